What follows belongs to an exercise in optimizing a design on an open flow for small area; a production flow would make more cautious choices.
At most, simulation tests tie the RTL to the original design; equivalence was not proved.
Order is by start time. A run may have started before the one above it ended, and the first run may already hold edits.
The series may have gaps, and a smaller design here may also do less where the tests do not look.
For runs 9, 10 and 14, only the layout was checked, not whether the RTL still works.
The flow treats the clock pin as an ideal source, which a real chip does not have.
Power figures rest on the tool's default switching activity, not on a simulated workload.

==> design.v <==
module pwm_module #(
    parameter PWM_RES = 2500
)(
    input wire clk,                       
    input wire reset,                     
    input wire enable,                    
    input wire signed [8:0] pwm_input,    
    output reg ChannelA,                  
    output reg ChannelB,                  
    output reg PWM_out                    
);
    reg [11:0] counter;                   
    reg [11:0] duty_cycle;                
    reg direction;                        
    always @(posedge clk or posedge reset) begin
        if (reset) begin
            duty_cycle <= 0;
            direction <= 0;
        end else if (enable) begin
            if (pwm_input > 0) begin
                duty_cycle <= (pwm_input * PWM_RES) / 255;
                direction <= 0;   
            end else if (pwm_input < 0) begin
                duty_cycle <= ((-pwm_input) * PWM_RES) / 255;
                direction <= 1;   
            end else begin
                duty_cycle <= 0;
                direction <= 0;   
            end
        end else begin
            duty_cycle <= 0;
            direction <= 0;
        end
    end
    always @(posedge clk or posedge reset) begin
        if (reset) begin
            counter <= 0;
        end else if (enable) begin
            if (counter >= PWM_RES - 1)
                counter <= 0;
            else
                counter <= counter + 1;
        end else begin
            counter <= 0;
        end
    end
    always @(posedge clk or posedge reset) begin
        if (reset) begin
            PWM_out <= 0;
        end else if (enable) begin
            PWM_out <= (counter < duty_cycle) ? 1'b1 : 1'b0;
        end else begin
            PWM_out <= 0;
        end
    end
    always @(posedge clk or posedge reset) begin
        if (reset) begin
            ChannelA <= 0;
            ChannelB <= 0;
        end else if (enable) begin
            if (direction == 0) begin
                ChannelA <= 1;   
                ChannelB <= 0;
            end else begin
                ChannelA <= 0;   
                ChannelB <= 1;
            end
        end else begin
            ChannelA <= 0;
            ChannelB <= 0;
        end
    end
endmodule
module pwm_bus_demo #(
		parameter pwm_WIDTH = 16,
        parameter DATA_WIDTH = 16
	) (
		input  wire [7:0]  slave_address,      
		input  wire        slave_read,         
		output reg  [DATA_WIDTH-1:0] slave_readdata,     
		input  wire        slave_write,        
		input  wire [DATA_WIDTH-1:0] slave_writedata,    
		input  wire        clk,           
		input  wire        reset,         
        input  wire [(DATA_WIDTH/8)-1:0] slave_byteenable,
        output wire channel_A,   
        output wire channel_B,   
        output wire pwm_out
	);
    reg [31:0] mem;
    wire enable = 1'b1;
    reg signed [8:0] pwmInput;
    pwm_module my_ip(
    .clk(clk),                       
    .reset(reset),                     
    .enable(enable),                    
    .pwm_input(pwmInput),    
    .ChannelA(channel_A),                  
    .ChannelB(channel_B),                  
    .PWM_out(pwm_out)                  
);
    always @(posedge clk or posedge reset) begin
        if (reset) begin
            mem <= 32'b0;
            pwmInput <= 9'sd0;
        end else begin
            if (slave_write) begin
                mem <= slave_writedata;
                pwmInput <= slave_writedata[8:0]; 
            end
        end
    end
    always @(posedge clk) begin
        if (!reset && slave_read) begin
            slave_readdata <= mem;
        end
    end
endmodule
==> run.sh <==
#!/bin/bash
# synth_recipe.tcl (not shown) runs the flow's synth.tcl, then flattens the netlist and writes it again
# the make line also repeats each setting of config.mk as NAME=value (left out here)
make -C /OpenROAD-flow-scripts/flow DESIGN_CONFIG=/design/flow/config.mk WORK_HOME=/design/flow/orfs CLKGATE_MAP_FILE= SYNTH_SCRIPT=/design/flow/synth_recipe.tcl finish
==> config.mk <==
export PLATFORM = sky130hd
export DESIGN_NAME = pwm_bus_demo
export DESIGN_NICKNAME = pwm_bus_demo
export VERILOG_FILES = /design/flow/design.v
export SDC_FILE = /design/flow/constraint.sdc
export NUM_CORES = 4
export LEC_CHECK = 0
export CAP_MARGIN = 20
export CORE_MARGIN = 2
export CORE_UTILIZATION = 40
export SLEW_MARGIN = 20
==> constraint.sdc <==
create_clock -name core_clock -period 32.0 [get_ports {clk}]
set_input_delay 6.4000 -clock core_clock [delete_from_list [all_inputs] [get_ports {clk}]]
set_output_delay 6.4000 -clock core_clock [all_outputs]
set_load 0.01 [all_outputs]
==> flow_metrics.tcl, run 1 <==
set metrics [dict create \
    grt_max_degree 45 \
    end_kind "flop" \
    avgViaCountPerCell 6.08 \
    min_period_over_period_pct 93.8 \
    synth_cells 3700 \
    antenna_found_initial 2 \
    drt-total-wl_um 87500 \
    h-tree-depth 3 \
    fin_nets 4209 \
    layout_min_cycle_time_ns 30.03 \
    die_h_um 265 \
    syn_avg_cell_area_um2 7.38 \
    die_area_um2 70400 \
    relSlewSlack_pct 31.4 \
    crit_required_ns 32.21 \
    ys_ff_latch 60 \
    status "no timing/DRC/antenna violations" \
    numPortBuffers 38 \
    setup_ws_ns 1.97 \
    gp_congestion 0.958 \
    final_cell_mix "305 x nor2_1, 283 x nand2_1, 282 x buf_4" \
    netlist_area_um2 27300 \
    grt_pass1_vias 27200 \
    final_common_cell "nor2_1" \
    crit_buf_inv 15 \
    crit_slowest_cell "or4_1" \
    maxCapViolations 0 \
    area_growth_pct 13.4 \
    tightest_slew_ns 1.02 \
    max_freq_ghz 0.0333 \
    diodes 0 \
    vias 29100 \
    hold_buffers 0 \
    synth_cell_types 157 \
    die_w_um 265 \
    drive_gt1_share_pct 14.9 \
    drv_slew 0 \
    cp.depth 110 \
    postSynth.topFlopCell "dfrtp_1" \
    clock_sinks 60 \
    insertion_delay_ns 0.35 \
    synth_nets 4006 \
    crit_path_max_fanout 18 \
    first_iter_violations 2312 \
    dpl.hpwl_um 71700 \
    arrival_ns 30.24 \
    synth-seq-area-share_pct 5.79 \
    core_um2 67400 \
    min_from "my_ip.direction" \
    ant_nets 0 \
    whs_path_depth 0 \
    row_count 95 \
    tritoncts "done" \
    worstRegToRegCells 110 \
    crit_start "pwmInput[0]" \
    timing.final.hold_violations 0 \
    drcViolationCount 0 \
    clock_skew_ns 0.00602 \
    groute.usage.overall_pct 24.3 \
    drt-wirelength-per-cell_um 18.3 \
    grt_first_pass_wirelength_um 143000 \
    cp_common_cell "buf_4" \
    pre_cts_slack_ns 0.718 \
    initial_utilization_pct 40.5 \
    start_kind "flop" \
    ios 49 \
    cts_buffers 9 \
    clk_pin_slew_ns 0.05 \
    cts_root_buf "clkbuf_16" \
    hold_path.class "reg2reg" \
    synth_edf_count 16 \
    clockBufferDepth 2 \
    worstReg2RegStart "pwmInput[0]" \
    crit_path_max_incr_delay_ns 0.62 \
    dr.pass1.iters 5 \
    async_reset_ff_share_pct 73.3 \
    finalSetupViolations 0 \
    synth_warnings 2 \
    crit_family "compound AO/OA/AOI/OAI gates" \
    globalRouteOverflowTotal 0 \
    crit_type "reg2reg" \
]
## cells in the mapped netlist (22+ instances only)
cell type | number | area [um^2]
nand2b_1 | 35 | 219
and2_1 | 58 | 363
inv_1 | 260 | 976
xnor2_1 | 266 | 2330
o21ai_0 | 136 | 681
or2_2 | 27 | 169
nor2b_1 | 30 | 188
o31a_1 | 24 | 210
dfrtp_1 | 44 | 1100
a211oi_1 | 52 | 390
nor2_1 | 306 | 1150
nor4_1 | 40 | 250
o21ai_1 | 47 | 235
nand4_1 | 67 | 419
fa_1 | 81 | 1620
buf_4 | 29 | 218
clkbuf_1 | 55 | 206
xor2_1 | 99 | 867
nand3_1 | 159 | 796
mux2i_1 | 46 | 460
nor3_1 | 140 | 701
ha_1 | 195 | 2440
or4_1 | 22 | 165
a21o_1 | 41 | 308
a31oi_1 | 69 | 432
o31ai_1 | 39 | 293
a21oi_1 | 180 | 901
o21a_1 | 40 | 300
nand2_1 | 284 | 1070
o211ai_1 | 55 | 413
a41oi_1 | 22 | 193
or3_1 | 54 | 338
and3_1 | 52 | 325
o2111ai_1 | 29 | 254
buf_2 | 28 | 140
## cells by family (layout without fill, tap and decap cells)
family / count (synthesis) / in the layout / share of synthesized area [%]
AO/OA/AOI/OAI: 1097 / 1097 / 30.3
XOR/XNOR: 373 / 373 / 12.3
adder cells (fa/ha/maj): 281 / 281 / 15.1
buffers and inverters: 395 / 603 / 6.28
flip-flops: 60 / 60 / 5.79
multiplexers: 67 / 67 / 2.55
AND/OR/NAND/NOR: 1427 / 1427 / 27.8
## final timing paths
check | to | slack [ns]
max | my_ip.duty_cycle[10] | 1.97
min | my_ip.ChannelB | 0.38
max reg2reg | my_ip.duty_cycle[10] | 1.97
min reg2reg | my_ip.ChannelB | 0.38
max in group asynchronous | pwmInput[2] | 24.89
min in group asynchronous | mem[13] | 6.52
## metal layers
metal | part of all wire, % | wire length, um | up-vias | track usage, %
met4 | 1.8 | 1540 | 2 | 4.70
met1 | 48 | 41700 | 13900 | 34.4
li1 | - | - | 14300 | -
met3 | 5.6 | 4910 | 90 | 3.08
met5 | 0.014 | 12 | - | 0
met2 | 45 | 39300 | 819 | 39.5
## worst reg2reg max path, delay by kind of cell (launching register included)
kind	cells	cell delay [ns]
DFF	1	0.50
muxes	3	1.22
AOI/OAI and AO/OA	41	10.36
adders and majority gates	10	3.82
xor gates and xnor gates	5	1.16
buffers and inverters	15	2.98
and+or+nand+nor	36	9.83
## through the flow
step           instances  area [um^2]  hold slack, ns  utilization [%]  setup TNS [ns]
4_1_cts             4758        30400           0.375             45.1               0
3_5_place_dp        4742        30100           0.362             44.6               0
2_1_floorplan       3700        27300           0.354                -               0
6_report            4781        31000           0.375             46.0               0
3_3_place_gp        4742        30100           0.358             44.6               0
5_1_grt             4781        31000           0.389             46.0         -0.0328
## layout make-up
class	count	area [um^2]
Clock buffer	15	288
Timing Repair Buffer	323	2540
Clock inverter	1	30.0
Inverter	264	1010
Multi-Input combinational cell	3245	24400
Tap cell	873	1090
Fill cell	6812	36400
Sequential cell	60	1580
## sequential cells by signal (all words and copies together), names as in the netlist
signal            count
my_ip.direction       1
my_ip.duty_cycle     12
my_ip.PWM_out         1
my_ip.counter        12
slave_readdata       16
pwmInput              8
my_ip.ChannelA        1
my_ip.ChannelB        1
mem                   8
## what timing repair did
item | 4_1_cts | 5_1_grt
setup buffers | 0 | 23
setup endpoints to repair | 0 | 12
resized for setup | 0 | 81
Power of run 1 is left out: the tool's default activity adds up to more than one toggle a clock period on the data nets, which glitch-free logic cannot reach.
==> inputs of run 2 (changes only) <==
==> design.v (replaced) <==
module pwm_module (
    input wire clk,
    input wire reset,                     
    input wire [8:0] pwm_input,           
    output reg ChannelA,
    output reg ChannelB,
    output reg PWM_out
);
    reg [7:0] quo;
    reg [8:0] rem;
    reg       cmp_q;                      
    reg       direction;                  
    wire [9:0] rem_inc = {1'b0, rem} + 10'd51;
    wire       step    = rem_inc[9];
    always @(posedge clk or posedge reset) begin
        if (reset) begin
            rem <= 9'd113;
            quo <= 8'd0;
        end else begin
            rem <= rem + (step ? 9'd63 : 9'd51);
            if (step)
                quo <= (quo == 8'd254) ? 8'd0 : quo + 8'd1;
        end
    end
    wire       s   = pwm_input[8];
    wire [7:0] x   = pwm_input[7:0] ^ {8{s}};
    wire [8:0] sum = {1'b0, x} + {1'b0, ~quo} + {8'd0, s};
    always @(posedge clk or posedge reset) begin
        if (reset) begin
            cmp_q     <= 1'b0;
            direction <= 1'b0;
            PWM_out   <= 1'b0;
            ChannelA  <= 1'b0;
            ChannelB  <= 1'b0;
        end else begin
            cmp_q     <= sum[8];
            direction <= s;
            PWM_out   <= cmp_q;
            ChannelA  <= ~direction;
            ChannelB  <= direction;
        end
    end
endmodule
module pwm_bus_demo #(
        parameter pwm_WIDTH = 16,
        parameter DATA_WIDTH = 16
    ) (
        input  wire [7:0]  slave_address,      
        input  wire        slave_read,         
        output reg  [DATA_WIDTH-1:0] slave_readdata,     
        input  wire        slave_write,        
        input  wire [DATA_WIDTH-1:0] slave_writedata,    
        input  wire        clk,           
        input  wire        reset,         
        input  wire [(DATA_WIDTH/8)-1:0] slave_byteenable,
        output wire channel_A,   
        output wire channel_B,   
        output wire pwm_out
    );
    reg [DATA_WIDTH-1:0] mem;
    pwm_module my_ip(
        .clk(clk),
        .reset(reset),
        .pwm_input(mem[8:0]),
        .ChannelA(channel_A),
        .ChannelB(channel_B),
        .PWM_out(pwm_out)
    );
    always @(posedge clk or posedge reset) begin
        if (reset)
            mem <= {DATA_WIDTH{1'b0}};
        else if (slave_write)
            mem <= slave_writedata;
    end
    always @(posedge clk) begin
        if (!reset && slave_read)
            slave_readdata <= mem;
    end
endmodule
==> flow_metrics.tcl, run 2 <==
set metrics [dict create \
    drcViolationCount 0 \
    hold_buffers 0 \
    die_w_um 80.3 \
    grt_pass1_vias 1501 \
    crit_required_ns 32.19 \
    postSynth.topFlopCell "dfrtp_1" \
    power_density_nw_per_um2 45.7 \
    final_cell_mix "38 x clkdlybuf4s50_1, 34 x dfrtp_1, 16 x edfxtp_1" \
    die_h_um 80.3 \
    tritoncts "done" \
    final_common_cell "clkdlybuf4s50_1" \
    numPortBuffers 38 \
    drive_gt1_share_pct 14.3 \
    ant_nets 0 \
    clock_sinks 54 \
    drt-wirelength-per-cell_um 13.3 \
    dr.pass1.iters 4 \
    reg2reg_slack_ns 29.75 \
    dpl.hpwl_um 2830 \
    gp_congestion 0.765 \
    synth-seq-area-share_pct 61.7 \
    synth_warnings 2 \
    rsz0062_at_grt "false" \
    hold_path.class "reg2reg" \
    syn_avg_cell_area_um2 12.9 \
    top_regs "mem x16, slave_readdata x16, my_ip.rem x9" \
    start_kind "input pin" \
    peakVddDrop_uv 21.7 \
    crit_buf_inv 1 \
    crit_slowest_cell "clkdlybuf4s50_1" \
    die_area_um2 6450 \
    cts_buffers 5 \
    crit_type "in2reg" \
    clock_skew_ns 0.0105 \
    post-cts-setup-buffer-count 0 \
    leakage_nw 1.20 \
    netlist_area_um2 2330 \
    row_count 27 \
    drt-total-wl_um 3950 \
    end_kind "flop" \
    h-tree-depth 2 \
    maxCapViolations 0 \
    antenna_found_initial 0 \
    insertion_delay_ns 0.30 \
    avgViaCountPerCell 4.87 \
    area_growth_pct 23.7 \
    finalSetupViolations 0 \
    synth_edf_count 16 \
    layout_min_cycle_time_ns 7.61 \
    diodes 0 \
    timing.final.hold_violations 0 \
    tightest_slew_ns 0.790 \
    clockBufferDepth 2 \
    cts_root_buf "clkbuf_8" \
    async_reset_ff_share_pct 70.4 \
    first_iter_violations 60 \
    drv_slew 0 \
    power_mw 0.132 \
    min_period_over_period_pct 23.8 \
    grt_first_pass_wirelength_um 6720 \
    ys_top_cells_by_area "dfrtp_1 37%, edfxtp_1 21%, mux2_2 7.3%, ha_1 6.4%, dfstp_2 4.5%" \
    synth_top_area_share_pct 36.5 \
    yosysTopAreaCell "dfrtp_1" \
    clk_pin_slew_ns 0.09 \
    relSlewSlack_pct 47.2 \
    crit_path_max_fanout 17 \
    arrival_ns 7.80 \
    ios 49 \
    status "no timing/DRC/antenna violations" \
    grt_max_degree 39 \
    crit_family "buffers and inverters" \
    synth_common_cells "34 x dfrtp_1, 16 x edfxtp_1, 15 x mux2_2" \
    initial_utilization_pct 41.8 \
    synth_nets 222 \
    fin_nets 265 \
    groute.usage.overall_pct 13.3 \
    synth_cell_types 30 \
    yosys.cell_count.top_type "dfrtp_1" \
    ys_ff_latch 54 \
    fill_cells 490 \
    vias 1442 \
    setup_tns_ns 0 \
    core_um2 5570 \
    cts_resized 0 \
    synth_cells 180 \
    path_cells "clkdlybuf4s50_1 -> mux2_2" \
    max_freq_ghz 0.131 \
    globalRouteOverflowTotal 0 \
    crit_path_max_incr_delay_ns 0.98 \
]
-- run 2: cell types whose count changed after synthesis, sizes merged, moves of 149 or more --
cell	previous run	this run
nand2	285	13
ha	195	12
nand3	163	5
xnor2	269	3
o21ai	192	13
a21oi	190	8
nor3	153	4
nor2	313	4
inv	263	14
-- run 2: per-layer routing --
layer	global-route usage [%]	routed length, um	vias to the layer above
li1	-	-	708
met1	16.5	1790	700
met2	23.5	1940	29
met3	2.92	179	5
met4	3.05	42	0
met5	0	0	-
-- run 2: cell families after synthesis --
family / Yosys count / synth area share, %
DFF: 54 / 61.7
and+or+nand+nor: 36 / 7.57
AOI/OAI and AO/OA: 30 / 8.00
buffers and inverters: 19 / 3.76
muxes: 16 / 7.68
xor gates and xnor gates: 13 / 4.89
adders and majority gates: 12 / 6.44
-- run 2: report_power, final --
group	switching (mW)	total (mW)	internal, mW
combinational	0.00646	0.0155	0.00901
clock	0.0224	0.0381	0.0157
sequential	0.00236	0.0781	0.0757
-- run 2: final cells by class --
class	count	area, um^2	area share, %
Multi-Input combinational cell	107	806	28.0
Sequential cell	54	1440	49.8
Tap cell	72	90.1	3.13
Inverter	15	61.3	2.13
Clock inverter	3	23.8	0.825
Timing Repair Buffer	40	395	13.7
Clock buffer	5	68.8	2.39
-- run 2: through the flow --
step	cell area, um^2	hold slack, ns	util [%]	cells	worst slack [ns]
3_3_place_gp	2790	0.337	50.0	288	24.08
2_1_floorplan	2330	0.331	-	180	24.45
6_report	2880	0.355	51.7	296	24.39
5_1_grt	2880	0.364	51.7	296	24.33
3_5_place_dp	2790	0.337	50.0	288	24.05
4_1_cts	2880	0.358	51.7	296	24.37
-- run 2: worst reg2reg max path: cells and delay by family (launching register included) --
kind | cells | cell delay, ns
DFF | 1 | 0.42
AOI/OAI and AO/OA | 4 | 0.96
adders and majority gates | 1 | 0.34
xor gates and xnor gates | 1 | 0.16
buffers and inverters | 1 | 0.13
and+or+nand+nor | 1 | 0.14
-- run 2: final timing paths --
check | start | endpoint | cells past startpoint
max in group asynchronous | reset | my_ip.rem[5] | 3
worst max register to register | my_ip.rem[1] | my_ip.rem[8] | 8
min in group asynchronous | reset | mem[12] | 3
worst max-delay path | slave_write | mem[1] | 2
worst min register to register | my_ip.cmp_q | my_ip.PWM_out | 0
worst min-delay path | my_ip.cmp_q | my_ip.PWM_out | 0
==> inputs of run 3 (changes only) <==
==> flow/run.sh (new file) <==
#!/bin/bash
# Own layout flow: the standard ORFS flow (standard.sh, unchanged synthesis),
# with the smallest buffer on the ports and a lighter clock tree.
set -euo pipefail
cd "$(dirname "$0")/.."
# Every port still gets its own buffer, just the 1x one (the design runs at 32 ns).
export BUFFER_PORTS_ARGS="-buffer_cell sky130_fd_sc_hd__buf_1"
# Clock tree from small clock buffers, without dummy loads.
export CTS_ARGS="-sink_clustering_enable -repair_clock_nets -dont_use_dummy_load -buf_list {sky130_fd_sc_hd__clkbuf_4 sky130_fd_sc_hd__clkbuf_8}"
bash standard.sh > flow_standard.log 2>&1
==> standard.sh (new file) <==
#!/bin/bash
# synth_recipe.tcl (not shown) runs the flow's synth.tcl, then flattens the netlist and writes it again
# the make line also repeats each setting of config.mk as NAME=value (left out here)
make -C /OpenROAD-flow-scripts/flow DESIGN_CONFIG=/design/flow/config.mk WORK_HOME=/design/flow/orfs CLKGATE_MAP_FILE= SYNTH_SCRIPT=/design/flow/synth_recipe.tcl "${@:-finish}"
removed: run.sh
==> flow_metrics.tcl, run 3 <==
set metrics [dict create \
    synth_xor_area_share_pct 4.89 \
    yosys.cell_count.top_type "dfrtp_1" \
    hold_path.class "reg2reg" \
    gp_congestion 0.731 \
    antenna_found_initial 0 \
    synth-seq-area-share_pct 61.7 \
    cts_resized 0 \
    yosys.area_share.simple_pct 7.57 \
    ant_nets 0 \
    async_reset_ff_share_pct 70.4 \
    crit_slowest_cell "buf_1" \
    dpl.hpwl_um 2660 \
    grt_first_pass_wirelength_um 6310 \
    ys_top_cells_by_area "dfrtp_1 37%, edfxtp_1 21%, mux2_2 7.3%, ha_1 6.4%, dfstp_2 4.5%" \
    stdcell_count 293 \
    dp_cells 288 \
    relSlewSlack_pct 38.1 \
    postSynth.topFlopCell "dfrtp_1" \
    yosysTopAreaCell "dfrtp_1" \
    crit_path_max_incr_delay_ns 0.67 \
    core_um2 5570 \
    hold_buffers 0 \
    die_h_um 80.3 \
    status "no timing/DRC/antenna violations" \
    synth_compound_area_share_pct 8.00 \
    synth.mux.area_fraction_pct 7.68 \
    insertion_delay_ns 0.31 \
    max_freq_ghz 0.136 \
    clock_skew_ns 0.0303 \
    synth_cells 180 \
    place_area_um2 2550 \
    clock_sinks 54 \
    leakage_nw 1.09 \
    clk_pin_slew_ns 0.06 \
    setup_tns_ns 0 \
    path_cells "buf_1 -> mux2_2" \
    synth_edf_count 16 \
    crit_buf_inv 1 \
    groute.usage.overall_pct 12.8 \
    initial_utilization_pct 41.8 \
    rsz0062_at_grt "false" \
    p_comb_share_pct 9.6 \
    timing.final.hold_violations 0 \
    tritoncts "done" \
    pwr-share-clk_pct 26.9 \
    layout_min_cycle_time_ns 7.34 \
    drcViolationCount 0 \
    p_sw_share_pct 22.4 \
    synthAdderAreaFrac_pct 6.44 \
    cts_buffers 5 \
    arrival_ns 7.50 \
    whs_ns 0.366 \
    p_int_mw 0.0954 \
    end_kind "flop" \
    synth_cell_types 30 \
    min_period_over_period_pct 22.9 \
    cts_root_buf "clkbuf_8" \
    synth_top_area_share_pct 36.5 \
    die_area_um2 6450 \
    clockBufferDepth 2 \
    crit_required_ns 32.16 \
    seqPwrFrac_pct 63.5 \
    dr.pass1.iters 4 \
    crit_family "buffers and inverters" \
    drt-wirelength-per-cell_um 12.7 \
    diodes 0 \
    post-cts-setup-buffer-count 0 \
    fin_nets 265 \
    vias 1418 \
    final_area_um2 2620 \
    peakVddDrop_uv 20.3 \
    finalSetupViolations 0 \
    crit_type "in2reg" \
    ys_ff_latch 54 \
    drive_gt1_share_pct 13.1 \
    synth_top_family_by_area "compound AO/OA/AOI/OAI gates" \
    grt_pass1_vias 1354 \
    h-tree-depth 2 \
    switchingPower_mw 0.0276 \
    synth_nets 222 \
    syn_avg_cell_area_um2 12.9 \
    area_growth_pct 12.5 \
    final_common_cell "buf_1" \
    top_regs "mem x16, slave_readdata x16, my_ip.rem x9" \
    avgViaCountPerCell 4.84 \
    first_iter_violations 51 \
    row_count 27 \
    start_kind "input pin" \
    drv_slew 0 \
    grt_max_degree 39 \
    drt-total-wl_um 3720 \
    numPortBuffers 38 \
    finish.utilization_pct 47.0 \
    synth_common_cells "34 x dfrtp_1, 16 x edfxtp_1, 15 x mux2_2" \
    maxCapViolations 0 \
    globalRouteOverflowTotal 0 \
    final_cell_mix "38 x buf_1, 34 x dfrtp_1, 16 x edfxtp_1" \
    power_density_nw_per_um2 46.9 \
    die_w_um 80.3 \
    ios 49 \
    netlist_area_um2 2330 \
    tightest_slew_ns 0.928 \
    synth_warnings 2 \
    crit_path_max_fanout 17 \
]
run 3: final cells by class:
type | instances | area, um^2
fillers | 514 | 2950
clock buffers | 5 | 68.8
flip-flops and latches | 54 | 1440
multi-input cells | 107 | 806
well taps | 72 | 90.1
repair buffers | 40 | 158
inverters | 15 | 61.3
run 3: final timing paths:
check / startpoint / end / slack [ns] / cells past startpoint
worst max-delay path: slave_write / mem[1] / 24.66 / 2
worst min-delay path: my_ip.cmp_q / my_ip.PWM_out / 0.37 / 0
worst max register to register: my_ip.rem[1] / my_ip.rem[8] / 29.71 / 8
worst min register to register: my_ip.cmp_q / my_ip.PWM_out / 0.37 / 0
max in group asynchronous: reset / my_ip.rem[4] / 25.43 / 3
min in group asynchronous: reset / mem[11] / 6.19 / 3
run 3: logic make-up after synthesis:
group,after synthesis
and+or+nand+nor,36
xor gates and xnor gates,13
buffers and inverters,19
AOI/OAI and AO/OA,30
DFF,54
adders and majority gates,12
muxes,16
run 3: power groups by stage:
stage	clock network [mW]	registers [mW]	logic [mW]
after floorplan	0	0.0796	0.00780
after global placement	0	0.0793	0.0119
after detailed placement	0	0.0796	0.0121
after CTS	0.0344	0.0782	0.0122
after global routing	0.0377	0.0787	0.0139
final	0.0331	0.0781	0.0118
run 3: per-layer routing:
metal	up-vias	share of wire (%)	track usage, %
met5	-	0	0
met4	0	1.5	4.58
met3	7	4.2	3.03
met2	31	45	19.6
met1	671	50	17.8
li1	709	-	-
run 3: metrics by stage:
stage          power [mW]  worst slack, ns
2_1_floorplan      0.0874            24.45
3_3_place_gp       0.0913            24.35
3_5_place_dp       0.0917            24.31
4_1_cts             0.125            24.62
5_1_grt             0.130            24.57
6_report            0.123            24.66
==> inputs of run 4 (changes only) <==
==> flow/run.sh (replaced) <==
#!/bin/bash
# Own layout flow for pwm_bus_demo:
#  1. the standard synthesis, unchanged (standard.sh synth);
#  2. the combinational cells between the registers re-mapped by ABC for area
#     (registers are kept as they are: same instances, names and cell types);
#  3. the rest of the standard ORFS flow, with the 1x buffer on every port
#     and a clock tree without dummy loads.
# Each tool's output goes to a log of its own in the work folder.
set -euo pipefail
cd "$(dirname "$0")/.."
W=$PWD
P=${FLOW_PLATFORM:-sky130hd}
R=$W/orfs/results/$P/pwm_bus_demo/base
LIB=$FLOW_HOME/platforms/$P/lib/sky130_fd_sc_hd__tt_025C_1v80.lib
YOSYS=$(command -v yosys || echo "$FLOW_HOME/../tools/install/yosys/bin/yosys")

export BUFFER_PORTS_ARGS="-buffer_cell sky130_fd_sc_hd__buf_1"
export CTS_ARGS="-sink_clustering_enable -repair_clock_nets -dont_use_dummy_load"

bash standard.sh synth > log_1_standard_synth.log 2>&1
cp "$R/1_2_yosys.v" "$W/synth_standard.v"

# Cells the platform marks don't-use, for ABC to leave out.
DONT_USE=$(sed -n '/^export DONT_USE_CELLS/,/^$/p' "$FLOW_HOME/platforms/$P/config.mk" \
  | grep -o 'sky130_fd_sc_hd__[A-Za-z0-9_]*' | sed 's/^/-dont_use /' | tr '\n' ' ')

cat > "$W/reopt.ys" <<EOF
read_liberty -ignore_miss_func $LIB
read_verilog $W/synth_standard.v
hierarchy -top $FLOW_TOP
setattr -mod -set keep_hierarchy 1 sky130_fd_sc_hd__df* sky130_fd_sc_hd__edf* sky130_fd_sc_hd__sdf* sky130_fd_sc_hd__dl*
flatten
techmap
opt -fast
select $FLOW_TOP
abc -liberty $LIB -script $W/flow/area.abc $DONT_USE
opt_clean
write_verilog -noattr -selected $W/synth_reopt.v
EOF
"$YOSYS" -s "$W/reopt.ys" > log_2_reopt.log 2>&1
cp "$W/synth_reopt.v" "$R/1_2_yosys.v"
rm -f "$R/1_synth.odb" "$R/1_synth.sdc"

bash standard.sh > log_3_standard_layout.log 2>&1
==> flow/area.abc (new file) <==
strash
&get -n
&deepsyn -T 30
&put
dch -f
amap
==> flow_metrics.tcl, run 4 <==
set metrics [dict create \
    status "no timing/DRC/antenna violations" \
    setup_tns_ns 0 \
    drv_slew 0 \
    crit_slowest_cell "clkinv_1" \
    netlist_area_um2 2010 \
    gp_congestion 0.755 \
    cts_root_buf "clkbuf_8" \
    crit_path_max_fanout 19 \
    maxCapViolations 0 \
    die_area_um2 5600 \
    antenna_found_initial 0 \
    dr.pass1.iters 4 \
    row_count 25 \
    leakage_nw 0.874 \
    tightest_slew_ns 0.619 \
    clockBufferDepth 2 \
    grt_max_degree 39 \
    drt-total-wl_um 3310 \
    first_iter_violations 55 \
    drive_gt1_share_pct 5.24 \
    fin_nets 242 \
    start_kind "input pin" \
    min_period_over_period_pct 24.0 \
    die_h_um 74.8 \
    cts_buffers 5 \
    crit_type "in2reg" \
    drt-wirelength-per-cell_um 11.9 \
    finalSetupViolations 0 \
    core_um2 4790 \
    timing.final.hold_violations 0 \
    insertion_delay_ns 0.29 \
    numPortBuffers 38 \
    arrival_ns 7.87 \
    die_w_um 74.8 \
    synth_cells 165 \
    area_growth_pct 15.5 \
    post-cts-setup-buffer-count 0 \
    ios 49 \
    tritoncts "done" \
    grt_pass1_vias 1221 \
    met3_usage_pct 4.42 \
    diodes 0 \
    hold_path.class "reg2reg" \
    path_cells "buf_1 -> clkinv_1 -> o22a_1" \
    power_density_nw_per_um2 51.0 \
    vias 1292 \
    crit_required_ns 32.18 \
    crit_path_max_incr_delay_ns 0.65 \
    groute.usage.overall_pct 13.1 \
    met1_usage_pct 16.2 \
    avgViaCountPerCell 4.66 \
    drcViolationCount 0 \
    fill_cells 458 \
    end_kind "flop" \
    max_freq_ghz 0.130 \
    cts_resized 0 \
    synth_nets 195 \
    syn_avg_cell_area_um2 12.2 \
    grt_use_met2_pct 21.5 \
    top_regs "mem x16, slave_readdata x16, my_ip.rem x9" \
    relSlewSlack_pct 58.7 \
    initial_utilization_pct 41.9 \
    globalRouteOverflowTotal 0 \
    layout_min_cycle_time_ns 7.69 \
    rsz0062_at_grt "false" \
    synth_warnings 2 \
    final_common_cell "buf_1" \
    reg2reg_slack_ns 29.36 \
    clock_sinks 54 \
    dpl.hpwl_um 2320 \
    busiest_layer "met2" \
    h-tree-depth 2 \
    ant_nets 0 \
    finish.utilization_pct 48.4 \
    grt_first_pass_wirelength_um 5460 \
    peakVddDrop_uv 20.2 \
    clock_skew_ns 0.0153 \
    hold_buffers 0 \
    clk_pin_slew_ns 0.09 \
    final_cell_mix "38 x buf_1, 34 x dfrtp_1, 30 x nor2_1" \
]
[run 4: area by class of cell]
cell class / count / area [um^2] / share of cell area, %
Sequential cell: 54 / 1440 / 62.0
Multi-Input combinational cell: 97 / 518 / 22.4
Timing Repair Buffer: 40 / 158 / 6.80
Tap cell: 67 / 83.8 / 3.62
Clock buffer: 5 / 68.8 / 2.97
Inverter: 14 / 52.6 / 2.27
[run 4: path summary, 6_finish.rpt]
kind,start,to,cells past startpoint
max,slave_write,mem[14],3
min,my_ip.cmp_q,my_ip.PWM_out,0
max reg2reg,my_ip.rem[0],my_ip.quo[7],11
min reg2reg,my_ip.cmp_q,my_ip.PWM_out,0
max in group asynchronous,reset,my_ip.rem[5],3
min in group asynchronous,reset,mem[10],3
[run 4: routing by layer]
metal	part of all wire [%]	wire, um
met5	0	0
met3	5.6	185
met4	1.4	45
met2	47	1550
met1	46	1530
[run 4: critical path, delay by kind of cell]
kind,cells,cell delay (ns)
AOI/OAI and AO/OA,1,0.36
buffers and inverters,2,1.11
[run 4: through the flow]
stage | hold WS [ns] | instances | power (mW) | cell area (um^2) | worst slack, ns
detailed placement | 0.339 | 272 | 0.0871 | 2250 | 23.95
global route | 0.371 | 277 | 0.124 | 2320 | 24.09
global placement | 0.336 | 272 | 0.0869 | 2250 | 23.94
floorplan | 0.331 | 165 | 0.0833 | 2010 | 24.45
finish | 0.355 | 277 | 0.118 | 2320 | 24.31
CTS | 0.358 | 277 | 0.120 | 2320 | 24.28
[run 4: report_power, final]
| part | switching [mW] | internal (mW) |
|---|---|---|
| combinational | 0.00520 | 0.00354 |
| clock | 0.0186 | 0.0141 |
| sequential | 0.00192 | 0.0747 |
==> inputs of run 5 (changes only) <==
--- a/flow/run.sh
+++ b/flow/run.sh
@@ -17,3 +17,3 @@
 export BUFFER_PORTS_ARGS="-buffer_cell sky130_fd_sc_hd__buf_1"
-export CTS_ARGS="-sink_clustering_enable -repair_clock_nets -dont_use_dummy_load"
+export CTS_ARGS="-sink_clustering_enable -sink_clustering_size 64 -sink_clustering_max_diameter 1000 -buf_list sky130_fd_sc_hd__clkbuf_8 -root_buf sky130_fd_sc_hd__clkbuf_8 -repair_clock_nets -dont_use_dummy_load"
 
--- a/config.mk
+++ b/config.mk
@@ -7,5 +7,5 @@
 export LEC_CHECK = 0
-export CAP_MARGIN = 20
+export CAP_MARGIN = 0
 export CORE_MARGIN = 2
 export CORE_UTILIZATION = 40
-export SLEW_MARGIN = 20
+export SLEW_MARGIN = 0
==> flow_metrics.tcl, run 5 <==
set metrics [dict create \
    p_int_mw 0.0924 \
    leakage_nw 0.874 \
    avgViaCountPerCell 4.66 \
    clock_skew_ns 0.0153 \
    rsz0062_at_grt "false" \
    setup_ws_ns 24.31 \
    arrival_ns 7.87 \
    grt_max_degree 39 \
    drt-wirelength-per-cell_um 11.9 \
    grt_first_pass_wirelength_um 5460 \
    syn_avg_cell_area_um2 12.2 \
    pwr-share-clk_pct 27.7 \
    clk_pin_slew_ns 0.09 \
    start_kind "input pin" \
    drv_slew 0 \
    groute.usage.overall_pct 13.1 \
    crit_required_ns 32.18 \
    hold_path.class "reg2reg" \
    globalRouteOverflowTotal 0 \
    area_growth_pct 15.5 \
    synth_cells 165 \
    cts_root_buf "clkbuf_8" \
    cts_buffers 5 \
    first_iter_violations 55 \
    die_w_um 74.8 \
    clock_sinks 54 \
    diodes 0 \
    die_area_um2 5600 \
    antenna_found_initial 0 \
    fill_cells 458 \
    insertion_delay_ns 0.29 \
    drcViolationCount 0 \
    die_h_um 74.8 \
    gp_congestion 0.755 \
    min_period_over_period_pct 24.0 \
    fin_nets 242 \
    dr.pass1.iters 4 \
    vias 1292 \
    pre_cts_slack_ns 23.95 \
    hold_buffers 0 \
    tightest_slew_ns 0.619 \
    switchingPower_mw 0.0258 \
    drive_gt1_share_pct 5.24 \
    finalSetupViolations 0 \
    crit_type "in2reg" \
    synth_warnings 2 \
    p_comb_share_pct 7.4 \
    ios 49 \
    setup_tns_ns 0 \
    status "no timing/DRC/antenna violations" \
    netlist_area_um2 2010 \
    tritoncts "done" \
    final_cell_mix "38 x buf_1, 34 x dfrtp_1, 30 x nor2_1" \
    p_sw_share_pct 21.8 \
    synth_nets 195 \
    initial_utilization_pct 41.9 \
    drt-total-wl_um 3310 \
    crit_path_max_fanout 19 \
    post-cts-setup-buffer-count 0 \
    layout_min_cycle_time_ns 7.69 \
    numPortBuffers 38 \
    seqPwrFrac_pct 64.9 \
    final_common_cell "buf_1" \
    end_kind "flop" \
    top_regs "mem x16, slave_readdata x16, my_ip.rem x9" \
    ant_nets 0 \
    cts_resized 0 \
    power_density_nw_per_um2 51.0 \
    peakVddDrop_uv 20.2 \
    clockBufferDepth 2 \
    timing.final.hold_violations 0 \
    max_freq_ghz 0.130 \
    row_count 25 \
    relSlewSlack_pct 58.7 \
    h-tree-depth 2 \
    core_um2 4790 \
    maxCapViolations 0 \
    dpl.hpwl_um 2320 \
    grt_pass1_vias 1221 \
]
[run 5: path summary, 6_finish.rpt]
kind,startpoint,endpoint,slack [ns],depth (start not counted)
min in group asynchronous,reset,mem[10],6.18,3
max in group asynchronous,reset,my_ip.rem[5],25.44,3
min reg2reg,my_ip.cmp_q,my_ip.PWM_out,0.36,0
max,slave_write,mem[14],24.31,3
min,my_ip.cmp_q,my_ip.PWM_out,0.36,0
max reg2reg,my_ip.rem[0],my_ip.quo[7],29.36,11
[run 5: worst max-delay path: stages]
cell	delay, ns
buf_1	0.46
clkinv_1	0.65
o22a_1	0.36
[run 5: final cells by class]
type	count	area, um^2	area share (%)
Inverter	14	52.6	2.27
Multi-Input combinational cell	97	518	22.4
Tap cell	67	83.8	3.62
Sequential cell	54	1440	62.0
Clock buffer	5	68.8	2.97
Timing Repair Buffer	40	158	6.80
[run 5: power groups by stage]
stage / Clock, mW / Sequential, mW / Combinational, mW
floorplan: 0 / 0.0784 / 0.00497
global placement: 0 / 0.0780 / 0.00886
detailed placement: 0 / 0.0782 / 0.00893
CTS: 0.0346 / 0.0767 / 0.00899
global route: 0.0366 / 0.0771 / 0.0100
finish: 0.0328 / 0.0766 / 0.00873
[run 5: through the flow]
stage	cell area (um^2)	hold WS, ns	util (%)	std cells	power, mW
finish	2320	0.355	48.4	277	0.118
detailed placement	2250	0.339	47.0	272	0.0871
global route	2320	0.371	48.4	277	0.124
floorplan	2010	0.331	-	165	0.0833
global placement	2250	0.336	47.0	272	0.0869
CTS	2320	0.358	48.4	277	0.120
[run 5: per-layer routing]
layer	track usage, %	vias up	routed length [um]
li1	-	669	-
met3	4.42	4	185
met2	21.5	30	1550
met5	0	-	0
met1	16.2	589	1530
met4	4.76	0	45
==> inputs of run 6 (changes only) <==
--- a/flow/run.sh
+++ b/flow/run.sh
@@ -17,3 +17,3 @@
 export BUFFER_PORTS_ARGS="-buffer_cell sky130_fd_sc_hd__buf_1"
-export CTS_ARGS="-sink_clustering_enable -sink_clustering_size 64 -sink_clustering_max_diameter 1000 -buf_list sky130_fd_sc_hd__clkbuf_8 -root_buf sky130_fd_sc_hd__clkbuf_8 -repair_clock_nets -dont_use_dummy_load"
+export CTS_ARGS="-sink_clustering_enable -sink_clustering_size 64 -sink_clustering_max_diameter 1000 -buf_list sky130_fd_sc_hd__clkbuf_16 -root_buf sky130_fd_sc_hd__clkbuf_16 -repair_clock_nets -dont_use_dummy_load"
 
==> flow_metrics.tcl, run 6 <==
set metrics [dict create \
    status "no timing/DRC/antenna violations" \
    dpl.hpwl_um 2320 \
    cp.depth 3 \
    crit_family "buffers and inverters" \
    reg2reg_slack_ns 29.38 \
    crit_buf_inv 2 \
    top_regs "mem x16, slave_readdata x16, my_ip.rem x9" \
    final_cell_mix "38 x buf_1, 34 x dfrtp_1, 30 x nor2_1" \
    drt-wirelength-per-cell_um 11.9 \
    peakVddDrop_uv 21.5 \
    power_density_nw_per_um2 56.2 \
    regToRegEndpoint "my_ip.quo[7]" \
    grt_first_pass_wirelength_um 5450 \
    clock_skew_ns 0.00960 \
    maxCapViolations 0 \
    initial_utilization_pct 41.9 \
    timing.final.hold_violations 0 \
    crit_path_max_incr_delay_ns 0.64 \
    end_kind "flop" \
    die_h_um 74.8 \
    rsz0062_at_grt "false" \
    synth_nets 195 \
    die_area_um2 5600 \
    die_w_um 74.8 \
    worstReg2RegStart "my_ip.rem[0]" \
    final_area_um2 2370 \
    crit_type "in2reg" \
    finalSetupViolations 0 \
    cts_root_buf "clkbuf_16" \
    cts_resized 0 \
    insertion_delay_ns 0.28 \
    tightest_slew_ns 0.621 \
    relSlewSlack_pct 58.6 \
    crit_path_max_fanout 19 \
    drcViolationCount 0 \
    h-tree-depth 2 \
    layout_min_cycle_time_ns 7.70 \
    ios 49 \
    core_um2 4790 \
    critPathCapture "mem[14]" \
    ant_nets 0 \
    clockBufferDepth 2 \
    start_kind "input pin" \
    grt_pass1_vias 1209 \
    globalRouteOverflowTotal 0 \
    row_count 25 \
    place_area_um2 2250 \
    area_growth_pct 18.3 \
    worstRegToRegCells 11 \
    crit_slowest_cell "clkinv_1" \
    syn_avg_cell_area_um2 12.2 \
    setup_tns_ns 0 \
    hold_path.class "reg2reg" \
    fin_nets 242 \
    max_freq_ghz 0.130 \
    diodes 0 \
    gp_congestion 0.755 \
    arrival_ns 7.86 \
    synth_cells 165 \
    cts_buffers 5 \
    numPortBuffers 38 \
    grt_max_degree 39 \
    netlist_area_um2 2010 \
    drive_gt1_share_pct 5.24 \
    clock_sinks 54 \
    synth_warnings 2 \
    avgViaCountPerCell 4.68 \
    path_cells "buf_1 -> clkinv_1 -> o22a_1" \
    clk_pin_slew_ns 0.06 \
    leakage_nw 0.900 \
    antenna_found_initial 0 \
    final_common_cell "buf_1" \
    min_period_over_period_pct 24.1 \
    post-cts-setup-buffer-count 0 \
    crit_start "slave_write" \
    hold_buffers 0 \
    drv_slew 0 \
    vias 1297 \
    dr.pass1.iters 4 \
    tritoncts "done" \
    drt-total-wl_um 3290 \
    first_iter_violations 42 \
    crit_required_ns 32.17 \
    groute.usage.overall_pct 13.2 \
]
-- run 6: changes by cell type in the layout (fill, tap and decap cells not counted) --
cell	previous run	this run
clkbuf_16	0	5
clkbuf_8	5	0
-- run 6: power breakdown --
group	internal, mW	switching [mW]
clock	0.0276	0.0202
sequential	0.0748	0.00192
combinational	0.00354	0.00516
total	0.106	0.0273
-- run 6: stage by stage --
| stage | power (mW) | instances | util (%) | hold WS, ns | setup slack, ns |
|---|---|---|---|---|---|
| after floorplan | 0.0833 | 165 | - | 0.331 | 24.45 |
| after global placement | 0.0869 | 272 | 47.0 | 0.336 | 23.94 |
| after detailed placement | 0.0871 | 272 | 47.0 | 0.339 | 23.95 |
| after CTS | 0.136 | 277 | 49.6 | 0.353 | 24.26 |
| after global routing | 0.139 | 277 | 49.6 | 0.365 | 24.07 |
| final | 0.133 | 277 | 49.6 | 0.350 | 24.30 |
-- run 6: layer usage --
metal  part of all wire (%)  track usage (%)
met3                    6.0             4.42
met5                      0                0
met4                    2.0             5.95
met2                     47             21.4
met1                     45             16.0
-- run 6: worst min path at each step --
stage | start | end | slack (ns) | cells past startpoint
final | my_ip.cmp_q | my_ip.PWM_out | 0.35 | 0
after global routing | my_ip.cmp_q | my_ip.PWM_out | 0.36 | 0
after CTS | my_ip.cmp_q | my_ip.PWM_out | 0.35 | 0
after detailed placement | my_ip.cmp_q | my_ip.PWM_out | 0.34 | 0
after global placement | my_ip.cmp_q | my_ip.PWM_out | 0.34 | 0
after floorplan | my_ip.cmp_q | my_ip.PWM_out | 0.33 | 0
-- run 6: cell type report --
class	count	area, um^2
Multi-Input combinational cell	97	518
Clock buffer	5	125
Inverter	14	52.6
Fill cell	458	2410
Tap cell	67	83.8
Timing Repair Buffer	40	158
Sequential cell	54	1440
-- run 6: worst reg2reg max path, cell delays in order, from the launching register on --
cell      delay [ns]
dfstp_2         0.54
or2_0           0.24
a311o_1         0.27
and3_1          0.21
nand2_1         0.16
a21oi_1         0.22
and2_0          0.23
nand2_1         0.09
nor2_1          0.14
clkinv_1        0.12
nor2_1          0.16
o21ai_0         0.10
==> inputs of run 7 (changes only) <==
--- a/flow/run.sh
+++ b/flow/run.sh
@@ -17,3 +17,8 @@
 export BUFFER_PORTS_ARGS="-buffer_cell sky130_fd_sc_hd__buf_1"
-export CTS_ARGS="-sink_clustering_enable -sink_clustering_size 64 -sink_clustering_max_diameter 1000 -buf_list sky130_fd_sc_hd__clkbuf_16 -root_buf sky130_fd_sc_hd__clkbuf_16 -repair_clock_nets -dont_use_dummy_load"
+# Clock buffers placed by flow/pre_cts.tcl (one per group of nearby registers)
+# before CTS, which then finds the clock already buffered and adds nothing.
+export PRE_CTS_TCL=$W/flow/pre_cts.tcl
+export CLK_BUF_GROUPS=${CLK_BUF_GROUPS:-4}
+export CLK_BUF_CELL=sky130_fd_sc_hd__clkbuf_8
+export CTS_ARGS="-sink_clustering_enable -repair_clock_nets -dont_use_dummy_load"
 
==> flow/pre_cts.tcl (new file) <==
# Clock buffering in place of CTS: the registers are split into CLK_BUF_GROUPS
# groups by position (along x), and one clock buffer placed at the centre of
# each group drives that group's clock pins. The clock port drives only these
# buffers' inputs.
set block [ord::get_db_block]
set dbu [$block getDbUnitsPerMicron]
set sinks {}
foreach pin [get_pins -of_objects [get_nets clk]] {
  if { [get_property $pin direction] ne "input" } { continue }
  set bb [[sta::sta_to_db_inst [get_cells -of_objects $pin]] getBBox]
  lappend sinks [list [expr {([$bb xMin] + [$bb xMax]) / 2.0}] [expr {([$bb yMin] + [$bb yMax]) / 2.0}] $pin]
}
set ng $::env(CLK_BUF_GROUPS)
set sinks [lsort -real -index 0 $sinks]
set n [llength $sinks]
# k-means on the register positions, started from equal slices along x
set cx {}; set cy {}
for {set g 0} {$g < $ng} {incr g} {
  set s [lindex $sinks [expr {(2 * $g + 1) * $n / (2 * $ng)}]]
  lappend cx [lindex $s 0]; lappend cy [lindex $s 1]
}
for {set it 0} {$it < 50} {incr it} {
  set groups {}
  for {set g 0} {$g < $ng} {incr g} { lappend groups {} }
  foreach s $sinks {
    set best 0; set bd 1e30
    for {set g 0} {$g < $ng} {incr g} {
      set d [expr {abs([lindex $s 0] - [lindex $cx $g]) + abs([lindex $s 1] - [lindex $cy $g])}]
      if {$d < $bd} { set bd $d; set best $g }
    }
    lset groups $best [concat [lindex $groups $best] [list $s]]
  }
  for {set g 0} {$g < $ng} {incr g} {
    set grp [lindex $groups $g]
    if {[llength $grp] == 0} { continue }
    set sx 0; set sy 0
    foreach s $grp { set sx [expr {$sx + [lindex $s 0]}]; set sy [expr {$sy + [lindex $s 1]}] }
    lset cx $g [expr {$sx / [llength $grp]}]; lset cy $g [expr {$sy / [llength $grp]}]
  }
}
for {set g 0} {$g < $ng} {incr g} {
  set grp [lindex $groups $g]
  if {[llength $grp] == 0} { continue }
  set sx 0; set sy 0; set pins {}
  foreach s $grp {
    set sx [expr {$sx + [lindex $s 0]}]
    set sy [expr {$sy + [lindex $s 1]}]
    lappend pins [lindex $s 2]
  }
  set x [expr {$sx / [llength $grp] / $dbu}]
  set y [expr {$sy / [llength $grp] / $dbu}]
  puts "clock buffer $g at $x $y for [llength $grp] registers"
  insert_buffer -buffer_cell $::env(CLK_BUF_CELL) -net clk -load_pins $pins \
    -location [list $x $y] -buffer_name clkbuf_$g -net_name clknet_$g
}
--- a/config.mk
+++ b/config.mk
@@ -7,5 +7,6 @@
 export LEC_CHECK = 0
-export CAP_MARGIN = 0
+export CAP_MARGIN = 20
 export CORE_MARGIN = 2
-export CORE_UTILIZATION = 40
-export SLEW_MARGIN = 0
+export CORE_UTILIZATION = 70
+export PLACE_DENSITY = 0.85
+export SLEW_MARGIN = 20
==> flow_metrics.tcl, run 7 <==
set metrics [dict create \
    leakage_nw 0.867 \
    status "no timing/DRC/antenna violations" \
    drcViolationCount 0 \
    drive_gt1_share_pct 4.78 \
    critPathCapture "mem[11]" \
    core_um2 2730 \
    row_count 19 \
    clk_pin_slew_ns 0.08 \
    diodes 0 \
    globalRouteOverflowTotal 0 \
    finalSetupViolations 0 \
    place_area_um2 2200 \
    start_kind "input pin" \
    maxCapViolations 0 \
    max_freq_ghz 0.127 \
    drv_slew 0 \
    hold_buffers 0 \
    die_area_um2 3310 \
    dr.pass1.iters 4 \
    layout_min_cycle_time_ns 7.85 \
    hold_path.class "reg2reg" \
    cts_resized 0 \
    crit_path_max_fanout 19 \
    insertion_delay_ns 0.16 \
    final_cell_mix "38 x buf_1, 34 x dfrtp_1, 30 x nor2_1" \
    grt_first_pass_wirelength_um 5820 \
    min_period_over_period_pct 24.5 \
    finish.utilization_pct 82.6 \
    rsz0062_at_grt "false" \
    tightest_slew_ns 0.621 \
    arrival_ns 7.86 \
    crit_type "in2reg" \
    grt_pass1_vias 1308 \
    ios 49 \
    numPortBuffers 38 \
    dp_cells 236 \
    peakVddDrop_uv 49.6 \
    dpl.hpwl_um 2500 \
    netlist_area_um2 2010 \
    synth_warnings 2 \
    crit_start "slave_write" \
    final_common_cell "buf_1" \
    groute.usage.overall_pct 22.4 \
    initial_utilization_pct 73.4 \
    timing.final.hold_violations 0 \
    fin_nets 241 \
    drt-wirelength-per-cell_um 14.5 \
    post-cts-setup-buffer-count 0 \
    reg2reg_slack_ns 29.18 \
    vias 1383 \
    worstReg2RegStart "my_ip.rem[0]" \
    synth_cells 165 \
    final_area_um2 2260 \
    gp_congestion 0.787 \
    die_w_um 57.5 \
    relSlewSlack_pct 58.6 \
    regToRegEndpoint "my_ip.quo[7]" \
    area_growth_pct 12.5 \
    power_density_nw_per_um2 49.9 \
    antenna_found_initial 0 \
    syn_avg_cell_area_um2 12.2 \
    die_h_um 57.5 \
    top_regs "mem x16, slave_readdata x16, my_ip.rem x9" \
    synth_nets 195 \
    setup_tns_ns 0 \
    worstRegToRegCells 11 \
    end_kind "flop" \
    clock_skew_ns 0.0190 \
    crit_required_ns 32.01 \
    stdcell_count 240 \
    drt-total-wl_um 3480 \
    grt_max_degree 39 \
    ant_nets 0 \
    avgViaCountPerCell 5.76 \
    first_iter_violations 50 \
]
-- run 7: power breakdown --
part | leakage [nW] | internal, mW | total, mW | switching (mW)
sequential | 0.582 | 0.0748 | 0.0769 | 0.00210
combinational | 0.256 | 0.00355 | 0.00888 | 0.00534
clock | 0.0288 | 0.0115 | 0.0269 | 0.0155
total | 0.867 | 0.0898 | 0.113 | 0.0229
-- run 7: worst max-delay path, stage by stage --
cell	delay, ns
buf_1	0.46
clkinv_1	0.63
o22a_1	0.36
-- run 7: how the worst min path moves through the flow --
| stage | start | endpoint | slack [ns] | cells past startpoint |
|---|---|---|---|---|
| 3_5_place_dp | my_ip.cmp_q | my_ip.PWM_out | 0.34 | 0 |
| 3_3_place_gp | my_ip.cmp_q | my_ip.PWM_out | 0.34 | 0 |
| 4_1_cts | my_ip.cmp_q | my_ip.PWM_out | 0.34 | 0 |
| 2_1_floorplan | my_ip.cmp_q | my_ip.PWM_out | 0.33 | 0 |
| 5_1_grt | my_ip.cmp_q | my_ip.PWM_out | 0.37 | 0 |
| 6_report | my_ip.cmp_q | my_ip.PWM_out | 0.36 | 0 |
-- run 7: final cells by class, without the clock buffers --
type / count / area (um^2)
Timing Repair Buffer: 40 / 158
Multi-Input combinational cell: 97 / 518
Tap cell: 31 / 38.8
Inverter: 14 / 52.6
Fill cell: 164 / 475
Sequential cell: 54 / 1440
-- run 7: stage by stage --
| step | power, mW | hold WS (ns) | setup slack (ns) |
|---|---|---|---|
| finish | 0.113 | 0.358 | 24.15 |
| global route | 0.116 | 0.367 | 24.01 |
| CTS | 0.109 | 0.343 | 24.00 |
| detailed placement | 0.0872 | 0.343 | 23.98 |
| global placement | 0.0865 | 0.337 | 24.04 |
| floorplan | 0.0833 | 0.331 | 24.45 |
-- run 7: metal layers --
metal | share of wire [%] | track usage (%) | up-vias
met5 | 0 | 0 | -
met4 | 1.0 | 2.33 | 0
met3 | 5.9 | 1.81 | 5
met2 | 51 | 39.9 | 42
met1 | 42 | 31.9 | 667
li1 | - | - | 669
==> inputs of run 8 (changes only) <==
--- a/flow/run.sh
+++ b/flow/run.sh
@@ -20,3 +20,3 @@
 export PRE_CTS_TCL=$W/flow/pre_cts.tcl
-export CLK_BUF_GROUPS=${CLK_BUF_GROUPS:-4}
+export CLK_BUF_GROUPS=${CLK_BUF_GROUPS:-3}
 export CLK_BUF_CELL=sky130_fd_sc_hd__clkbuf_8
==> flow_metrics.tcl, run 8 <==
set metrics [dict create \
    leakage_nw 0.860 \
    max_freq_ghz 0.128 \
    die_h_um 57.5 \
    synth_nets 195 \
    insertion_delay_ns 0.16 \
    dr.pass1.iters 5 \
    pwr-share-clk_pct 22.2 \
    met1_usage_pct 30.0 \
    vias 1378 \
    hold_path.class "reg2reg" \
    die_w_um 57.5 \
    drcViolationCount 0 \
    final_area_um2 2240 \
    drt-wirelength-per-cell_um 14.4 \
    globalRouteOverflowTotal 0 \
    place_area_um2 2200 \
    fin_nets 240 \
    regToRegEndpoint "my_ip.quo[7]" \
    switchingPower_mw 0.0232 \
    setup_tns_ns 0 \
    worstRegToRegCells 11 \
    timing.final.hold_violations 0 \
    worstReg2RegStart "my_ip.rem[0]" \
    gp_congestion 0.787 \
    first_iter_violations 52 \
    layout_min_cycle_time_ns 7.84 \
    ios 49 \
    area_growth_pct 11.8 \
    peakVddDrop_uv 54.1 \
    met3_usage_pct 1.81 \
    crit_required_ns 32.05 \
    clk_pin_slew_ns 0.10 \
    grt_use_met2_pct 40.4 \
    top_regs "mem x16, slave_readdata x16, my_ip.rem x9" \
    start_kind "input pin" \
    setup_ws_ns 24.16 \
    grt_first_pass_wirelength_um 5820 \
    maxCapViolations 0 \
    grt_pass1_vias 1338 \
    seqPwrFrac_pct 69.7 \
    hold_buffers 0 \
    crit_type "in2reg" \
    p_comb_share_pct 8.1 \
    die_area_um2 3310 \
    final_common_cell "buf_1" \
    synth_cells 165 \
    min_from "my_ip.cmp_q" \
    cts_resized 0 \
    power_density_nw_per_um2 49.1 \
    row_count 19 \
    critPathCapture "mem[11]" \
    crit_path_max_fanout 19 \
    final_cell_mix "38 x buf_1, 34 x dfrtp_1, 30 x nor2_1" \
    pre_cts_slack_ns 23.98 \
    initial_utilization_pct 73.4 \
    busiest_layer "met2" \
    arrival_ns 7.89 \
    dpl.hpwl_um 2500 \
    relSlewSlack_pct 57.3 \
    p_sw_share_pct 21.0 \
    p_int_mw 0.0870 \
    end_kind "flop" \
    reg2reg_slack_ns 29.17 \
    grt_max_degree 39 \
    syn_avg_cell_area_um2 12.2 \
    groute.usage.overall_pct 22.3 \
    finalSetupViolations 0 \
    synth_warnings 2 \
    post-cts-setup-buffer-count 0 \
    drive_gt1_share_pct 4.33 \
    antenna_found_initial 0 \
    diodes 0 \
    tightest_slew_ns 0.640 \
    ant_nets 0 \
    drv_slew 0 \
    status "no timing/DRC/antenna violations" \
    min_period_over_period_pct 24.5 \
    power_mw 0.110 \
    clock_skew_ns 0.00448 \
    core_um2 2730 \
    avgViaCountPerCell 5.77 \
    whs_ns 0.363 \
    drt-total-wl_um 3440 \
    netlist_area_um2 2010 \
    rsz0062_at_grt "false" \
    numPortBuffers 38 \
    crit_start "slave_write" \
]
[run 8: layout make-up, without the clock buffers]
type / count / area, um^2
Multi-Input combinational cell: 97 / 518
Sequential cell: 54 / 1440
Inverter: 14 / 52.6
Fill cell: 168 / 489
Tap cell: 31 / 38.8
Timing Repair Buffer: 40 / 158
[run 8: through the flow]
step,util (%),std cells
2_1_floorplan,-,165
3_3_place_gp,80.6,236
3_5_place_dp,80.6,236
4_1_cts,82.1,239
5_1_grt,82.1,239
6_report,82.1,239
[run 8: worst min path at each step]
stage	end	slack [ns]	depth (start not counted)
floorplan	my_ip.PWM_out	0.33	0
global placement	my_ip.PWM_out	0.34	0
detailed placement	my_ip.PWM_out	0.34	0
CTS	my_ip.PWM_out	0.34	0
global route	my_ip.PWM_out	0.37	0
finish	my_ip.PWM_out	0.36	0
[run 8: power groups by stage]
stage               registers [mW]  clock network [mW]  logic [mW]
detailed placement          0.0782                   0     0.00896
CTS                         0.0782              0.0187     0.00900
floorplan                   0.0784                   0     0.00497
finish                      0.0768              0.0245     0.00889
global route                0.0773              0.0267     0.00992
global placement            0.0779                   0     0.00856
[run 8: per-layer routing]
layer | up-vias | share of wire (%)
li1 | 667 | -
met1 | 671 | 43
met2 | 35 | 51
met3 | 5 | 5.2
met4 | 0 | 1.1
met5 | - | 0
[run 8: worst max-delay path, cell delays in order]
cell and delay (ns):
buf_1 0.48, clkinv_1 0.64, o22a_1 0.36
==> inputs of run 9 (changes only) <==
--- a/design.v
+++ b/design.v
@@ -3,2 +3,3 @@
     input wire reset,                     
+    input wire valid,                     
     input wire [8:0] pwm_input,           
@@ -35,4 +36,4 @@
         end else begin
-            cmp_q     <= sum[8];
-            direction <= s;
+            cmp_q     <= sum[8] & valid;
+            direction <= s & valid;
             PWM_out   <= cmp_q;
@@ -60,2 +61,3 @@
     reg [DATA_WIDTH-1:0] mem;
+    reg                  written;
     pwm_module my_ip(
@@ -63,2 +65,3 @@
         .reset(reset),
+        .valid(written),
         .pwm_input(mem[8:0]),
@@ -70,10 +73,35 @@
         if (reset)
-            mem <= {DATA_WIDTH{1'b0}};
+            written <= 1'b0;
         else if (slave_write)
-            mem <= slave_writedata;
+            written <= 1'b1;
+    end
+    wire                  rd_load = slave_read & ~reset;
+    wire [DATA_WIDTH-1:0] mem_d, rd_d;
+    bus_sel #(.W(DATA_WIDTH)) mem_sel (
+        .a(slave_writedata), .sa(slave_write),
+        .b(mem),             .sb(~slave_write),
+        .y(mem_d)
+    );
+    bus_sel #(.W(DATA_WIDTH)) rd_sel (
+        .a(mem),             .sa(rd_load & written),
+        .b(slave_readdata),  .sb(~rd_load),
+        .y(rd_d)
+    );
+    always @(posedge clk) begin
+        mem <= mem_d;
     end
     always @(posedge clk) begin
-        if (!reset && slave_read)
-            slave_readdata <= mem;
+        slave_readdata <= rd_d;
     end
 endmodule
+module bus_sel #(
+    parameter W = 16
+) (
+    input  wire [W-1:0] a,
+    input  wire         sa,
+    input  wire [W-1:0] b,
+    input  wire         sb,
+    output wire [W-1:0] y
+);
+    assign y = (a & {W{sa}}) | (b & {W{sb}});
+endmodule
--- a/flow/run.sh
+++ b/flow/run.sh
@@ -4,3 +4,4 @@
 #  2. the combinational cells between the registers re-mapped by ABC for area
-#     (registers are kept as they are: same instances, names and cell types);
+#     (registers are kept as they are: same instances, names and cell types;
+#     so are the and-or selects, a22o, that feed the bus registers);
 #  3. the rest of the standard ORFS flow, with the 1x buffer on every port
@@ -35,3 +36,4 @@
 hierarchy -top $FLOW_TOP
-setattr -mod -set keep_hierarchy 1 sky130_fd_sc_hd__df* sky130_fd_sc_hd__edf* sky130_fd_sc_hd__sdf* sky130_fd_sc_hd__dl*
+chtype -map sky130_fd_sc_hd__a22o_1 t:sky130_fd_sc_hd__a22o_2
+setattr -mod -set keep_hierarchy 1 sky130_fd_sc_hd__df* sky130_fd_sc_hd__edf* sky130_fd_sc_hd__sdf* sky130_fd_sc_hd__dl* sky130_fd_sc_hd__a22o_1
 flatten
--- a/config.mk
+++ b/config.mk
@@ -12 +12,3 @@
 export SLEW_MARGIN = 20
+export SYNTH_HIERARCHICAL = 1
+export SYNTH_MINIMUM_KEEP_SIZE = 0
==> flow_metrics.tcl, run 9 <==
set metrics [dict create \
    stop_stage "netlist read-in after synthesis" \
    status "aborted with a tool error" \
    synth_warnings 8 \
    error "[ERROR ORD-2013] instance _132_ LEF master t:sky130_fd_sc_hd__a22o_2 not found." \
]
==> inputs of run 10 (changes only) <==
--- a/flow/run.sh
+++ b/flow/run.sh
@@ -32,3 +32,6 @@
 
-cat > "$W/reopt.ys" <<EOF
+# Two ABC scripts; the netlist with the smaller cell area is kept.
+best=""; best_area=""
+for s in area area2; do
+  cat > "$W/reopt_$s.ys" <<EOF
 read_liberty -ignore_miss_func $LIB
@@ -36,3 +39,4 @@
 hierarchy -top $FLOW_TOP
-chtype -map sky130_fd_sc_hd__a22o_1 t:sky130_fd_sc_hd__a22o_2
+chtype -map sky130_fd_sc_hd__a22o_2 sky130_fd_sc_hd__a22o_1 t:sky130_fd_sc_hd__a22o_2
+chtype -map sky130_fd_sc_hd__a22o_4 sky130_fd_sc_hd__a22o_1 t:sky130_fd_sc_hd__a22o_4
 setattr -mod -set keep_hierarchy 1 sky130_fd_sc_hd__df* sky130_fd_sc_hd__edf* sky130_fd_sc_hd__sdf* sky130_fd_sc_hd__dl* sky130_fd_sc_hd__a22o_1
@@ -42,7 +46,20 @@
 select $FLOW_TOP
-abc -liberty $LIB -script $W/flow/area.abc $DONT_USE
+abc -liberty $LIB -script $W/flow/$s.abc $DONT_USE
 opt_clean
-write_verilog -noattr -selected $W/synth_reopt.v
+write_verilog -noattr -selected $W/synth_reopt_$s.v
+design -reset
+read_liberty -lib $LIB
+read_verilog $W/synth_reopt_$s.v
+hierarchy -top $FLOW_TOP
+tee -o $W/synth_reopt_$s.area stat -liberty $LIB
 EOF
-"$YOSYS" -s "$W/reopt.ys" > log_2_reopt.log 2>&1
+  "$YOSYS" -s "$W/reopt_$s.ys" > "log_2_reopt_$s.log" 2>&1
+  a=$(awk '/Chip area for/ {print $NF}' "$W/synth_reopt_$s.area" | tail -1)
+  echo "reopt $s: area $a" >> log_2_reopt_choice.log
+  if [[ -z "$best" ]] || awk -v a="$a" -v b="$best_area" 'BEGIN {exit !(a < b)}'; then
+    best=$s; best_area=$a
+  fi
+done
+echo "kept $best" >> log_2_reopt_choice.log
+cp "$W/synth_reopt_$best.v" "$W/synth_reopt.v"
 cp "$W/synth_reopt.v" "$R/1_2_yosys.v"
==> flow/area2.abc (new file) <==
strash
&get -n
&deepsyn -T 30
&dch -f
&nf -R 1000
&put
==> flow_metrics.tcl, run 10 <==
set metrics [dict create \
    status "no timing/DRC/antenna violations" \
    regToRegEndpoint "my_ip.quo[7]" \
    vias 1426 \
    power_density_nw_per_um2 53.3 \
    clk_pin_slew_ns 0.10 \
    worstReg2RegStart "my_ip.rem[0]" \
    fin_nets 236 \
    layout_min_cycle_time_ns 8.03 \
    arrival_ns 8.08 \
    reg2reg_slack_ns 29.71 \
    seqPwrFrac_pct 67.1 \
    final_common_cell "buf_1" \
    synth_cells 163 \
    syn_avg_cell_area_um2 12.0 \
    fill_cells 193 \
    die_area_um2 3230 \
    max_freq_ghz 0.124 \
    diodes 0 \
    avgViaCountPerCell 6.07 \
    synth_nets 193 \
    pwr-share-clk_pct 20.6 \
    drv_slew 0 \
    holdPathEnd "my_ip.PWM_out" \
    final_cell_mix "38 x buf_1, 32 x a22o_1, 32 x dfxtp_1" \
    antenna_found_initial 0 \
    dr.pass1.iters 4 \
    top_regs "mem x16, slave_readdata x16, my_ip.rem x9" \
    insertion_delay_ns 0.16 \
    globalRouteOverflowTotal 0 \
    ant_nets 0 \
    initial_utilization_pct 72.2 \
    grt_pass1_vias 1377 \
    min_from "my_ip.cmp_q" \
    end_kind "flop" \
    maxCapViolations 0 \
    stdcell_count 235 \
    timing.final.hold_violations 0 \
    tightest_slew_ns 0.788 \
    place_area_um2 2140 \
    area_growth_pct 11.4 \
    min_period_over_period_pct 25.1 \
    drt-wirelength-per-cell_um 15.6 \
    crit_required_ns 32.05 \
    first_iter_violations 53 \
    rsz0062_at_grt "false" \
    gp_congestion 0.809 \
    drive_gt1_share_pct 3.43 \
    ios 49 \
    p_comb_share_pct 12.3 \
    final_area_um2 2180 \
    grt_first_pass_wirelength_um 6280 \
    clock_skew_ns 0.0176 \
    leakage_nw 0.885 \
    crit_type "in2reg" \
    relSlewSlack_pct 47.1 \
    hold_path.class "reg2reg" \
    peakVddDrop_uv 60.5 \
    finalSetupViolations 0 \
    dpl.hpwl_um 2740 \
    drcViolationCount 0 \
    netlist_area_um2 1960 \
    row_count 19 \
    p_int_mw 0.0897 \
    whs_path_depth 0 \
    die_w_um 56.9 \
    numPortBuffers 38 \
    switchingPower_mw 0.0265 \
    post-cts-setup-buffer-count 0 \
    drt-total-wl_um 3670 \
    synth_warnings 8 \
    dp_cells 232 \
    crit_path_max_fanout 25 \
    groute.usage.overall_pct 24.0 \
    hold_buffers 0 \
    cts_resized 0 \
    finish.utilization_pct 80.4 \
    grt_max_degree 26 \
    setup_tns_ns 0 \
    core_um2 2710 \
    p_sw_share_pct 22.8 \
    start_kind "input pin" \
    die_h_um 56.9 \
    worstRegToRegCells 8 \
]
run 10: routing by layer:
metal	up-vias	global-route usage [%]	wire length (um)
met5	-	0	0
met1	686	31.5	1480
met4	0	2.66	51
met3	5	2.76	207
li1	686	-	-
met2	49	44.0	1930
run 10: power by group through the flow:
| stage | combinational [mW] | clock, mW | sequential (mW) |
|---|---|---|---|
| after floorplan | 0.00759 | 0 | 0.0802 |
| after global placement | 0.0136 | 0 | 0.0789 |
| after detailed placement | 0.0143 | 0 | 0.0794 |
| after CTS | 0.0144 | 0.0190 | 0.0795 |
| after global routing | 0.0159 | 0.0265 | 0.0786 |
| final | 0.0142 | 0.0240 | 0.0780 |
run 10: stage by stage:
stage / worst slack (ns) / hold slack, ns / power [mW]
after CTS: 23.74 / 0.339 / 0.113
final: 23.97 / 0.358 / 0.116
after detailed placement: 23.74 / 0.339 / 0.0936
after floorplan: 24.17 / 0.331 / 0.0878
after global routing: 23.69 / 0.366 / 0.121
after global placement: 23.82 / 0.333 / 0.0925
run 10: cell type report, without the clock buffers:
type,count,area (um^2),area share (%)
inverter,7,26.3,1.21
timing repair buffer,38,143,6.55
multi-input combinational,101,708,32.5
sequential,55,1220,56.1
tap,31,38.8,1.78
run 10: worst max-delay path, cell delays in order:
cell,delay [ns]
buf_1,0.07
clkinv_1,0.62
and3_1,0.69
a22o_1,0.30
run 10: worst max path at each step:
stage                                   end  slack [ns]  cells after the start  start
after floorplan           slave_readdata[0]       24.17                      3  reset
after global placement    slave_readdata[7]       23.82                      4  reset
after detailed placement  slave_readdata[1]       23.74                      4  reset
after CTS                 slave_readdata[1]       23.74                      4  reset
after global routing      slave_readdata[5]       23.69                      4  reset
final                     slave_readdata[1]       23.97                      4  reset
==> inputs of run 11 (changes only) <==
--- a/design.v
+++ b/design.v
@@ -3,3 +3,3 @@
     input wire reset,                     
-    input wire valid,                     
+    input wire run,                       
     input wire [8:0] pwm_input,           
@@ -10,16 +10,19 @@
     reg [7:0] quo;
-    reg [8:0] rem;
+    reg [8:0] rem_x;
+    wire [8:0] rem = rem_x ^ 9'd164;
     reg       cmp_q;                      
     reg       direction;                  
-    wire [9:0] rem_inc = {1'b0, rem} + 10'd51;
-    wire       step    = rem_inc[9];
-    always @(posedge clk or posedge reset) begin
-        if (reset) begin
-            rem <= 9'd113;
-            quo <= 8'd0;
-        end else begin
-            rem <= rem + (step ? 9'd63 : 9'd51);
-            if (step)
-                quo <= (quo == 8'd254) ? 8'd0 : quo + 8'd1;
-        end
+    wire [9:0] rem_inc  = {1'b0, rem} + 10'd51;
+    wire       step     = rem_inc[9];
+    wire [8:0] rem_next = rem + (step ? 9'd63 : 9'd51);
+    wire       wrap = (quo == 8'd254);
+    wire [7:0] tog;
+    assign tog[0] = step & ~wrap;
+    genvar i;
+    generate for (i = 1; i < 8; i = i + 1) begin : g_tog
+        assign tog[i] = step & ((&quo[i-1:0]) | wrap);
+    end endgenerate
+    always @(posedge clk) begin
+        rem_x <= run ? (rem_next ^ 9'd164) : 9'd0;
+        quo   <= run ? (quo ^ tog) : 8'd0;
     end
@@ -36,4 +39,4 @@
         end else begin
-            cmp_q     <= sum[8] & valid;
-            direction <= s & valid;
+            cmp_q     <= sum[8] & run;
+            direction <= s & run;
             PWM_out   <= cmp_q;
@@ -61,3 +64,3 @@
     reg [DATA_WIDTH-1:0] mem;
-    reg                  written;
+    wire                 run = channel_A | channel_B;
     pwm_module my_ip(
@@ -65,3 +68,3 @@
         .reset(reset),
-        .valid(written),
+        .run(run),
         .pwm_input(mem[8:0]),
@@ -71,8 +74,2 @@
     );
-    always @(posedge clk or posedge reset) begin
-        if (reset)
-            written <= 1'b0;
-        else if (slave_write)
-            written <= 1'b1;
-    end
     wire                  rd_load = slave_read & ~reset;
@@ -81,3 +78,3 @@
         .a(slave_writedata), .sa(slave_write),
-        .b(mem),             .sb(~slave_write),
+        .b(mem),             .sb(~slave_write & run),
         .y(mem_d)
@@ -85,3 +82,3 @@
     bus_sel #(.W(DATA_WIDTH)) rd_sel (
-        .a(mem),             .sa(rd_load & written),
+        .a(mem),             .sa(rd_load & run),
         .b(slave_readdata),  .sb(~rd_load),
--- a/flow/run.sh
+++ b/flow/run.sh
@@ -6,4 +6,5 @@
 #     so are the and-or selects, a22o, that feed the bus registers);
-#  3. the rest of the standard ORFS flow, with the 1x buffer on every port
-#     and a clock tree without dummy loads.
+#  3. the rest of the standard ORFS flow, with the 1x buffer on every port;
+#     the clock is buffered by flow/pre_cts.tcl (one clock buffer per group of
+#     nearby registers) just before CTS, which then has nothing left to add.
 # Each tool's output goes to a log of its own in the work folder.
==> flow_metrics.tcl, run 11 <==
set metrics [dict create \
    avgViaCountPerCell 5.98 \
    arrival_ns 8.20 \
    groute.usage.overall_pct 23.0 \
    row_count 18 \
    clk_pin_slew_ns 0.10 \
    end_kind "flop" \
    worstRegToRegCells 14 \
    initial_utilization_pct 74.4 \
    power_density_nw_per_um2 74.3 \
    status "no timing/DRC/antenna violations" \
    dpl.hpwl_um 2430 \
    start_kind "input pin" \
    stdcell_count 243 \
    dp_cells 239 \
    fill_cells 148 \
    insertion_delay_ns 0.17 \
    rsz0062_at_grt "false" \
    final_area_um2 2100 \
    crit_required_ns 32.09 \
    first_iter_violations 68 \
    reg2reg_slack_ns 29.21 \
    relSlewSlack_pct 31.1 \
    finalSetupViolations 0 \
    layout_min_cycle_time_ns 8.10 \
    fin_nets 245 \
    grt_first_pass_wirelength_um 5930 \
    post-cts-setup-buffer-count 0 \
    place_area_um2 2050 \
    dr.pass1.iters 5 \
    grt_max_degree 21 \
    crit_type "in2reg" \
    max_freq_ghz 0.123 \
    top_regs "mem x16, slave_readdata x16, my_ip.rem_x x9" \
    hold_buffers 0 \
    timing.final.hold_violations 0 \
    tightest_slew_ns 1.03 \
    multiInputGateArea_um2 747 \
    whs_path_depth 0 \
    hold_path.class "reg2reg" \
    diodes 0 \
    clock_skew_ns 0.0143 \
    globalRouteOverflowTotal 0 \
    worstReg2RegStart "my_ip.rem_x[0]" \
    drt-total-wl_um 3770 \
    drive_gt1_share_pct 2.35 \
    cts_resized 0 \
    ios 49 \
    die_w_um 55.6 \
    crit_path_max_fanout 17 \
    seq_area_um2 1110 \
    die_h_um 55.6 \
    peakVddDrop_uv 68.9 \
    ant_nets 0 \
    drv_slew 0 \
    drcViolationCount 0 \
    netlist_area_um2 1860 \
    synth_warnings 8 \
    leakage_nw 0.819 \
    setup_tns_ns 0 \
    min_period_over_period_pct 25.3 \
    core_um2 2500 \
    power_mw 0.156 \
    holdPathEnd "my_ip.PWM_out" \
    area_growth_pct 12.7 \
    numPortBuffers 38 \
    antenna_found_initial 0 \
    vias 1454 \
    gp_congestion 0.765 \
    synth_cells 170 \
    final_cell_mix "49 x dfxtp_1, 38 x buf_1, 33 x a22o_1" \
    final_common_cell "dfxtp_1" \
    maxCapViolations 0 \
    regToRegEndpoint "my_ip.quo[6]" \
    syn_avg_cell_area_um2 10.9 \
    die_area_um2 3090 \
    drt-wirelength-per-cell_um 15.5 \
    grt_pass1_vias 1288 \
    min_from "my_ip.cmp_q" \
    finish.utilization_pct 83.9 \
    synth_nets 200 \
]
## run 11: worst max-delay path by stage
| stage | from | endpoint | slack, ns | depth (start not counted) |
|---|---|---|---|---|
| 2_1_floorplan | reset | slave_readdata[0] | 24.36 | 4 |
| 3_3_place_gp | reset | slave_readdata[6] | 23.81 | 5 |
| 3_5_place_dp | reset | slave_readdata[13] | 23.77 | 5 |
| 4_1_cts | reset | slave_readdata[13] | 23.70 | 5 |
| 5_1_grt | reset | slave_readdata[13] | 23.75 | 5 |
| 6_report | reset | slave_readdata[13] | 23.90 | 5 |
## run 11: cell type report, without the clock buffers
type	instances	area share (%)
flip-flops and latches	54	52.7
multi-input cells	114	35.6
repair buffers	40	7.52
well taps	30	1.79
inverters	2	0.358
## run 11: where the power goes
part	switching (mW)	internal (mW)
clock	0.0159	0.00872
sequential	0.00969	0.0807
combinational	0.0218	0.0191
## run 11: critical path, stage by stage
cell and delay, ns:
buf_1 0.07, clkinv_1 0.11, nand2_1 0.38, nor2_1 0.92
a22o_1 0.30
## run 11: layer usage
layer | up-vias | wire length (um) | GRT usage, %
met5 | - | 0 | 0
met4 | 0 | 26 | 4.53
met3 | 3 | 165 | 2.11
met2 | 52 | 1930 | 39.6
met1 | 685 | 1650 | 31.9
li1 | 714 | - | -
## run 11: per-stage QoR
step	setup slack, ns	hold slack [ns]
6_report	23.90	0.372
5_1_grt	23.75	0.386
4_1_cts	23.70	0.348
3_5_place_dp	23.77	0.348
3_3_place_gp	23.81	0.334
2_1_floorplan	24.36	0.331
==> inputs of run 12 (changes only) <==
--- a/config.mk
+++ b/config.mk
@@ -8,4 +8,4 @@
 export CAP_MARGIN = 20
-export CORE_MARGIN = 2
-export CORE_UTILIZATION = 70
+export CORE_AREA = 2.3 2.72 61.64 61.2
+export DIE_AREA = 0 0 64 64
 export PLACE_DENSITY = 0.85
==> flow_metrics.tcl, run 12 <==
set metrics [dict create \
    status "no timing/DRC/antenna violations" \
    post-cts-setup-buffer-count 0 \
    first_iter_violations 66 \
    hold_path.class "reg2reg" \
    crit_required_ns 32.10 \
    die_w_um 64 \
    drt-total-wl_um 3660 \
    power_density_nw_per_um2 73.4 \
    numPortBuffers 38 \
    p_int_mw 0.108 \
    stdcell_count 259 \
    min_from "my_ip.cmp_q" \
    clk_pin_slew_ns 0.09 \
    cts_resized 0 \
    dr.pass1.iters 4 \
    whs_ns 0.353 \
    netlist_area_um2 1860 \
    avgViaCountPerCell 5.54 \
    area_growth_pct 13.9 \
    syn_avg_cell_area_um2 10.9 \
    start_kind "input pin" \
    insertion_delay_ns 0.17 \
    p_sw_share_pct 30.3 \
    setup_tns_ns 0 \
    maxCapViolations 0 \
    fin_nets 245 \
    pre_cts_slack_ns 23.57 \
    max_freq_ghz 0.128 \
    grt_first_pass_wirelength_um 6390 \
    setup_ws_ns 24.17 \
    dpl.hpwl_um 2610 \
    finish.utilization_pct 62.5 \
    relSlewSlack_pct 49.1 \
    crit_start "reset" \
    timing.final.hold_violations 0 \
    crit_path_max_fanout 17 \
    antenna_found_initial 0 \
    seqPwrFrac_pct 58.1 \
    end_kind "flop" \
    drive_gt1_share_pct 2.82 \
    drv_slew 0 \
    groute.usage.overall_pct 18.7 \
    hold_buffers 0 \
    drt-wirelength-per-cell_um 14.1 \
    arrival_ns 7.93 \
    synth_cells 170 \
    initial_utilization_pct 54.9 \
    switchingPower_mw 0.0471 \
    globalRouteOverflowTotal 0 \
    grt_pass1_vias 1503 \
    vias 1435 \
    finalSetupViolations 0 \
    diodes 0 \
    gp_congestion 0.808 \
    core_um2 3390 \
    multiInputGateArea_um2 749 \
    row_count 21 \
    drcViolationCount 0 \
    leakage_nw 0.819 \
    min_period_over_period_pct 24.5 \
    pwr-share-clk_pct 15.7 \
    ios 49 \
    p_comb_share_pct 26.2 \
    top_regs "mem x16, slave_readdata x16, my_ip.rem_x x9" \
    synth_nets 200 \
    clock_skew_ns 0.0273 \
    die_h_um 64 \
    synth_warnings 8 \
    fill_cells 290 \
    grt_max_degree 24 \
    die_area_um2 4100 \
    rsz0062_at_grt "false" \
    worstReg2RegStart "my_ip.rem_x[0]" \
    seq_area_um2 1110 \
    final_common_cell "dfxtp_1" \
    crit_type "in2reg" \
    dp_cells 255 \
    ant_nets 0 \
    layout_min_cycle_time_ns 7.83 \
    tightest_slew_ns 0.763 \
    final_cell_mix "49 x dfxtp_1, 38 x buf_1, 33 x a22o_1" \
    peakVddDrop_uv 39.3 \
]
run 12: area by class of cell, without the clock buffers:
| cell class | count | share of cell area [%] |
|---|---|---|
| multi-input cells | 114 | 35.4 |
| flip-flops and latches | 54 | 52.2 |
| inverters | 2 | 0.354 |
| repair buffers | 40 | 7.44 |
| well taps | 46 | 2.72 |
run 12: path summary, 6_finish.rpt:
kind | to | slack (ns) | depth (start not counted)
max in group asynchronous | my_ip.ChannelB | 25.77 | 2
setup reg to reg | my_ip.quo[6] | 29.20 | 14
setup / recovery | slave_readdata[12] | 24.17 | 5
hold reg to reg | my_ip.PWM_out | 0.35 | 0
hold / removal | my_ip.PWM_out | 0.35 | 0
min in group asynchronous | my_ip.cmp_q | 6.09 | 2
run 12: per-layer routing:
metal	share of wire [%]	wire [um]	global-route usage (%)	vias up
li1	-	-	-	716
met4	1.3	48	5.16	0
met5	0	0	0	-
met1	45	1650	23.5	681
met2	48	1770	33.7	33
met3	5.4	196	2.29	5
run 12: metrics by stage:
stage               cell area, um^2  power, mW
global route                   2120      0.167
global placement               2070      0.130
detailed placement             2070      0.132
finish                         2120      0.156
CTS                            2110      0.152
floorplan                      1860      0.121
run 12: power by group through the flow:
stage	clock (mW)	sequential [mW]	combinational, mW
floorplan	0	0.0915	0.0297
global placement	0	0.0911	0.0387
detailed placement	0	0.0918	0.0407
CTS	0.0188	0.0920	0.0409
global route	0.0281	0.0921	0.0463
finish	0.0245	0.0904	0.0408
run 12: critical path, cell delays in order:
cell      delay (ns)
buf_1           0.07
clkinv_1        0.12
nand2_1         0.39
nor2_2          0.68
a22o_1          0.26
==> inputs of run 13 (changes only) <==
--- a/flow/run.sh
+++ b/flow/run.sh
@@ -22,3 +22,3 @@
 export PRE_CTS_TCL=$W/flow/pre_cts.tcl
-export CLK_BUF_GROUPS=${CLK_BUF_GROUPS:-3}
+export CLK_BUF_GROUPS=${CLK_BUF_GROUPS:-4}
 export CLK_BUF_CELL=sky130_fd_sc_hd__clkbuf_8
==> flow_metrics.tcl, run 13 <==
set metrics [dict create \
    status "no timing/DRC/antenna violations" \
    initial_utilization_pct 54.9 \
    power_density_nw_per_um2 74.2 \
    globalRouteOverflowTotal 0 \
    finalSetupViolations 0 \
    power_mw 0.158 \
    core_um2 3390 \
    maxCapViolations 0 \
    crit_path_max_fanout 17 \
    first_iter_violations 72 \
    holdPathEnd "my_ip.PWM_out" \
    leakage_nw 0.826 \
    crit_required_ns 32.08 \
    dr.pass1.iters 5 \
    drive_gt1_share_pct 3.27 \
    reg2reg_slack_ns 29.21 \
    ant_nets 0 \
    final_common_cell "dfxtp_1" \
    gp_congestion 0.808 \
    rsz0062_at_grt "false" \
    clock_skew_ns 0.0115 \
    die_h_um 64 \
    row_count 21 \
    hold_buffers 0 \
    antenna_found_initial 0 \
    dpl.hpwl_um 2610 \
    drcViolationCount 0 \
    setup_tns_ns 0 \
    cts_resized 0 \
    avgViaCountPerCell 5.57 \
    relSlewSlack_pct 49.1 \
    crit_path_max_incr_delay_ns 0.70 \
    groute.usage.overall_pct 18.7 \
    synth_nets 200 \
    post-cts-setup-buffer-count 0 \
    peakVddDrop_uv 45.2 \
    end_kind "flop" \
    die_area_um2 4100 \
    fin_nets 246 \
    vias 1449 \
    tightest_slew_ns 0.764 \
    drv_slew 0 \
    worstRegToRegCells 14 \
    area_growth_pct 14.7 \
    clk_pin_slew_ns 0.08 \
    netlist_area_um2 1860 \
    grt_max_degree 18 \
    timing.final.hold_violations 0 \
    drt-total-wl_um 3760 \
    synth_cells 170 \
    min_from "my_ip.cmp_q" \
    fill_cells 284 \
    worstReg2RegStart "my_ip.rem_x[0]" \
    synth_warnings 8 \
    drt-wirelength-per-cell_um 14.5 \
    numPortBuffers 38 \
    grt_first_pass_wirelength_um 6390 \
    crit_slowest_cell "nor2_2" \
    whs_path_depth 0 \
    arrival_ns 7.99 \
    max_freq_ghz 0.127 \
    top_regs "mem x16, slave_readdata x16, my_ip.rem_x x9" \
    ios 49 \
    insertion_delay_ns 0.15 \
    path_cells "buf_1 -> clkinv_1 -> nand2_1 -> nor2_2 -> a22o_1" \
    syn_avg_cell_area_um2 10.9 \
    grt_pass1_vias 1462 \
    regToRegEndpoint "my_ip.quo[6]" \
    layout_min_cycle_time_ns 7.90 \
    diodes 0 \
    min_period_over_period_pct 24.7 \
    hold_path.class "reg2reg" \
    start_kind "input pin" \
    crit_type "in2reg" \
    final_cell_mix "49 x dfxtp_1, 38 x buf_1, 33 x a22o_1" \
    die_w_um 64 \
]
==> run 13: changes by cell type in the layout (fill, tap and decap cells not counted) <==
cell,previous run,this run
clkbuf_8,3,4
==> run 13: area by class of cell, without the clock buffers <==
class / instances / area, um^2 / area share (%)
sequential: 54 / 1110 / 51.8
inverter: 2 / 7.51 / 0.352
tap: 46 / 57.6 / 2.70
multi-input combinational: 114 / 749 / 35.1
timing repair buffer: 40 / 158 / 7.39
==> run 13: layer usage <==
metal / track usage, % / part of all wire [%]
met4: 3.80 / 0.77
met3: 2.29 / 5.3
met1: 23.7 / 45
met5: 0 / 0
met2: 34.0 / 49
==> run 13: worst max-delay path: cells and delay by family <==
kind,cells,cell delay [ns]
buffers and inverters,2,0.19
and+or+nand+nor,2,1.10
AOI/OAI and AO/OA,1,0.28
==> run 13: how the worst max path moves through the flow <==
stage | from | to | cells after the start
5_1_grt | reset | slave_readdata[13] | 5
3_5_place_dp | reset | slave_readdata[13] | 5
3_3_place_gp | reset | slave_readdata[2] | 5
6_report | reset | slave_readdata[13] | 5
4_1_cts | reset | slave_readdata[13] | 5
2_1_floorplan | reset | slave_readdata[0] | 4
==> run 13: through the flow <==
step | hold slack [ns] | worst slack, ns | area, um^2 | utilization (%) | cells
after floorplan | 0.331 | 24.36 | 1860 | - | 170
after global placement | 0.334 | 23.65 | 2070 | 61.0 | 255
after detailed placement | 0.336 | 23.57 | 2070 | 61.0 | 255
after CTS | 0.337 | 23.54 | 2120 | 62.6 | 259
after global routing | 0.373 | 23.92 | 2130 | 62.9 | 260
final | 0.352 | 24.10 | 2130 | 62.9 | 260
==> run 13: power by group <==
group / leakage, nW / switching, mW / internal (mW)
sequential: 0.464 / 0.00969 / 0.0807
combinational: 0.333 / 0.0217 / 0.0191
clock: 0.0288 / 0.0156 / 0.0115
total: 0.826 / 0.0469 / 0.111
==> inputs of run 14 (changes only) <==
--- a/design.v
+++ b/design.v
@@ -29,4 +29,4 @@
     wire       s   = pwm_input[8];
-    wire [7:0] x   = pwm_input[7:0] ^ {8{s}};
-    wire [8:0] sum = {1'b0, x} + {1'b0, ~quo} + {8'd0, s};
+    wire [7:0] r   = quo ^ {8{s}};
+    wire [8:0] sum = {(pwm_input[7:0] > r) ^ s, 8'd0};
     always @(posedge clk or posedge reset) begin
--- a/flow/run.sh
+++ b/flow/run.sh
@@ -19,2 +19,3 @@
 export BUFFER_PORTS_ARGS="-buffer_cell sky130_fd_sc_hd__buf_1"
+export PRE_GLOBAL_PLACE_TCL=$W/flow/upsize.tcl
 # Clock buffers placed by flow/pre_cts.tcl (one per group of nearby registers)
==> flow/upsize.tcl (new file) <==
# Before placement: a 1x gate that drives UPSIZE_FANOUT or more pins is swapped
# for its 2x version, so that repair need not add a buffer on that net.
set limit [expr {[info exists ::env(UPSIZE_FANOUT)] ? $::env(UPSIZE_FANOUT) : 12}]
foreach net [get_nets *] {
  set drv [get_pins -quiet -of_objects $net -filter "direction==output"]
  if {[llength $drv] != 1} { continue }
  set n [llength [get_pins -quiet -of_objects $net -filter "direction==input"]]
  if {$n < $limit} { continue }
  set inst [get_cells -of_objects $drv]
  set ref [get_property $inst ref_name]
  if {![regexp {^(sky130_fd_sc_hd__[a-z0-9]+)_[01]$} $ref -> base]} { continue }
  if {[regexp {__(df|edf|sdf|dl)} $base]} { continue }
  set cell [get_lib_cells -quiet */${base}_2]
  if {[llength $cell] == 0} { continue }
  puts "upsize [get_full_name $inst] $ref -> ${base}_2 (fanout $n)"
  replace_cell $inst [get_full_name $cell]
}
==> flow_metrics.tcl, run 14 <==
set metrics [dict create \
    min_period_over_period_pct 23.9 \
    crit_path_max_fanout 17 \
    maxCapViolations 0 \
    post-cts-setup-buffer-count 0 \
    clk_pin_slew_ns 0.09 \
    whs_path_depth 0 \
    peakVddDrop_uv 42.7 \
    synth_nets 202 \
    ios 49 \
    holdPathEnd "my_ip.PWM_out" \
    row_count 21 \
    end_kind "flop" \
    grt_first_pass_wirelength_um 6130 \
    status "no timing/DRC/antenna violations" \
    tightest_slew_ns 0.906 \
    leakage_nw 0.823 \
    drive_gt1_share_pct 3.27 \
    layout_min_cycle_time_ns 7.65 \
    relSlewSlack_pct 39.1 \
    grt_pass1_vias 1367 \
    die_w_um 64 \
    insertion_delay_ns 0.15 \
    hold_buffers 0 \
    area_growth_pct 14.1 \
    timing.final.hold_violations 0 \
    min_from "my_ip.cmp_q" \
    drt-wirelength-per-cell_um 13.3 \
    fin_nets 246 \
    core_um2 3390 \
    die_area_um2 4100 \
    pre_cts_slack_ns 24.13 \
    antenna_found_initial 0 \
    first_iter_violations 101 \
    clock_skew_ns 0.0159 \
    multiInputGateArea_um2 741 \
    die_h_um 64 \
    crit_type "in2reg" \
    drv_slew 0 \
    seq_area_um2 1110 \
    setup_ws_ns 24.35 \
    globalRouteOverflowTotal 0 \
    regToRegEndpoint "my_ip.quo[2]" \
    fill_cells 288 \
    numPortBuffers 38 \
    synth_cells 172 \
    start_kind "input pin" \
    drt-total-wl_um 3460 \
    groute.usage.overall_pct 17.9 \
    vias 1412 \
    hold_path.class "reg2reg" \
    final_cell_mix "49 x dfxtp_1, 38 x buf_1, 32 x a22o_1" \
    power_density_nw_per_um2 73.9 \
    ant_nets 0 \
    cts_resized 0 \
    syn_avg_cell_area_um2 10.8 \
    reg2reg_slack_ns 29.67 \
    avgViaCountPerCell 5.43 \
    synth_warnings 8 \
    netlist_area_um2 1860 \
    setup_tns_ns 0 \
    diodes 0 \
    max_freq_ghz 0.131 \
    worstReg2RegStart "my_ip.rem_x[0]" \
    worstRegToRegCells 10 \
    dpl.hpwl_um 2460 \
    grt_max_degree 18 \
    drcViolationCount 0 \
    final_common_cell "dfxtp_1" \
    power_mw 0.157 \
    rsz0062_at_grt "false" \
    top_regs "mem x16, slave_readdata x16, my_ip.rem_x x9" \
    dr.pass1.iters 4 \
    gp_congestion 0.746 \
    arrival_ns 7.73 \
    initial_utilization_pct 54.8 \
    crit_required_ns 32.08 \
    finalSetupViolations 0 \
    finish.utilization_pct 62.6 \
]
==> run 14: changes by cell type in the layout (fill, tap and decap cells not counted), moves of 2 or more <==
cell      before  now
buf_4          2    0
xnor2_1       11    9
clkinv_1       2    5
nand2_1        7    5
o22ai_1        5    2
==> run 14: where the power goes <==
part / switching, mW / internal, mW / total (mW)
registers: 0.00997 / 0.0812 / 0.0912
logic: 0.0205 / 0.0181 / 0.0386
clock network: 0.0154 / 0.0115 / 0.0269
total: 0.0459 / 0.111 / 0.157
==> run 14: worst max path at each step <==
stage | from | depth (start not counted) | endpoint | slack [ns]
6_report | reset | 5 | slave_readdata[5] | 24.35
5_1_grt | reset | 5 | slave_readdata[5] | 24.15
4_1_cts | reset | 5 | slave_readdata[5] | 24.16
2_1_floorplan | reset | 4 | slave_readdata[0] | 24.36
3_3_place_gp | reset | 5 | slave_readdata[3] | 24.27
3_5_place_dp | reset | 5 | slave_readdata[15] | 24.13
==> run 14: routing by layer <==
| metal | GRT usage (%) | share of wire (%) | vias up |
|---|---|---|---|
| li1 | - | - | 717 |
| met4 | 1.36 | 0.55 | 0 |
| met1 | 25.5 | 48 | 662 |
| met5 | 0 | 0 | - |
| met2 | 30.5 | 48 | 31 |
| met3 | 2.11 | 3.5 | 2 |
==> run 14: critical path: stages <==
cell      delay, ns
buf_1          0.08
clkinv_1       0.13
nand2_2        0.24
nor2_2         0.61
a22o_1         0.26
==> run 14: per-stage QoR <==
step	std cells	instance area [um^2]	hold WS (ns)
final	260	2120	0.348
after global routing	260	2120	0.352
after CTS	260	2120	0.347
after detailed placement	256	2070	0.347
after global placement	256	2070	0.332
after floorplan	172	1860	0.331
==> run 14: final cells by class, without the clock buffers <==
cell class | instances | share of cell area [%]
sequential | 54 | 52.2
multi-input combinational | 113 | 34.9
timing repair buffer | 38 | 6.73
tap | 46 | 2.71
inverter | 5 | 0.885
==> inputs of run 15 (changes only) <==
--- a/design.v
+++ b/design.v
@@ -30,3 +30,3 @@
     wire [7:0] r   = quo ^ {8{s}};
-    wire [8:0] sum = {(pwm_input[7:0] > r) ^ s, 8'd0};
+    wire       on  = (pwm_input[7:0] > r) ^ s;
     always @(posedge clk or posedge reset) begin
@@ -39,3 +39,3 @@
         end else begin
-            cmp_q     <= sum[8] & run;
+            cmp_q     <= on & run;
             direction <= s & run;
==> flow_metrics.tcl, run 15 <==
set metrics [dict create \
    whs_path_depth 0 \
    p_int_mw 0.111 \
    synth_nets 202 \
    worstReg2RegStart "my_ip.rem_x[0]" \
    relSlewSlack_pct 39.1 \
    max_freq_ghz 0.131 \
    p_sw_share_pct 29.3 \
    rsz0062_at_grt "false" \
    grt_max_degree 18 \
    die_w_um 64 \
    die_h_um 64 \
    cts_resized 0 \
    leakage_nw 0.823 \
    min_from "my_ip.cmp_q" \
    timing.final.hold_violations 0 \
    vias 1412 \
    ios 49 \
    reg2reg_slack_ns 29.67 \
    crit_path_max_fanout 17 \
    hold_path.class "reg2reg" \
    initial_utilization_pct 54.8 \
    grt_pass1_vias 1367 \
    crit_type "in2reg" \
    insertion_delay_ns 0.15 \
    globalRouteOverflowTotal 0 \
    peakVddDrop_uv 42.7 \
    path_cells "buf_1 -> clkinv_1 -> nand2_2 -> nor2_2 -> a22o_1" \
    dpl.hpwl_um 2460 \
    drive_gt1_share_pct 3.27 \
    seqPwrFrac_pct 58.2 \
    ant_nets 0 \
    drcViolationCount 0 \
    crit_required_ns 32.08 \
    antenna_found_initial 0 \
    tightest_slew_ns 0.906 \
    drt-total-wl_um 3460 \
    crit_path_max_incr_delay_ns 0.61 \
    post-cts-setup-buffer-count 0 \
    core_um2 3390 \
    pwr-share-clk_pct 17.1 \
    gp_congestion 0.746 \
    syn_avg_cell_area_um2 10.8 \
    numPortBuffers 38 \
    crit_slowest_cell "nor2_2" \
    place_area_um2 2070 \
    layout_min_cycle_time_ns 7.65 \
    end_kind "flop" \
    dr.pass1.iters 4 \
    area_growth_pct 14.1 \
    clock_skew_ns 0.0159 \
    first_iter_violations 101 \
    groute.usage.overall_pct 17.9 \
    final_cell_mix "49 x dfxtp_1, 38 x buf_1, 32 x a22o_1" \
    diodes 0 \
    maxCapViolations 0 \
    drv_slew 0 \
    fin_nets 246 \
    regToRegEndpoint "my_ip.quo[2]" \
    avgViaCountPerCell 5.43 \
    clk_pin_slew_ns 0.09 \
    finalSetupViolations 0 \
    holdPathEnd "my_ip.PWM_out" \
    row_count 21 \
    grt_first_pass_wirelength_um 6130 \
    synth_cells 172 \
    hold_buffers 0 \
    power_density_nw_per_um2 73.9 \
    final_common_cell "dfxtp_1" \
    die_area_um2 4100 \
    arrival_ns 7.73 \
    p_comb_share_pct 24.6 \
    min_period_over_period_pct 23.9 \
    final_area_um2 2120 \
    netlist_area_um2 1860 \
    start_kind "input pin" \
    switchingPower_mw 0.0459 \
    synth_warnings 8 \
    top_regs "mem x16, slave_readdata x16, my_ip.rem_x x9" \
    drt-wirelength-per-cell_um 13.3 \
    status "no timing/DRC/antenna violations" \
    setup_tns_ns 0 \
    worstRegToRegCells 10 \
]
run 15: worst max path at each step:
stage | slack (ns) | start | endpoint
6_report | 24.35 | reset | slave_readdata[5]
5_1_grt | 24.15 | reset | slave_readdata[5]
4_1_cts | 24.16 | reset | slave_readdata[5]
3_5_place_dp | 24.13 | reset | slave_readdata[15]
3_3_place_gp | 24.27 | reset | slave_readdata[3]
2_1_floorplan | 24.36 | reset | slave_readdata[0]
run 15: area by class of cell, without the clock buffers:
class,instances,area [um^2]
well taps,46,57.6
inverters,5,18.8
fillers,288,1270
repair buffers,38,143
flip-flops and latches,54,1110
multi-input cells,113,741
run 15: per-layer routing:
layer / global-route usage (%) / up-vias / routed length (um)
met5: 0 / - / 0
met4: 1.36 / 0 / 19
met3: 2.11 / 2 / 121
met2: 30.5 / 31 / 1670
met1: 25.5 / 662 / 1650
li1: - / 717 / -
run 15: critical path, delay by kind of cell:
family,cells,cell delay (ns)
buf+inv,2,0.21
simple gates,2,0.85
compound gates,1,0.26
run 15: power by group through the flow:
stage / clock (mW) / sequential [mW] / combinational [mW]
2_1_floorplan: 0 / 0.0924 / 0.0283
3_3_place_gp: 0 / 0.0919 / 0.0375
3_5_place_dp: 0 / 0.0926 / 0.0386
4_1_cts: 0.0216 / 0.0929 / 0.0389
5_1_grt: 0.0305 / 0.0932 / 0.0446
6_report: 0.0269 / 0.0912 / 0.0386
run 15: stage by stage:
step                cells  setup slack (ns)  hold WS [ns]  total power [mW]  util [%]
floorplan             172             24.36         0.331             0.121         -
global placement      256             24.27         0.332             0.129      60.9
detailed placement    256             24.13         0.347             0.131      60.9
CTS                   260             24.16         0.347             0.153      62.6
global route          260             24.15         0.352             0.168      62.6
finish                260             24.35         0.348             0.157      62.6
==> inputs of run 16 (changes only) <==
--- a/design.v
+++ b/design.v
@@ -31,2 +31,6 @@
     wire       on  = (pwm_input[7:0] > r) ^ s;
+    wire dir_run = direction & run;
+    always @(posedge clk) begin
+        direction <= s & run;
+    end
     always @(posedge clk or posedge reset) begin
@@ -34,3 +38,2 @@
             cmp_q     <= 1'b0;
-            direction <= 1'b0;
             PWM_out   <= 1'b0;
@@ -40,6 +43,5 @@
             cmp_q     <= on & run;
-            direction <= s & run;
             PWM_out   <= cmp_q;
-            ChannelA  <= ~direction;
-            ChannelB  <= direction;
+            ChannelA  <= ~dir_run;
+            ChannelB  <= dir_run;
         end
==> flow_metrics.tcl, run 16 <==
set metrics [dict create \
    end_kind "flop" \
    setup_tns_ns 0 \
    leakage_nw 0.801 \
    pwr-share-clk_pct 16.9 \
    drt-wirelength-per-cell_um 12.8 \
    synth_cells 183 \
    ios 49 \
    first_iter_violations 108 \
    final_cell_mix "50 x dfxtp_1, 38 x buf_1, 32 x a22o_1" \
    cts_resized 0 \
    p_int_mw 0.111 \
    vias 1480 \
    layout_min_cycle_time_ns 7.65 \
    syn_avg_cell_area_um2 10.1 \
    switchingPower_mw 0.0480 \
    diodes 0 \
    crit_type "in2reg" \
    fin_nets 257 \
    dp_cells 267 \
    stdcell_count 271 \
    p_sw_share_pct 30.3 \
    crit_path_max_fanout 17 \
    post-cts-setup-buffer-count 0 \
    initial_utilization_pct 54.6 \
    die_h_um 64 \
    die_area_um2 4100 \
    top_regs "mem x16, slave_readdata x16, my_ip.rem_x x9" \
    clock_skew_ns 0.0225 \
    seqPwrFrac_pct 57.3 \
    tightest_slew_ns 0.800 \
    peakVddDrop_uv 41.0 \
    drcViolationCount 0 \
    insertion_delay_ns 0.15 \
    synth_warnings 8 \
    hold_path.class "reg2reg" \
    relSlewSlack_pct 46.6 \
    ant_nets 0 \
    min_period_over_period_pct 23.9 \
    status "no timing/DRC/antenna violations" \
    avgViaCountPerCell 5.46 \
    numPortBuffers 38 \
    grt_pass1_vias 1309 \
    drive_gt1_share_pct 3.56 \
    grt_max_degree 21 \
    drt-total-wl_um 3470 \
    clk_pin_slew_ns 0.09 \
    arrival_ns 7.73 \
    crit_required_ns 32.08 \
    worstRegToRegCells 15 \
    fill_cells 283 \
    row_count 21 \
    drv_slew 0 \
    final_common_cell "dfxtp_1" \
    antenna_found_initial 0 \
    dr.pass1.iters 4 \
    area_growth_pct 14.3 \
    globalRouteOverflowTotal 0 \
    hold_buffers 0 \
    maxCapViolations 0 \
    finish.utilization_pct 62.4 \
    groute.usage.overall_pct 17.4 \
    gp_congestion 0.779 \
    die_w_um 64 \
    finalSetupViolations 0 \
    p_comb_share_pct 25.9 \
    power_density_nw_per_um2 75.0 \
    start_kind "input pin" \
    timing.final.hold_violations 0 \
    dpl.hpwl_um 2390 \
    netlist_area_um2 1850 \
    max_freq_ghz 0.131 \
    grt_first_pass_wirelength_um 5950 \
    whs_path_depth 0 \
    core_um2 3390 \
    rsz0062_at_grt "false" \
    synth_nets 213 \
]
## run 16: cell types whose count changed in the layout (fill, tap and decap cells not counted), moves of 2 or more
cell and change:
nor3_1 -4, nand2_1 +4, nor2_1 +5, o22ai_1 +3
xor2_1 -3, o21ai_0 +7, xnor2_1 -9, clkinv_1 +11
a211oi_1 +4, and3_1 -2, a21oi_1 -5, a22oi_1 -2
## run 16: worst max-delay path, stage by stage
cell      delay (ns)
buf_1           0.07
clkinv_1        0.11
nand2_2         0.24
nor2_2          0.64
a22o_1          0.26
## run 16: final cells by class, without the clock buffers
type	instances	area, um^2	area share (%)
inverters	16	60.1	2.84
well taps	46	57.6	2.72
multi-input cells	113	699	33.1
repair buffers	38	143	6.74
flip-flops and latches	54	1100	52.0
## run 16: final timing paths
check	from	endpoint	slack [ns]
worst max-delay path	reset	slave_readdata[0]	24.35
worst min-delay path	my_ip.cmp_q	my_ip.PWM_out	0.36
worst max register to register	my_ip.rem_x[0]	my_ip.quo[7]	29.11
worst min register to register	my_ip.cmp_q	my_ip.PWM_out	0.36
max in group asynchronous	reset	my_ip.ChannelA	25.79
min in group asynchronous	reset	my_ip.cmp_q	6.07
## run 16: metrics by stage
stage	hold WS, ns	setup WS [ns]	total power, mW	cell area, um^2
2_1_floorplan	0.331	24.38	0.122	1850
3_3_place_gp	0.335	24.31	0.131	2060
3_5_place_dp	0.339	24.18	0.133	2060
4_1_cts	0.339	24.20	0.155	2120
5_1_grt	0.387	24.21	0.171	2120
6_report	0.363	24.35	0.159	2120
## run 16: power by group through the flow
stage | sequential (mW) | clock (mW) | combinational, mW
after floorplan | 0.0928 | 0 | 0.0287
after global placement | 0.0917 | 0 | 0.0393
after detailed placement | 0.0923 | 0 | 0.0408
after CTS | 0.0926 | 0.0216 | 0.0412
after global routing | 0.0932 | 0.0302 | 0.0474
final | 0.0908 | 0.0268 | 0.0410
## run 16: per-layer routing
layer  global-route usage, %  part of all wire (%)  up-vias  wire length [um]
met5                       0                     0        -                 0
met4                    2.45                   1.2        0                41
met3                    1.94                   5.3        4               185
met2                    29.3                    48       34              1660
met1                    24.7                    46      689              1580
li1                        -                     -      753                 -
==> inputs of run 17 (changes only) <==
--- a/design.v
+++ b/design.v
@@ -9,3 +9,4 @@
 );
-    reg [7:0] quo;
+    reg [7:0] quo_x;
+    wire [7:0] quo = ~quo_x;
     reg [8:0] rem_x;
@@ -26,3 +27,3 @@
         rem_x <= run ? (rem_next ^ 9'd164) : 9'd0;
-        quo   <= run ? (quo ^ tog) : 8'd0;
+        quo_x <= run ? ~(quo ^ tog) : 8'hff;
     end
==> flow_metrics.tcl, run 17 <==
set metrics [dict create \
    status "no timing/DRC/antenna violations" \
    arrival_ns 7.68 \
    timing.final.hold_violations 0 \
    synth_warnings 8 \
    whs_ns 0.356 \
    post-cts-setup-buffer-count 0 \
    power_density_nw_per_um2 76.1 \
    globalRouteOverflowTotal 0 \
    whs_path_depth 0 \
    dpl.hpwl_um 2480 \
    regToRegEndpoint "my_ip.cmp_q" \
    ant_nets 0 \
    crit_path_max_fanout 17 \
    drt-wirelength-per-cell_um 13.1 \
    finalSetupViolations 0 \
    max_freq_ghz 0.132 \
    cts_resized 0 \
    gp_congestion 0.741 \
    syn_avg_cell_area_um2 10.2 \
    ios 49 \
    netlist_area_um2 1840 \
    setup_tns_ns 0 \
    final_common_cell "dfxtp_1" \
    min_period_over_period_pct 23.7 \
    core_um2 3390 \
    row_count 21 \
    min_from "my_ip.cmp_q" \
    clk_pin_slew_ns 0.08 \
    drt-total-wl_um 3520 \
    crit_path_max_incr_delay_ns 0.60 \
    end_kind "flop" \
    crit_buf_inv 2 \
    maxCapViolations 0 \
    holdPathEnd "my_ip.PWM_out" \
    area_growth_pct 14.4 \
    clock_skew_ns 0.0117 \
    antenna_found_initial 0 \
    worstRegToRegCells 11 \
    relSlewSlack_pct 47.0 \
    reg2reg_slack_ns 29.45 \
    drcViolationCount 0 \
    die_h_um 64 \
    die_w_um 64 \
    peakVddDrop_uv 43.4 \
    first_iter_violations 82 \
    final_cell_mix "50 x dfxtp_1, 38 x buf_1, 32 x a22o_1" \
    vias 1492 \
    pre_cts_slack_ns 24.22 \
    numPortBuffers 38 \
    crit_slowest_cell "nor2_2" \
    synth_cells 181 \
    crit_type "in2reg" \
    crit_required_ns 32.08 \
    drv_slew 0 \
    path_cells "buf_1 -> clkinv_1 -> nand2_2 -> nor2_2 -> a22o_1" \
    tightest_slew_ns 0.795 \
    diodes 0 \
    grt_pass1_vias 1367 \
    rsz0062_at_grt "false" \
    hold_buffers 0 \
    hold_path.class "reg2reg" \
    groute.usage.overall_pct 18.2 \
    fill_cells 290 \
    crit_family "simple AND/OR/NAND/NOR gates" \
    grt_first_pass_wirelength_um 6260 \
    fin_nets 255 \
    initial_utilization_pct 54.3 \
    synth_nets 211 \
    top_regs "mem x16, slave_readdata x16, my_ip.rem_x x9" \
    drive_gt1_share_pct 3.59 \
    avgViaCountPerCell 5.55 \
    grt_max_degree 18 \
    insertion_delay_ns 0.15 \
    start_kind "input pin" \
    leakage_nw 0.819 \
    worstReg2RegStart "mem[8]" \
    dr.pass1.iters 4 \
    die_area_um2 4100 \
    layout_min_cycle_time_ns 7.59 \
    setup_ws_ns 24.41 \
]
run 17: through the flow:
stage	utilization, %	instance area (um^2)	std cells	power (mW)
3_5_place_dp	60.5	2050	265	0.135
3_3_place_gp	60.5	2050	265	0.132
4_1_cts	62.1	2100	269	0.157
6_report	62.1	2100	269	0.160
2_1_floorplan	-	1840	181	0.123
5_1_grt	62.1	2100	269	0.173
run 17: power by group:
| group | internal (mW) | total, mW | switching, mW |
|---|---|---|---|
| Combinational | 0.0179 | 0.0424 | 0.0244 |
| Clock | 0.0115 | 0.0271 | 0.0156 |
| Sequential | 0.0822 | 0.0907 | 0.00849 |
| Total | 0.112 | 0.160 | 0.0485 |
run 17: worst register-to-register path: stages, from the launching register on:
cell and delay (ns):
dfxtp_1 0.55, clkinv_1 0.34, o22ai_1 0.22, nor2_1 0.06, a211oi_1 0.16, o22ai_1 0.09, a31oi_1 0.18, a221oi_1 0.08
o31ai_1 0.34, or2_0 0.18, o221ai_1 0.11, a31oi_1 0.15
run 17: worst max-delay path by stage:
stage / startpoint / slack, ns / to / cells after the start
after floorplan: reset / 24.38 / slave_readdata[0] / 4
after global placement: reset / 24.29 / slave_readdata[13] / 5
after detailed placement: reset / 24.22 / slave_readdata[2] / 5
after CTS: reset / 24.22 / slave_readdata[11] / 5
after global routing: reset / 24.22 / slave_readdata[2] / 5
final: reset / 24.41 / slave_readdata[0] / 5
run 17: area by class of cell, without the clock buffers:
| cell class | instances | area, um^2 | share of cell area, % |
|---|---|---|---|
| inverters | 12 | 45.0 | 2.14 |
| flip-flops and latches | 54 | 1100 | 52.3 |
| well taps | 46 | 57.6 | 2.73 |
| multi-input cells | 115 | 703 | 33.4 |
| repair buffers | 38 | 143 | 6.78 |
run 17: layer usage:
layer  global-route usage, %  part of all wire, %
met1                    25.6                   45
met2                    30.7                   46
met3                    2.11                  7.3
met4                    2.99                  1.4
met5                       0                    0

[afterwards: timing with drivers on the ports]
No port has a modelled driver above. Below, the same layouts with a new extraction and two added sets of constraints. Step 1 (the two cells are an assumption about what drives the block):
set clk [get_ports {clk}]
set_driving_cell -lib_cell sky130_fd_sc_hd__clkbuf_16 $clk
set_driving_cell -lib_cell sky130_fd_sc_hd__buf_2 [delete_from_list [all_inputs] $clk]
Step 2 adds t to the input delays and takes it off the output delays; t is the mean of the earliest and latest rising clock arrival at the registers after step 1. Input paths then give back, and output paths get back, about the clock's delay inside the block. a / b / c = no drivers / after step 1 / after step 2; a / b = the first two.
run | t, ns | slack for setup (ns) | hold WS [ns] | slew at the worst register clock pin (ns) | pins driven straight from the clock port
run 1 | 0.411 | 1.972 / 1.972 / 1.972 | 0.375 / 0.375 / 0.375 | 0.06 / 0.06 | 1
run 2 | 0.323 | 24.393 / 24.388 / 24.065 | 0.355 / 0.355 / 0.355 | 0.10 / 0.10 | 1
run 3 | 0.319 | 24.661 / 24.661 / 24.343 | 0.366 / 0.366 / 0.366 | 0.10 / 0.10 | 1
run 4 | 0.315 | 24.315 / 24.315 / 24.000 | 0.355 / 0.355 / 0.355 | 0.09 / 0.09 | 1
run 5 | 0.315 | 24.315 / 24.315 / 24.000 | 0.355 / 0.355 / 0.355 | 0.09 / 0.09 | 1
run 6 | 0.310 | 24.302 / 24.307 / 23.997 | 0.350 / 0.350 / 0.350 | 0.06 / 0.06 | 1
run 7 | 0.191 | 24.148 / 24.167 / 23.976 | 0.358 / 0.358 / 0.358 | 0.10 / 0.10 | 4
run 8 | 0.201 | 24.163 / 24.177 / 23.976 | 0.363 / 0.363 / 0.363 | 0.10 / 0.10 | 3
run 10 | 0.203 | 23.966 / 23.990 / 23.787 | 0.358 / 0.358 / 0.358 | 0.11 / 0.11 | 3
run 11 | 0.202 | 23.897 / 23.921 / 23.719 | 0.372 / 0.372 / 0.372 | 0.11 / 0.11 | 3
run 12 | 0.204 | 24.167 / 24.191 / 23.987 | 0.353 / 0.353 / 0.353 | 0.12 / 0.12 | 3
run 13 | 0.195 | 24.098 / 24.132 / 23.938 | 0.352 / 0.352 / 0.352 | 0.09 / 0.09 | 4
run 14 | 0.190 | 24.350 / 24.374 / 24.184 | 0.348 / 0.348 / 0.348 | 0.09 / 0.09 | 4
run 15 | 0.190 | 24.350 / 24.374 / 24.184 | 0.348 / 0.348 / 0.348 | 0.09 / 0.09 | 4
run 16 | 0.194 | 24.352 / 24.385 / 24.191 | 0.363 / 0.362 / 0.362 | 0.09 / 0.09 | 4
run 17 | 0.195 | 24.405 / 24.440 / 24.245 | 0.356 / 0.356 / 0.356 | 0.09 / 0.09 | 4
After both steps every run listed still meets setup and hold. For run 2, which loses most, drivers alone change the setup slack by -0.005 ns; drivers and shift together by -0.328 ns.
